This design comes from an exercise in tuning for small area on the open sky130 flow, not from production work.
The RTL was checked by simulation tests, not by an equivalence proof against the original design.
Order is by start time. A run may have started before the one above it ended, and the first run may already hold edits.
Not every run is shown, and edits may drop behaviour that the tests do not exercise.
Power figures rest on the tool's default switching activity, not on a simulated workload.

### flow/run.sh
#!/bin/bash
# synth_recipe.tcl (not shown) runs the flow's synth.tcl, then flattens the netlist and writes it again
# the make line also repeats each setting of config.mk as NAME=value (left out here)
make -C /OpenROAD-flow-scripts/flow DESIGN_CONFIG=/design/flow/config.mk WORK_HOME=/design/flow/orfs CLKGATE_MAP_FILE= SYNTH_SCRIPT=/design/flow/synth_recipe.tcl finish
### flow/config.mk
export PLATFORM = sky130hd
export DESIGN_NAME = mips_core
export DESIGN_NICKNAME = mips_core
export VERILOG_FILES = /design/flow/design.v
export SDC_FILE = /design/flow/constraint.sdc
export NUM_CORES = 4
export LEC_CHECK = 0
export CAP_MARGIN = 20
export CORE_MARGIN = 2
export CORE_UTILIZATION = 40
export SLEW_MARGIN = 20
### flow/constraint.sdc
create_clock -name core_clock -period 15.0 [get_ports {clk}]
set_input_delay 3.0000 -clock core_clock [delete_from_list [all_inputs] [get_ports {clk}]]
set_output_delay 3.0000 -clock core_clock [all_outputs]
set_load 0.01 [all_outputs]
### flow/design.v
module pc(
    input [31:0] newpc,
    input clk,
    input reset,
    output [31:0] oldpc
    );
	reg [31:0] _pc;
	always@(posedge clk or posedge reset)
	begin
		if(reset) _pc <= 32'h00003000;
		else begin
			_pc  <= newpc;
		end
	end
	assign oldpc = _pc;
endmodule
module npc(
   	input [31:0] oldPC,
	input [15:0] beq_imm,
	input [25:0] addr,
	input [31:0] reg_in,
	input [31:0] PC_ID,
	input beq_zero,    
    input [1:0] PC_sel,   
    output reg [31:0] newPC,
	output reg Flush,
	input Stall1,
	input Stall2
    );
   wire [31:0] PC4;
   wire [31:0] PC4_ID;
   assign PC4 = oldPC + 4;
   assign PC4_ID = PC_ID + 4;
	always @(*) begin
		if(Stall1 || Stall2) begin
			newPC = oldPC;
			Flush = 0;
		end
		else
			case(PC_sel)
				2'b00:	begin
					newPC = PC4;
					Flush = 0;
				end
				2'b01:	begin			
					if(beq_zero == 1) begin
						newPC = PC4_ID + {{14{beq_imm[15]}},beq_imm[15:0],2'b00}; 
						Flush = 1;
					end
					else begin
						newPC = PC4;	
						Flush = 0;
					end
				end
				2'b10:  
					begin
						newPC = {{PC4[31:28]},addr[25:0],2'b00};
						Flush = 1;
					end
				2'b11:  
				begin
					newPC = reg_in; 
					Flush = 1;
				end
			endcase
	 end	 
endmodule
module IF_ID (clk, rst, IRWr, Flush,
PC_in, im_dout, 
PC, instr);
   input clk;
   input rst;
   input IRWr; 
   input Flush;
   input  [31:0] PC_in;
   input  [31:0] im_dout;
   output reg [31:0] PC;
   output reg [31:0] instr;
   always @(posedge clk or posedge rst) begin
      if ( rst ) begin
         PC <= 0;
         instr <= 0;
      end
      else if (IRWr) begin
         if(Flush) begin
            PC <= PC_in;
            instr <= 32'b0;
         end
         else begin
            PC <= PC_in;
            instr <= im_dout;
         end
      end
   end  
endmodule
module ctrl(
    input [5:0] opcode,
    input [5:0] func,
    output reg [1:0] RegDst,
    output reg ALUSrc,
    output reg MemRead,
    output reg RegWrite,
    output reg MemWrite,
    output reg [1:0] DatatoReg,
    output reg [1:0] PC_sel,
    output reg ExtOp,
    output reg [4:0] ALUCtrl,
    output reg ShamtSrc,
	output reg Branch
    );
	always @(opcode or func ) begin
		case(opcode)
		6'b000000:    
				case(func)
				  6'b100001:
				  begin
					  RegDst = 2'b01;
					  ALUSrc = 0;
					  MemRead = 0;
					  RegWrite = 1;
					  MemWrite = 0;
					  DatatoReg = 2'b00;
					  PC_sel = 2'b00;
					  ExtOp = 0;
					  ALUCtrl = 5'b00001;		
					  ShamtSrc = 0;
					  Branch = 0;
				  end
				  6'b100011:
				  begin
					  RegDst = 2'b01;
				    ALUSrc = 0;
					  MemRead = 0;
					  RegWrite = 1;
					  MemWrite = 0;
					  DatatoReg = 2'b00;
					  PC_sel = 2'b00;
					  ExtOp = 0;
					  ALUCtrl = 5'b00011;		
					  ShamtSrc = 0;
					  Branch = 0;
				  end								
					6'b100000:
					begin
					  RegDst = 2'b01;
						ALUSrc = 0;
						MemRead = 0;
						RegWrite = 1;
						MemWrite = 0;
						DatatoReg = 2'b00;
						PC_sel = 2'b00;
						ExtOp = 0;
						ALUCtrl = 5'b00010;		
						ShamtSrc = 0;
						Branch = 0;
					end								
					6'b100010:
					begin
					  RegDst = 2'b01;
						ALUSrc = 0;
						MemRead = 0;
						RegWrite = 1;
						MemWrite = 0;
						DatatoReg = 2'b00;
						PC_sel = 2'b00;
						ExtOp = 0;
						ALUCtrl = 5'b00100;		
						ShamtSrc = 0;
						Branch = 0;
					end
					6'b100101:
					begin
					  RegDst = 2'b01;
						ALUSrc = 0;
						MemRead = 0;
						RegWrite = 1;
						MemWrite = 0;
						DatatoReg = 2'b00;
						PC_sel = 2'b00;
						ExtOp = 0;
						ALUCtrl = 5'b00110;		
						ShamtSrc = 0;
						Branch = 0;
					end
					6'b100100:
					begin
					  RegDst = 2'b01;
						ALUSrc = 0;
						MemRead = 0;
						RegWrite = 1;
						MemWrite = 0;
						DatatoReg = 2'b00;
						PC_sel = 2'b00;
						ExtOp = 0;
						ALUCtrl = 5'b00101;		
						ShamtSrc = 0;
						Branch = 0;
					end
					6'b000000:
					begin
					  RegDst = 2'b01;
						ALUSrc = 0;
						MemRead = 0;
						RegWrite = 1;
						MemWrite = 0;
						DatatoReg = 2'b00;
						PC_sel = 2'b00;
						ExtOp = 0;
						ALUCtrl = 5'b10001;
						ShamtSrc = 1;
						Branch = 0;
					end
					6'b000010:
					begin
					  RegDst = 2'b01;
						ALUSrc = 0;
						MemRead = 0;
						RegWrite = 1;
						MemWrite = 0;
						DatatoReg = 2'b00;
						PC_sel = 2'b00;
						ExtOp = 0;
						ALUCtrl = 5'b10010;
						ShamtSrc = 1;
						Branch = 0;
					end
					6'b000011:
					begin
					  RegDst = 2'b01;
						ALUSrc = 0;
						MemRead = 0;
						RegWrite = 1;
						MemWrite = 0;
						DatatoReg = 2'b00;
						PC_sel = 2'b00;
						ExtOp = 0;
						ALUCtrl = 5'b10011;
						ShamtSrc = 1;
						Branch = 0;
					end
			    6'b001000:
			    begin
			      RegDst = 2'b00;
				    ALUSrc = 0;
				    MemRead = 0;
				    RegWrite = 0;
				    MemWrite = 0;
				    DatatoReg = 2'b00;
				    PC_sel = 2'b11;
				    ExtOp = 0;
				    ALUCtrl = 3'b000;			
				    ShamtSrc = 0;
					Branch = 1;
			    end
			    6'b101010:
			    begin
					  RegDst = 2'b01;
						ALUSrc = 0;
						MemRead = 0;
						RegWrite = 1;
						MemWrite = 0;
						DatatoReg = 2'b00;
						PC_sel = 2'b00;
						ExtOp = 0;
						ALUCtrl = 5'b01001;		
						ShamtSrc = 0;
						Branch = 0;
					end
					default:
					begin
						RegDst = 2'b00;
						ALUSrc = 0;
						MemRead = 0;
						RegWrite = 0;
						MemWrite = 0;
						DatatoReg = 2'b00;
						PC_sel = 2'b00;
						ExtOp = 0;
						ALUCtrl = 3'b000;
						ShamtSrc = 0;
						Branch = 0;
					end
				endcase  
			6'b001000:
			begin
			  RegDst = 2'b00;
				ALUSrc = 1;
				MemRead = 0;
				RegWrite = 1;
				MemWrite = 0;
				DatatoReg = 2'b00;
				PC_sel = 2'b00;
				ExtOp = 1;
				ALUCtrl = 5'b00010;		
				ShamtSrc = 0;
				Branch = 0;
			end
			6'b001010:
			begin
			  RegDst = 2'b00;
				ALUSrc = 1;
				MemRead = 0;
				RegWrite = 1;
				MemWrite = 0;
				DatatoReg = 2'b00;
				PC_sel = 2'b00;
				ExtOp = 1;
				ALUCtrl = 5'b01001;		
				ShamtSrc = 0;
				Branch = 0;
			end
			6'b001101:   
			 begin
				 RegDst = 2'b00;
				 ALUSrc = 1;
				 MemRead = 0;
				 RegWrite = 1;
				 MemWrite = 0;
				 DatatoReg = 2'b00;
				 PC_sel = 2'b00;
				 ExtOp = 0;
				 ALUCtrl = 5'b00110;				
				 ShamtSrc = 0;
				 Branch = 0;
			 end
			 6'b001111:
			 begin
			   RegDst = 2'b00;
				 ALUSrc = 1;
				 MemRead = 0;
				 RegWrite = 1;
				 MemWrite = 0;
				 DatatoReg = 2'b00;
				 PC_sel = 2'b00;
				 ExtOp = 0;
				 ALUCtrl = 5'b10100;		
				 ShamtSrc = 0;
				 Branch = 0;
			 end
			6'b000100:  
			begin
				RegDst = 2'b00;
				ALUSrc = 0;
				MemRead = 0;
				RegWrite = 0;
				MemWrite = 0;
				DatatoReg = 2'b00;
				PC_sel = 2'b01;
				ExtOp = 0;
				ALUCtrl = 5'b01011;			
				ShamtSrc = 0;
				Branch = 1;
			end
			6'b000101:  
			begin
				RegDst = 2'b00;
				ALUSrc = 0;
				MemRead = 0;
				RegWrite = 0;
				MemWrite = 0;
				DatatoReg = 2'b00;
				PC_sel = 2'b01;
				ExtOp = 0;
				ALUCtrl = 5'b01100;			
				ShamtSrc = 0;
				Branch = 1;
			end
			6'b000010:
			begin
			  RegDst = 2'b00;
				ALUSrc = 0;
				MemRead = 0;
				RegWrite = 0;
				MemWrite = 0;
				DatatoReg = 2'b00;
				PC_sel = 2'b10;
				ExtOp = 0;
				ALUCtrl = 3'b000;			
				ShamtSrc = 0;
				Branch = 1;
			end
			6'b000011:
			begin
			  RegDst = 2'b10;
				ALUSrc = 0;
				MemRead = 0;
				RegWrite = 1;
				MemWrite = 0;
				DatatoReg = 2'b10;
				PC_sel = 2'b10;
				ExtOp = 0;
				ALUCtrl = 3'b000;			
				ShamtSrc = 0;
				Branch = 1;
			end
			6'b100011:
			begin
			  RegDst = 2'b00;
				ALUSrc = 1;
				MemRead = 1;
				RegWrite = 1;
				MemWrite = 0;
				DatatoReg = 2'b01;
				PC_sel = 2'b00;
				ExtOp = 0;
				ALUCtrl = 5'b11111;			
				ShamtSrc = 0;
				Branch = 0;
			end
			6'b101011:
			begin
			  RegDst = 2'b00;
				ALUSrc = 1;
				MemRead = 0;
				RegWrite = 0;
				MemWrite = 1;
				DatatoReg = 2'b00;
				PC_sel = 2'b00;
				ExtOp = 0;
				ALUCtrl = 5'b11110;			
				ShamtSrc = 0;
				Branch = 0;
			end
			default:
					begin
						RegDst = 2'b00;
						ALUSrc = 0;
						MemRead = 0;
						RegWrite = 0;
						MemWrite = 0;
						DatatoReg = 2'b00;
						PC_sel = 2'b00;
						ExtOp = 0;
						ALUCtrl = 3'b000;
					  ShamtSrc = 0;
					  Branch = 0;
					end
		endcase
	 end
endmodule
module RegDst_mux(
		input [1:0] RegDst,
		input [20:16] Instrl_rs,
		input [15:11] Instrl_rt,
		output reg [4:0] Reg_rd
    );
	always@(RegDst or Instrl_rs or Instrl_rt)begin
		case(RegDst)
			2'b00: Reg_rd = Instrl_rs[20:16];
			2'b01: Reg_rd = Instrl_rt[15:11];		
			2'b10: Reg_rd = 5'b11111;
			default: Reg_rd = 5'b00000;
		endcase
	end
endmodule
module ALUSrc_mux(
	input [31:0] grf_out,
	input [31:0] extend_out,
	input ALUSrc,
	output reg [31:0] ALUSrc_mux_out
	);	
	always@(grf_out or extend_out or ALUSrc)begin
		if(ALUSrc == 1) ALUSrc_mux_out = extend_out;
		else ALUSrc_mux_out = grf_out;
	end
endmodule
module ShamtSrc_mux(
  input [4:0] in,
  input ShamtSrc,
  output reg [4:0] out);
  always@(in or ShamtSrc) begin
    if(ShamtSrc == 1) out = in;
    else out = 5'b00000;
  end
endmodule
module DatatoReg_mux(
	input [31:0] ALU_data,
	input [31:0] Mem_data,
	input [31:0] PC_data,
	input [1:0]  DatatoReg,
	output reg [31:0] DatatoReg_out
	);
	always@(ALU_data or Mem_data or DatatoReg or PC_data) begin
		case(DatatoReg)
			2'b00: DatatoReg_out = ALU_data;
			2'b01: DatatoReg_out = Mem_data;	
			2'b10: DatatoReg_out = PC_data - 4;		
			default: DatatoReg_out = 32'h0000_0000;
		endcase
	end
endmodule
module ForwardA_mux(
	input [1:0] ForwardA,
	input [31:0] grf_out_A,  
	input [31:0] dm,  
	input [31:0] ALURes,  
	output reg [31:0] out
);
	always@(*) begin
		if(ForwardA == 2'b00)
			out <= grf_out_A;
		else if(ForwardA == 2'b01)
			out <= dm;
		else if(ForwardA == 2'b10)
			out <= ALURes;
		else
			out <= grf_out_A;
	end
endmodule
module ForwardB_mux(
	input [1:0] ForwardB,
	input [31:0] grf_out_B,
	input [31:0] dm, 
	input [31:0] ALURes,
	output reg [31:0] out
);
	always@(*) begin
		if(ForwardB == 2'b00)
			out <= grf_out_B;
		else if(ForwardB == 2'b01)
			out <= dm;
		else if(ForwardB == 2'b10)
			out <= ALURes;
		else
			out <= grf_out_B;
	end
endmodule
module Mux_Gpr(
	input Gpr_sel,
	input [31:0] WrData,
	input [31:0] GprData,
	output reg [31:0] out
);
	always @(*) begin
		if(Gpr_sel)
			out <= WrData;
		else
			out <= GprData;
	end
endmodule
module gpr(
    input clk,
	input rst,
	input [4:0] rs,
    input [4:0] rt,
    input [4:0] rd,
    input [31:0] wd,
    input we,
    output [31:0] outa,
    output [31:0] outb
    );
	reg [31:0] Gpr[31:0];
	wire [31:0] out1;
	wire [31:0] out2;
	genvar g;
	generate
		for(g = 0; g < 32; g = g+1) begin : regs
			always @(posedge clk or posedge rst) begin
				if(rst)
					Gpr[g] <= 0;
				else if(we && rd == g)
					Gpr[g] <= (rd == 0)?0:wd;
			end
		end
	endgenerate
	assign Gpr_sel1 = wd && (rd == rs);
	assign Gpr_sel2 = wd && (rd == rt);
	Mux_Gpr mux1(Gpr_sel1,wd,Gpr[rs],out1);
	Mux_Gpr mux2(Gpr_sel2,wd,Gpr[rt],out2);
	assign outa = (rs == 0) ? 0: out1;
	assign outb = (rt == 0) ? 0: out2;
endmodule
module extend(
    input [15:0] in,
    input ExtOp,
    output reg[31:0] out
    );
	always@(in or ExtOp)begin
		if(ExtOp == 1) out = {{16{in[15]}},in[15:0]};
		else out = {{16{1'b0}},in[15:0]};
	end
endmodule
module Forward_EX(EX_MEM_RegRd, MEM_WB_RegRd, EX_MEM_RegWr, MEM_WB_RegWr, ID_EX_RegRs, ID_EX_RegRt,
ForwardA_EX, ForwardB_EX);
    input [4:0] EX_MEM_RegRd;
    input [4:0] MEM_WB_RegRd;
    input EX_MEM_RegWr;
    input MEM_WB_RegWr;
    input [4:0] ID_EX_RegRs;
    input [4:0] ID_EX_RegRt;
    output reg [1:0] ForwardA_EX;
    output reg [1:0] ForwardB_EX;
    always @(*) begin
        if(EX_MEM_RegWr && EX_MEM_RegRd != 5'b00000 && EX_MEM_RegRd == ID_EX_RegRs ) begin
            ForwardA_EX <= 2'b10;
            ForwardB_EX <= 2'b00;
        end
        else if (EX_MEM_RegWr && EX_MEM_RegRd != 5'b00000 && EX_MEM_RegRd == ID_EX_RegRt) begin
            ForwardA_EX <= 2'b00;
            ForwardB_EX <= 2'b10;
        end
        else if (MEM_WB_RegWr && MEM_WB_RegRd != 5'b00000 && MEM_WB_RegRd == ID_EX_RegRs) begin
            ForwardA_EX <= 2'b01;
            ForwardB_EX <= 2'b00;
        end
        else if (MEM_WB_RegWr && MEM_WB_RegRd != 5'b00000 && MEM_WB_RegRd == ID_EX_RegRt) begin
            ForwardA_EX <= 2'b00;
            ForwardB_EX <= 2'b01;
        end
        else begin
            ForwardA_EX <= 2'b00;
            ForwardB_EX <= 2'b00;
        end
    end
endmodule
module Forward_ID(EX_MEM_RegRd, MEM_WB_RegRd, EX_MEM_RegWr, MEM_WB_RegWr, IF_ID_RegRs, IF_ID_RegRt,
ForwardA_ID, ForwardB_ID);
    input [4:0] EX_MEM_RegRd;
    input [4:0] MEM_WB_RegRd;
    input EX_MEM_RegWr;
    input MEM_WB_RegWr;
    input [4:0] IF_ID_RegRs;
    input [4:0] IF_ID_RegRt;
    output reg [1:0] ForwardA_ID;
    output reg [1:0] ForwardB_ID;
    always @(*) begin
        if(EX_MEM_RegWr && EX_MEM_RegRd != 5'b00000 && EX_MEM_RegRd == IF_ID_RegRs ) begin
            ForwardA_ID <= 2'b10;
            ForwardB_ID <= 2'b00;
        end
        else if (EX_MEM_RegWr && EX_MEM_RegRd != 5'b00000 && EX_MEM_RegRd == IF_ID_RegRt) begin
            ForwardA_ID <= 2'b00;
            ForwardB_ID <= 2'b10;
        end
        else if (MEM_WB_RegWr && MEM_WB_RegRd != 5'b00000 && MEM_WB_RegRd == IF_ID_RegRs) begin
            ForwardA_ID <= 2'b01;
            ForwardB_ID <= 2'b00;
        end
        else if (MEM_WB_RegWr && MEM_WB_RegRd != 5'b00000 && MEM_WB_RegRd == IF_ID_RegRt) begin
            ForwardA_ID <= 2'b00;
            ForwardB_ID <= 2'b01;
        end
        else begin
            ForwardA_ID <= 2'b00;
            ForwardB_ID <= 2'b00;
        end
    end
endmodule
module ID_comp(Instr_Type,in_A,in_B,isValid);
    input [5:0] Instr_Type;
    input [31:0] in_A;
    input [31:0] in_B;
    output reg isValid;
    always @(*) begin
        if(Instr_Type == 6'b000100)
            isValid <= ~|(in_A ^ in_B)?1'b1:1'b0;
        else if(Instr_Type == 6'b000101)
            isValid <= ~|(in_A ^ in_B)?1'b0:1'b1;
        else
            isValid <= 1'b0;
    end
endmodule
module Hazard_Data(IF_ID_RegRs, IF_ID_RegRt, ID_EX_RegRt, ID_EX_MemRead, Stall);
    input [4:0] IF_ID_RegRs;
    input [4:0] IF_ID_RegRt;
    input [4:0] ID_EX_RegRt;
    input ID_EX_MemRead;
    output reg Stall;
    always @(*) begin
        if(ID_EX_MemRead && 
        ((ID_EX_RegRt == IF_ID_RegRs) || (ID_EX_RegRt == IF_ID_RegRt)))
            Stall <= 1;
        else
            Stall <= 0;
    end
endmodule
module Hazard_Ctrl_1(IF_ID_RegRs1, IF_ID_RegRt1, ID_EX_RegRd1, ID_EX_RegWrite, Branch, Stall1);
    input [4:0] IF_ID_RegRs1;
    input [4:0] IF_ID_RegRt1;
    input [4:0] ID_EX_RegRd1;
    input ID_EX_RegWrite;
    input Branch;
    output reg Stall1;
    always @(*) begin
        if(ID_EX_RegWrite && Branch &&
        ((ID_EX_RegRd1 == IF_ID_RegRs1) || (ID_EX_RegRd1 == IF_ID_RegRt1)))
            Stall1 <= 1;
        else
            Stall1 <= 0;
    end
endmodule
module Hazard_Ctrl_2(IF_ID_RegRs2, IF_ID_RegRt2, ID_EX_RegRt2, ID_EX_MemRead2, IRWr_IF,IRWr_ID,IRWr_EX,IRWr_MEM,Branch2);
    input [4:0] IF_ID_RegRs2;
    input [4:0] IF_ID_RegRt2;
    input [4:0] ID_EX_RegRt2;
    input ID_EX_MemRead2;
    input Branch2;
    output reg IRWr_IF;
    output reg IRWr_ID;
    output reg IRWr_EX;
    output reg IRWr_MEM;
    always @(*) begin
        if(ID_EX_MemRead2 && Branch2 &&
        ((ID_EX_RegRt2 == IF_ID_RegRs2) || (ID_EX_RegRt2 == IF_ID_RegRt2))) begin
            IRWr_IF <= 1'b0;
            IRWr_ID <= 1'b0;
            IRWr_EX <= 1'b1;
            IRWr_MEM <= 1'b1;
        end
        else begin
            IRWr_IF <= 1'b1;
            IRWr_ID <= 1'b1;
            IRWr_EX <= 1'b1;
            IRWr_MEM <= 1'b1;
        end
    end
endmodule
module ID_EX (clk, rst, IRWr, Stall1, Stall2,
PC_in, im_dout, grf_out_A_in, grf_out_B_in, reg_write_no_in, RegDst_in, ALUOp_in, ALUSrc_in, Branch_in, MemRead_in, MemWrite_in, RegWrite_in, DatatoReg_in,ext_in,ShamtSrc_in,
PC, instr, grf_out_A, grf_out_B, reg_write_no , RegDst, ALUOp, ALUSrc, Branch, MemRead, MemWrite, RegWrite, DatatoReg, ext, ShamtSrc);               
   input clk;
   input rst;
   input IRWr; 
   input Stall1;
   input Stall2;
   input [31:0] PC_in;
   input [31:0] im_dout;
   input [31:0] grf_out_A_in;
   input [31:0] grf_out_B_in;
   input [31:0] ext_in;
   input [4:0] reg_write_no_in;
   input [1:0] RegDst_in;
   input [4:0] ALUOp_in;
   input ALUSrc_in;
   input Branch_in;
   input MemRead_in;
   input MemWrite_in;
   input RegWrite_in;
   input [1:0] DatatoReg_in;
   input ShamtSrc_in;
   output reg [31:0] PC;
   output reg [31:0] instr;
   output reg [31:0] grf_out_A;
   output reg [31:0] grf_out_B;
   output reg [31:0] ext;
   output reg [4:0] reg_write_no;
   output reg [1:0] RegDst;
   output reg [4:0] ALUOp;
   output reg ALUSrc;
   output reg Branch;
   output reg MemRead;
   output reg MemWrite;
   output reg RegWrite;
   output reg [1:0] DatatoReg;
   output reg ShamtSrc;
   always @(posedge clk or posedge rst) begin
      if ( rst ) begin
         PC <= 0;
         instr <= 0;
         grf_out_A <= 0;
         grf_out_B <= 0;
         reg_write_no <= 0;
         RegDst <= 0;
         ALUOp <= 5'b00000;
         ALUSrc <= 0;
         Branch <= 0;
         MemRead <= 0;
         MemWrite <= 0;
         RegWrite <= 0;
         DatatoReg <= 2'b00;
         ext <= 0;
         ShamtSrc <= 0;
      end
      else if (IRWr) begin
         if(Stall1 || Stall2) begin
            PC <= PC_in;
            instr <= im_dout;
            grf_out_A <= grf_out_A_in;
            grf_out_B <= grf_out_B_in;
            reg_write_no <= reg_write_no_in;
            RegDst <= RegDst_in;
            ALUOp <= ALUOp_in;
            ALUSrc <= ALUSrc_in;
            Branch <= Branch_in;
            MemRead <= 0;
            MemWrite <= 0;
            RegWrite <= 0;
            DatatoReg <= DatatoReg_in;
            ext <= ext_in;
            ShamtSrc <= ShamtSrc_in;
         end
         else begin
            PC <= PC_in;
            instr <= im_dout;
            grf_out_A <= grf_out_A_in;
            grf_out_B <= grf_out_B_in;
            reg_write_no <= reg_write_no_in;
            RegDst <= RegDst_in;
            ALUOp <= ALUOp_in;
            ALUSrc <= ALUSrc_in;
            Branch <= Branch_in;
            MemRead <= MemRead_in;
            MemWrite <= MemWrite_in;
            RegWrite <= RegWrite_in;
            DatatoReg <= DatatoReg_in;
            ext <= ext_in;
            ShamtSrc <= ShamtSrc_in;
         end
      end
   end  
endmodule
module alu(
    input [31:0] A,
    input [31:0] B,  
    input [4:0] ALUOp,
    input [4:0] shamt,
    input [15:0] offset,
    output reg [31:0] C
    );
	 always @(*) begin
		case(ALUOp)
			5'b00001: C = A + B;  
			5'b00011: C = A - B;  
			5'b00010: C = $signed(A) + $signed(B);  
			5'b00100: C = $signed(A) - $signed(B);  
			5'b00110: C = A | B;  
			5'b00101: C = A & B;  
			5'b10100: C = {B[15:0],16'h0000};  
			5'b10001: C = B << shamt;  
			5'b10010: C = B >> shamt;  
			5'b10011: C = $signed(B) >>> shamt;  
			5'b01001: begin  
			     if($signed(A)<$signed(B)) C = 32'h0001;
			     else C = 32'h0000;
			   end
			5'b11110: C = $signed(A) + {{16{offset[15]}},offset[15:0]};
			5'b11111: C = $signed(A) + {{16{offset[15]}},offset[15:0]};
			default: C = 32'h0000_0000;
		endcase
	 end
endmodule
module EX_MEM (clk, rst, IRWr, 
ext_in, ALURes_in,   grf_out_B_in, reg_write_no_in, Branch_in, MemRead_in, MemWrite_in, RegWrite_in, DatatoReg_in,
ext, ALURes,   grf_out_B, reg_write_no, Branch, MemRead, MemWrite, RegWrite, DatatoReg);
   input clk;
   input rst;
   input IRWr;
   input [31:0] ext_in;
   input [31:0] ALURes_in;
   input [31:0] grf_out_B_in;
   input [4:0] reg_write_no_in;
   input Branch_in;
   input MemRead_in;
   input MemWrite_in;
   input RegWrite_in;
   input [1:0] DatatoReg_in;
   output reg [31:0] ext;
   output reg [31:0] ALURes;
   output reg [31:0] grf_out_B;
   output reg [4:0] reg_write_no;
   output reg Branch;
   output reg MemRead;
   output reg MemWrite;
   output reg RegWrite;
   output reg [1:0] DatatoReg;
   always @(posedge clk or posedge rst) begin
      if ( rst ) begin
         ext <= 0;
         ALURes <= 0;
         grf_out_B <= 0;
         reg_write_no <= 0;
         Branch <= 0;
         MemRead <= 0;
         MemWrite <= 0;
         RegWrite <= 0;
         DatatoReg <= 0;
      end
      else if (IRWr) begin
         ext <= ext_in;
         ALURes <= ALURes_in;
         grf_out_B <= grf_out_B_in;
         reg_write_no <= reg_write_no_in;
         Branch <= Branch_in;
         MemRead <= MemRead_in;
         MemWrite <= MemWrite_in;
         RegWrite <= RegWrite_in;
         DatatoReg <= DatatoReg_in;
      end
   end  
endmodule
module MEM_WB (clk, rst, IRWr, 
MemAddr_in, Mem_out_in, reg_write_no_in, RegWrite_in, DatatoReg_in,
MemAddr, Mem_out, reg_write_no, RegWrite, DatatoReg);
   input clk;
   input rst;
   input IRWr; 
   input [31:0] MemAddr_in;
   input [31:0] Mem_out_in;
   input [4:0] reg_write_no_in;
   input RegWrite_in;
   input [1:0] DatatoReg_in;
   output reg [31:0] MemAddr;
   output reg [31:0] Mem_out;
   output reg [4:0] reg_write_no;
   output reg RegWrite;
   output reg [1:0] DatatoReg;
   always @(posedge clk or posedge rst) begin
      if ( rst ) begin
         MemAddr <= 0;
         Mem_out <= 0;
         reg_write_no <= 0;
         RegWrite <= 0;
         DatatoReg <= 0;
      end
      else if (IRWr) begin
         MemAddr <= MemAddr_in;
         Mem_out <= Mem_out_in;
         reg_write_no <= reg_write_no_in;
         RegWrite <= RegWrite_in;
         DatatoReg <= DatatoReg_in;
      end
   end  
endmodule
module mips_core(
	input         clk,
	input         reset,
	output [31:0] imem_addr,
	input  [31:0] imem_rdata,
	output [31:0] dmem_addr,
	output [31:0] dmem_wdata,
	output        dmem_we,
	output        dmem_re,
	input  [31:0] dmem_rdata
	);
	wire [31:0] old_PC;
	wire [31:0] new_PC;
	wire beq_zero;
	wire [1:0]  PC_sel;
	wire [31:0] Instrl;
	wire ExtOp;
	wire [31:0] ext_out;
	wire [1:0]  Data_to_Reg_sel;
	wire [31:0] Data_to_Reg;
	wire [1:0]  RegDst;
	wire [4:0]  Reg_rd;
	wire RegWrite;
	wire [31:0] grf_out_A;
	wire [31:0] grf_out_B;
	wire ShamtSrc;
	wire ALUSrc;
	wire [31:0] ALUSrc_out;
	wire [4:0]  ALUCtr;
	wire [4:0]  Shamt;
	wire [31:0] ALU_out;	 
	wire [31:0] dm_data_out;
	wire MemWrite;
	wire MemRead;
	wire [31:0] PC_ID;
	wire [31:0] Instrl_ID;
	wire IRWr_IF;
	wire Flush;
	wire [31:0] grf_out_A_comp;
	wire [31:0] grf_out_B_comp;
	wire [1:0] ForwardA_ID;
	wire [1:0] ForwardB_ID;
	wire IRWr_ID;
	wire Stall1;
	wire Stall2;
	wire Branch;
	wire [31:0] PC_EX;
	wire [31:0] Instrl_EX;
	wire [31:0] grf_out_A_EX;
	wire [31:0] grf_out_B_EX;
	wire [4:0] reg_write_no_EX;
	wire [1:0] RegDst_EX;
	wire [4:0] ALUOp_EX;
	wire ALUSrc_EX;
	wire Branch_EX;
	wire MemRead_EX;
	wire MemWrite_EX;
	wire RegWrite_EX;
	wire [1:0] DatatoReg_EX;
	wire [31:0] ext_EX;
	wire ShmatSrc_EX;
	wire [31:0] grf_out_A_alu;
	wire [31:0] grf_out_B_alu;
	wire [1:0] ForwardA_EX;
	wire [1:0] ForwardB_EX;
	wire IRWr_EX;
	wire IRWr_MEM;
	wire [31:0] ext_MEM;
	wire [31:0] ALURes_MEM;
	wire [31:0] grf_out_B_MEM;
	wire [4:0] reg_write_no_MEM;
	wire Branch_MEM;
	wire MemRead_MEM;
	wire MemWrite_MEM;
	wire RegWrite_MEM;
	wire [1:0] DatatoReg_MEM;
	wire [31:0] ALURes_WB;
	wire [31:0] Mem_out_WB;
	wire [4:0] reg_write_no_WB;
	wire RegWrite_WB;
	wire [1:0] DatatoReg_WB;
	assign imem_addr = old_PC;
	assign Instrl = imem_rdata;
	npc NPC(old_PC,Instrl_ID[15:0],Instrl_ID[25:0],grf_out_A,PC_ID,beq_zero,PC_sel,new_PC,Flush,Stall1,Stall2);
	pc  PC(new_PC,clk,reset,old_PC);
	IF_ID if_id(clk,reset,IRWr_IF,Flush,old_PC,Instrl,PC_ID,Instrl_ID);
	ctrl CTRL(Instrl_ID[31:26],Instrl_ID[5:0],RegDst,ALUSrc,MemRead,RegWrite,MemWrite,Data_to_Reg_sel,PC_sel,ExtOp,ALUCtr,ShamtSrc,Branch);
	RegDst_mux REGDST(RegDst,Instrl_ID[20:16],Instrl_ID[15:11],Reg_rd);
	gpr GRF(clk,reset,Instrl_ID[25:21],Instrl_ID[20:16],reg_write_no_WB,Data_to_Reg,RegWrite_WB,grf_out_A,grf_out_B);
	extend EXTEND(Instrl_ID[15:0],ExtOp,ext_out);
	Forward_ID FrID(reg_write_no_EX,reg_write_no_MEM,RegWrite_MEM,RegWrite_WB,Instrl_ID[25:21],Instrl_ID[20:16],ForwardA_ID, ForwardB_ID);
	ForwardA_mux FrA_ID(ForwardA_ID,grf_out_A,Data_to_Reg,ALU_out,grf_out_A_comp);
	ForwardB_mux FrB_ID(ForwardB_ID,grf_out_B,Data_to_Reg,ALU_out,grf_out_B_comp);
	ID_comp comp(Instrl_ID[31:26],grf_out_A_comp,grf_out_B_comp,beq_zero);
	Hazard_Data HzDt(Instrl_ID[25:21],Instrl_ID[20:16],Instrl_EX[20:16],MemRead_EX,Stall1);
	Hazard_Ctrl_1 HzCt1(Instrl_ID[25:21],Instrl_ID[20:16],reg_write_no_EX,RegWrite_EX,Branch_EX,Stall2);
	Hazard_Ctrl_2 HzCt2(Instrl_ID[25:21],Instrl_ID[20:16],Instrl_EX[20:16],MemRead_EX,IRWr_IF,IRWr_ID,IRWr_EX,IRWr_MEM,Branch_EX);
	ID_EX id_ex(clk,reset,IRWr_ID,Stall1,Stall2,PC_ID,Instrl_ID,grf_out_A,grf_out_B,Reg_rd,RegDst,ALUCtr,ALUSrc,Branch,MemRead,MemWrite,RegWrite,Data_to_Reg_sel,ext_out, ShamtSrc,
				PC_EX,Instrl_EX,grf_out_A_EX,grf_out_B_EX,reg_write_no_EX,RegDst_EX,ALUOp_EX,ALUSrc_EX,Branch_EX,MemRead_EX,MemWrite_EX,RegWrite_EX,DatatoReg_EX,ext_EX, ShmatSrc_EX);  
	Forward_EX FrEX(reg_write_no_MEM,reg_write_no_WB,RegWrite_MEM,RegWrite_WB,Instrl_EX[25:21],Instrl_EX[20:16],ForwardA_EX,ForwardB_EX);
	ForwardA_mux FrA_EX(ForwardA_EX,grf_out_A_EX,Data_to_Reg,ALURes_MEM,grf_out_A_alu);
	ForwardB_mux FrB_EX(ForwardB_EX,grf_out_B_EX,Data_to_Reg,ALURes_MEM,grf_out_B_alu);
	ALUSrc_mux ALUSRC(grf_out_B_alu,ext_EX,ALUSrc_EX,ALUSrc_out);
	ShamtSrc_mux SHAMTSRC(Instrl_EX[10:6],ShmatSrc_EX,Shamt);
	alu ALU(grf_out_A_alu,ALUSrc_out,ALUOp_EX,Shamt,Instrl_EX[15:0],ALU_out);
	EX_MEM ex_mem(clk,reset,IRWr_EX,ext_EX,ALU_out,grf_out_B_alu,reg_write_no_EX,Branch_EX,MemRead_EX,MemWrite_EX,RegWrite_EX,DatatoReg_EX,
					ext_MEM,ALURes_MEM,grf_out_B_MEM,reg_write_no_MEM,Branch_MEM,MemRead_MEM,MemWrite_MEM,RegWrite_MEM,DatatoReg_MEM);
	assign dmem_addr  = ALURes_MEM;
	assign dmem_wdata = grf_out_B_MEM;
	assign dmem_we    = MemWrite_MEM;
	assign dmem_re    = MemRead_MEM;
	assign dm_data_out = dmem_rdata;
	MEM_WB mem_wb(clk,reset,IRWr_MEM,ALURes_MEM,dm_data_out,reg_write_no_MEM,RegWrite_MEM,DatatoReg_MEM,
					ALURes_WB,Mem_out_WB,reg_write_no_WB,RegWrite_WB,DatatoReg_WB);
	DatatoReg_mux DATATOREG(ALURes_WB,Mem_out_WB,PC_EX,DatatoReg_WB,Data_to_Reg);
endmodule
==> metrics.md, run 1 <==
| Metric | Value |
|---|---|
| Clock buffer depth | `3` |
| Worst R2R Start | `mem_wb.reg_write_no[3]` |
| Worst path slowest cell | `nor4_1` |
| CTS Buf Count | `159` |
| Crit path launch type | `register` |
| CP Launch Point | `mem_wb.reg_write_no[3]` |
| Drt total wl | `493600 um` |
| Slew @ Worst Pin | `1.335 ns` |
| Fin area | `95090 sq um` |
| Layout cell share with drive strength beyond 1 | `0.08783` |
| Synth async-reset ratio | `1.000` |
| Final setup vio count | `0` |
| Routed len/inst | `38.34 um` |
| Hold_buf cts | `0` |
| RSZ-0062 raised after global routing | `false` |
| Starting Density | `0.4030` |
| Filler Cell Count | `20251` |
| I/O Buffers | `163` |
| Most flops, register | `GRF.Gpr` |
| Vias | `91357` |
| Die Y | `461.2 um` |
| Power Dens Cells | `112.6 nW/um^2` |
| Most frequent cells after synthesis | `2013 x nand2_1, 1373 x dfrtp_1, 1323 x o21ai_0` |
| IO Pins | `164` |
| Maxcap violations | `0` |
| Final Max Tran Viols | `0` |
| Post-synth EDFFs | `0` |
| Highest clock rate | `0.07682 GHz` |
| Status | `timing/DRC/antenna clean` |
| Setup WS post-layout | `1.983 ns` |
| Top cells by area, synth | `dfrtp_1 41%, nand2_1 9.0%, o21ai_0 7.9%` |
| Syn avg cell area | `8.293 sq um` |
| CTS tree | `built` |
| Critical Path Sink Type | `register` |
| Routability congestion estimate | `1.110` |
| Min Tclk post-route | `13.02 ns` |
| Main synth FF type | `dfrtp_1` |
| Post-route ant nets | `0` |
| Initial antenna violation count | `43` |
| Max incr delay on CP | `1.09 ns` |
| Layout net count | `10211` |
| Die Width | `461.2 um` |
| Top Family by Delay on Critical Path | `simple AND/OR/NAND/NOR gates` |
| Count of cell types in the netlist | `107` |
| CP Data Arrival Time | `13.78 ns` |
| Clock Sinks | `1375` |
| Global-route wire length before repair | `675000 um` |
| Relative slew margins | `0.1008` |
| Max reg flops | `992` |
| Most common cell in the netlist | `nand2_1` |
| Post-synthesis cell count | `10083` |
| Mapped Area | `83620 sq um` |
| Largest net degree at the start of global routing | `174` |
| DRT Pass-1 Iters | `9` |
| Post-CTS resize count | `0` |
| Worst min path class | `reg2reg` |
| GR Util All Layers | `0.4506` |
| Layout Skew | `0.07400 ns` |
| Worst hold path startpoint | `ex_mem.DatatoReg[0]` |
| CP max FO | `34` |
| Post-CTS setup buffers | `0` |
| Final hold slack | `0.3667 ns` |
| Required time of the worst setup path | `15.76 ns` |
| Place WS | `2.496 ns` |
| Maximum vdd ir drop | `0.0001260 V` |
| Yosys top cell area share | `0.4109` |
| Crit share post-route | `0.8678` |
| Synth-to-Final Area Change | `13.72%` |
| Grt total ovfl | `0` |
| Yosys warns | `29` |
| Synthesized flop and latch total | `1375` |
| Lkg Pwr | `40.36 nW` |
| Register area share after synthesis | `0.4115` |
| H-tree depth | `4` |
| CTS root buf | `clkbuf_16` |
| Die ar. | `212700 sq um` |
| Final HPWL DP | `321700 um` |
| Row cnt | `167` |
| Final Hold Violating Endpoints | `0` |
| Worst-path clk slew | `0.06 ns` |
| CP Class | `reg2reg` |
| Vias in the first global route | `84038` |
| Final core occ | `0.4583` |
| Initial drt markers | `15743` |
| Worst-Skew Late Latency | `0.87 ns` |
| Residual DRC count | `0` |
| CP Buf/Inv Count | `2` |
| Synth area leader | `dfrtp_1` |
| Area post-placement | `89110 sq um` |
| Core region area | `207500 sq um` |
| DR vias/cell | `7.095` |
-- cell families (layout without fill, tap and decap cells) --
logic type                 Yosys count  count (layout)  share of synthesized area
and+or+nand+nor                   3567            3567                     0.1883
AOI/OAI and AO/OA                 3565            3565                     0.2795
DFF                               1375            1375                     0.4115
buffers and inverters              984             954                    0.04522
adders and majority gates          222             222                    0.03358
xor gates and xnor gates           221             221                    0.02315
muxes                              149             149                    0.01873
other                                0              35                          0
-- cell usage in the layout (no fill, tap or decap), types with 125 or more instances in the layout --
master / netlist / routed
a21oi_1: 391 / 389
nand3_1: 230 / 222
ha_1: 218 / 218
mux2i_1: 125 / 125
clkdlybuf4s50_1: 0 / 163
o21ai_0: 1323 / 1302
a22oi_1: 793 / 793
nand2_1: 2013 / 1976
nor2_1: 537 / 476
xnor2_1: 154 / 154
buf_4: 1 / 337
nand4_1: 161 / 161
nor3_1: 170 / 164
dfrtp_1: 1373 / 1368
inv_1: 139 / 138
clkbuf_16: 0 / 162
-- metrics by stage --
stage	setup TNS, ns	power, mW	cells
floorplan	-9644.16	5.434	10083
detailed placement	0	6.342	12544
finish	0	10.71	12876
global route	0	10.97	12842
global placement	0	6.315	12541
CTS	0	10.59	12835
-- per-layer routing --
metal,global-route usage,share of wire,vias to the layer above
li1,-,-,36680
met1,0.5528,0.36,43895
met2,0.6192,0.39,8208
met3,0.1971,0.15,2536
met4,0.3376,0.096,38
met5,0,0.00066,-
-- layout make-up --
cell class                 instances  area [sq um]  share of cell area
multi-input combinational       7724         46350              0.4874
clock buffer                     214          4559             0.04795
sequential                      1375         34420              0.3620
inverter                         148         559.3            0.005882
timing repair buffer             515          4451             0.04680
clock inverter                    77          1179             0.01239
antenna                           35         87.58           0.0009211
tap                             2788          3488             0.03668
-- worst paths after layout --
kind	end	cells past startpoint	slack (ns)
max	PC._pc[0]	33	1.98
max in group asynchronous	GRF.Gpr[7][26]	5	9.17
min	mem_wb.DatatoReg[0]	0	0.37
max reg2reg	PC._pc[0]	33	1.98
min in group asynchronous	GRF.Gpr[15][14]	2	2.62
min reg2reg	mem_wb.DatatoReg[0]	0	0.37
-- where the power goes --
group | switching (mW) | internal [mW] | leakage, nW
combinational | 1.45 | 0.754 | 18.8
clock | 1.78 | 2.53 | 2.80
sequential | 0.300 | 3.89 | 18.8
-- worst register-to-register path: cells and delay by family, from the launching register on --
| family | cells | cell delay, ns |
|---|---|---|
| AND/OR/NAND/NOR | 11 | 5.54 |
| XOR/XNOR | 1 | 0.17 |
| flip-flops | 1 | 0.33 |
| buffers and inverters | 2 | 0.43 |
| adder cells (fa/ha/maj) | 1 | 0.37 |
| multiplexers | 1 | 0.94 |
| AO/OA/AOI/OAI | 17 | 5.21 |
==> inputs of run 2 (changes only) <==
==> flow/design.v (replaced) <==
module mips_core(
	input         clk,
	input         reset,
	output [31:0] imem_addr,
	input  [31:0] imem_rdata,
	output [31:0] dmem_addr,
	output [31:0] dmem_wdata,
	output        dmem_we,
	output        dmem_re,
	input  [31:0] dmem_rdata
	);
	localparam [3:0] A_ZERO = 4'd0, A_ADD = 4'd1, A_SUB = 4'd2, A_AND = 4'd3,
	                 A_OR   = 4'd4, A_SLT = 4'd5, A_SLL = 4'd6, A_SRL = 4'd7,
	                 A_SRA  = 4'd8, A_LUI = 4'd9;
	reg  [31:0] pc;                  
	reg  [31:0] pc_id;               
	reg  [31:0] ir;
	reg  [31:0] a_ex, b_ex;          
	reg  [15:0] imm_ex;
	reg         immhi_ex;            
	reg  [4:0]  rn_ex;
	reg  [3:0]  aop_ex;
	reg         alusrc_ex, mr_ex, mw_ex, rw_ex, lw_ex, jal_ex;
	reg         fam_ex, fbm_ex, faw_ex, fbw_ex;    
	reg  [31:0] res_mem, b_mem;      
	reg  [4:0]  rn_mem;
	reg         mr_mem, mw_mem, rw_mem, lw_mem, jal_mem;
	reg  [31:0] wd;                  
	reg  [4:0]  rn_wb;
	reg         rw_wb;
	reg  [31:0] gpr [1:31];
	reg  [31:1] gv;
	wire wdnz = |wd;
	wire [5:0] op = ir[31:26];
	wire [5:0] fn = ir[5:0];
	wire [4:0] rs = ir[25:21];
	wire [4:0] rt = ir[20:16];
	wire [4:0] rd = ir[15:11];
	wire isR    = (op == 6'h00);
	wire r_addu = isR & (fn == 6'h21);
	wire r_add  = isR & (fn == 6'h20);
	wire r_subu = isR & (fn == 6'h23);
	wire r_sub  = isR & (fn == 6'h22);
	wire r_and  = isR & (fn == 6'h24);
	wire r_or   = isR & (fn == 6'h25);
	wire r_slt  = isR & (fn == 6'h2a);
	wire r_sll  = isR & (fn == 6'h00);
	wire r_srl  = isR & (fn == 6'h02);
	wire r_sra  = isR & (fn == 6'h03);
	wire r_jr   = isR & (fn == 6'h08);
	wire i_addi = (op == 6'h08);
	wire i_slti = (op == 6'h0a);
	wire i_ori  = (op == 6'h0d);
	wire i_lui  = (op == 6'h0f);
	wire i_beq  = (op == 6'h04);
	wire i_bne  = (op == 6'h05);
	wire i_j    = (op == 6'h02);
	wire i_jal  = (op == 6'h03);
	wire i_lw   = (op == 6'h23);
	wire i_sw   = (op == 6'h2b);
	wire r_alu  = r_addu | r_add | r_subu | r_sub | r_and | r_or | r_slt | r_sll | r_srl | r_sra;
	wire d_rw   = r_alu | i_addi | i_slti | i_ori | i_lui | i_jal | i_lw;
	wire d_src  = i_addi | i_slti | i_ori | i_lui | i_lw | i_sw;
	wire d_sx   = i_addi | i_slti | i_lw | i_sw;
	wire [4:0] d_rn = r_alu ? rd : (i_jal ? 5'd31 : rt);
	reg [3:0] d_aop;
	always @(*) begin
		d_aop = A_ZERO;
		if (r_addu | r_add | i_addi | i_lw | i_sw) d_aop = A_ADD;
		if (r_subu | r_sub)  d_aop = A_SUB;
		if (r_and)           d_aop = A_AND;
		if (r_or | i_ori)    d_aop = A_OR;
		if (r_slt | i_slti)  d_aop = A_SLT;
		if (r_sll)           d_aop = A_SLL;
		if (r_srl)           d_aop = A_SRL;
		if (r_sra)           d_aop = A_SRA;
		if (i_lui)           d_aop = A_LUI;
	end
	wire rsnz = |rs;
	wire rtnz = |rt;
	wire wtA = wdnz & (rn_wb == rs);
	wire wtB = wdnz & (rn_wb == rt);
	wire [31:0] sa, sb;
	assign sa[0] = rsnz & wtA;
	assign sb[0] = rtnz & wtB;
	wire [31:0] grfA, grfB;
	genvar g, b;
	generate
		for (g = 1; g < 32; g = g + 1) begin : sel
			assign sa[g] = (rs == g) & gv[g] & ~wtA;
			assign sb[g] = (rt == g) & gv[g] & ~wtB;
		end
		for (b = 0; b < 32; b = b + 1) begin : rdp
			wire [31:0] col;
			assign col[0] = wd[b];
			for (g = 1; g < 32; g = g + 1) begin : c
				assign col[g] = gpr[g][b];
			end
			rf_mux32 ma(.s(sa), .d(col), .y(grfA[b]));
			rf_mux32 mb(.s(sb), .d(col), .y(grfB[b]));
		end
	endgenerate
	wire ex_rs  = (rn_ex == rs);
	wire ex_rt  = (rn_ex == rt);
	wire mem_rs = (rn_mem == rs);
	wire mem_rt = (rn_mem == rt);
	wire stall = (mr_ex | (rw_ex & jal_ex)) & (ex_rs | ex_rt);
	wire fi_a1 = rw_mem & rsnz & ex_rs;
	wire fi_b1 = rw_mem & rtnz & ex_rt & ~fi_a1;
	wire fi_x  = fi_a1 | (rw_mem & rtnz & ex_rt);
	wire fi_a2 = ~fi_x & rw_wb & rsnz & mem_rs;
	wire fi_b2 = ~fi_x & ~(rw_wb & rsnz & mem_rs) & rw_wb & rtnz & mem_rt;
	wire [31:0] alu_out;
	wire [31:0] cmpA, cmpB;    
	sel3n u_cmpa(.s1(fi_a1), .d1(alu_out), .s2(fi_a2), .d2(wd), .s0(~(fi_a1 | fi_a2)), .d0(grfA), .y(cmpA));
	sel3n u_cmpb(.s1(fi_b1), .d1(alu_out), .s2(fi_b2), .d2(wd), .s0(~(fi_b1 | fi_b2)), .d0(grfB), .y(cmpB));
	wire eq;
	eq32 u_eq(.a(cmpA), .b(cmpB), .eq(eq));
	wire taken = (i_beq & eq) | (i_bne & ~eq);
	wire fe_a1 = rw_ex & rsnz & ex_rs;
	wire fe_b1 = rw_ex & rtnz & ex_rt & ~fe_a1;
	wire fe_x  = fe_a1 | (rw_ex & rtnz & ex_rt);
	wire fe_a2 = ~fe_x & rw_mem & rsnz & mem_rs;
	wire fe_b2 = ~fe_x & ~(rw_mem & rsnz & mem_rs) & rw_mem & rtnz & mem_rt;
	wire [29:0] pc4h, brh, pcm4h;
	inc30 u_pc4(.a(pc[31:2]), .y(pc4h));
	add30c1 u_br(.a(pc_id[31:2]), .b({{14{ir[15]}}, ir[15:0]}), .y(brh));
	dec30 u_pcm4(.a(pc_id[31:2]), .y(pcm4h));
	wire flush = ~stall & (taken | i_j | i_jal | r_jr);
	wire n_br = ~stall & taken;
	wire n_j  = ~stall & (i_j | i_jal);
	wire n_jr = ~stall & r_jr;
	wire n_4  = ~stall & ~taken & ~(i_j | i_jal) & ~r_jr;
	wire [31:0] npc;
	sel5 u_npc(.s0(stall), .d0(pc),
	           .s1(n_br),  .d1({brh, pc_id[1:0]}),
	           .s2(n_j),   .d2({pc4h[29:26], ir[25:0], 2'b00}),
	           .s3(n_jr),  .d3(grfA),
	           .s4(n_4),   .d4({pc4h, pc[1:0]}),
	           .y(npc));
	wire [31:0] fA, fB;
	sel3 u_fa(.s1(fam_ex), .d1(res_mem), .s2(faw_ex), .d2(wd), .s0(~(fam_ex | faw_ex)), .d0(a_ex), .y(fA));
	sel3 u_fb(.s1(fbm_ex), .d1(res_mem), .s2(fbw_ex), .d2(wd), .s0(~(fbm_ex | fbw_ex)), .d0(b_ex), .y(fB));
	wire [31:0] opB = alusrc_ex ? {{16{immhi_ex}}, imm_ex} : fB;
	wire c_sub  = (aop_ex == A_SUB) | (aop_ex == A_SLT);
	wire c_sum  = (aop_ex == A_ADD) | (aop_ex == A_SUB);
	wire c_log  = (aop_ex == A_AND) | (aop_ex == A_OR);
	wire c_or   = (aop_ex == A_OR);
	wire c_slt  = (aop_ex == A_SLT);
	wire c_left = (aop_ex == A_SLL) | (aop_ex == A_LUI);
	wire c_sl   = c_left;
	wire c_sr   = (aop_ex == A_SRL) | (aop_ex == A_SRA);
	wire c_fill = (aop_ex == A_SRA) & opB[31];
	wire [4:0] c_sh = (aop_ex == A_LUI) ? 5'd16 : imm_ex[10:6];
	alu32 u_alu(.a(fA), .b(opB), .sub(c_sub), .e_sum(c_sum), .e_log(c_log), .log_or(c_or),
	            .e_slt(c_slt), .left(c_left), .e_sl(c_sl), .e_sr(c_sr), .fill(c_fill), .sh(c_sh),
	            .y(alu_out));
	assign imem_addr  = pc;
	assign dmem_addr  = res_mem;
	assign dmem_wdata = b_mem;
	assign dmem_we    = mw_mem;
	assign dmem_re    = mr_mem;
	always @(posedge clk or posedge reset) begin
		if (reset) begin
			pc <= 32'h00003000;
			ir <= 32'b0;
			rn_ex <= 5'b0; aop_ex <= A_ZERO; immhi_ex <= 1'b0;
			alusrc_ex <= 1'b0; mr_ex <= 1'b0; mw_ex <= 1'b0; rw_ex <= 1'b0;
			lw_ex <= 1'b0; jal_ex <= 1'b0;
			fam_ex <= 1'b0; fbm_ex <= 1'b0; faw_ex <= 1'b0; fbw_ex <= 1'b0;
			res_mem <= 32'b0; rn_mem <= 5'b0;
			mr_mem <= 1'b0; mw_mem <= 1'b0; rw_mem <= 1'b0; lw_mem <= 1'b0; jal_mem <= 1'b0;
			rn_wb <= 5'b0; rw_wb <= 1'b0;
		end else begin
			pc <= npc;
			ir <= flush ? 32'b0 : imem_rdata;
			rn_ex <= d_rn; aop_ex <= d_aop; immhi_ex <= d_sx & ir[15];
			alusrc_ex <= d_src;
			mr_ex <= i_lw & ~stall; mw_ex <= i_sw & ~stall; rw_ex <= d_rw & ~stall;
			lw_ex <= i_lw; jal_ex <= i_jal;
			fam_ex <= fe_a1; fbm_ex <= fe_b1; faw_ex <= fe_a2; fbw_ex <= fe_b2;
			res_mem <= alu_out; rn_mem <= rn_ex;
			mr_mem <= mr_ex; mw_mem <= mw_ex; rw_mem <= rw_ex; lw_mem <= lw_ex; jal_mem <= jal_ex;
			rn_wb <= rn_mem; rw_wb <= rw_mem;
		end
	end
	always @(posedge clk) begin
		pc_id  <= pc;
		a_ex   <= grfA;
		b_ex   <= grfB;
		imm_ex <= ir[15:0];
		b_mem  <= fB;
		wd     <= (lw_mem ? dmem_rdata : res_mem) | ({32{jal_mem}} & {pcm4h, pc_id[1:0]});
	end
	always @(posedge clk or posedge reset) begin
		if (reset) gv <= 31'b0;
		else if (rw_wb && rn_wb != 5'd0) gv[rn_wb] <= 1'b1;
	end
	generate
		for (g = 1; g < 32; g = g + 1) begin : regs
			always @(posedge clk)
				if (rw_wb && rn_wb == g) gpr[g] <= wd;
		end
	endgenerate
endmodule
module alu32(
	input  [31:0] a,
	input  [31:0] b,
	input         sub,       
	input         e_sum,     
	input         e_log,     
	input         log_or,
	input         e_slt,
	input         left,      
	input         e_sl,
	input         e_sr,
	input         fill,      
	input  [4:0]  sh,
	output [31:0] y
	);
	wire [31:0] bx;
	wire [31:0] sum;
	genvar i;
	generate for (i = 0; i < 32; i = i + 1) begin : inv
		cell_xor2 u(.a(b[i]), .b(sub), .y(bx[i]));
	end endgenerate
	csa32 u_add(.a(a), .b(bx), .ci(sub), .s(sum));
	wire lt = (a[31] ^ b[31]) ? a[31] : sum[31];
	wire fn = ~fill;
	wire [31:0] s0n, s1, s2n, s3, s4n, s5;
	generate for (i = 0; i < 32; i = i + 1) begin : sft
		cell_mux2i m0(.a0(b[i]), .a1(b[31-i]), .s(left), .y(s0n[i]));
		cell_mux2i m1(.a0(s0n[i]), .a1(i + 16 < 32 ? s0n[(i + 16) % 32] : fn), .s(sh[4]), .y(s1[i]));
		cell_mux2i m2(.a0(s1[i]),  .a1(i + 8  < 32 ? s1[(i + 8) % 32]   : fill), .s(sh[3]), .y(s2n[i]));
		cell_mux2i m3(.a0(s2n[i]), .a1(i + 4  < 32 ? s2n[(i + 4) % 32]  : fn), .s(sh[2]), .y(s3[i]));
		cell_mux2i m4(.a0(s3[i]),  .a1(i + 2  < 32 ? s3[(i + 2) % 32]   : fill), .s(sh[1]), .y(s4n[i]));
		cell_mux2i m5(.a0(s4n[i]), .a1(i + 1  < 32 ? s4n[(i + 1) % 32]  : fn), .s(sh[0]), .y(s5[i]));
	end endgenerate
	generate for (i = 0; i < 32; i = i + 1) begin : res
		wire lg, t1, t2;
		cell_maj3 ml(.a(a[i]), .b(b[i]), .c(log_or), .y(lg));
		cell_a222oi ao(.a1(e_sum), .a2(sum[i]), .b1(e_log), .b2(lg), .c1(e_sr), .c2(s5[i]), .y(t1));
		cell_nand2 nl(.a(e_sl), .b(s5[31-i]), .y(t2));
		if (i == 0) begin : b0
			wire t3;
			cell_nand2 ns(.a(e_slt), .b(lt), .y(t3));
			cell_nand3 o(.a(t1), .b(t2), .c(t3), .y(y[i]));
		end else begin : bn
			cell_nand2 o(.a(t1), .b(t2), .y(y[i]));
		end
	end endgenerate
endmodule
module csa32(input [31:0] a, input [31:0] b, input ci, output [31:0] s);
	wire cl;
	wire [15:0] h0, h1;
	wire c0, c1;
	rca16 lo(.a(a[15:0]), .b(b[15:0]), .ci(ci), .s(s[15:0]), .co(cl));
	rca16 hi0(.a(a[31:16]), .b(b[31:16]), .ci(1'b0), .s(h0), .co(c0));
	rca16 hi1(.a(a[31:16]), .b(b[31:16]), .ci(1'b1), .s(h1), .co(c1));
	assign s[31:16] = cl ? h1 : h0;
endmodule
module rca16(input [15:0] a, input [15:0] b, input ci, output [15:0] s, output co);
	wire [16:0] c;
	assign c[0] = ci;
	genvar i;
	generate for (i = 0; i < 16; i = i + 1) begin : r
		assign s[i] = a[i] ^ b[i] ^ c[i];
		assign c[i+1] = (a[i] & b[i]) | (c[i] & (a[i] ^ b[i]));
	end endgenerate
	assign co = c[16];
endmodule
module sel3(input s0, input [31:0] d0, input s1, input [31:0] d1, input s2, input [31:0] d2, output [31:0] y);
	wire [31:0] yn;
	sel3n u(.s0(s0), .d0(d0), .s1(s1), .d1(d1), .s2(s2), .d2(d2), .y(yn));
	genvar i;
	generate for (i = 0; i < 32; i = i + 1) begin : b
		cell_inv v(.a(yn[i]), .y(y[i]));
	end endgenerate
endmodule
module sel3n(input s0, input [31:0] d0, input s1, input [31:0] d1, input s2, input [31:0] d2, output [31:0] y);
	genvar i;
	generate for (i = 0; i < 32; i = i + 1) begin : b
		cell_a222oi u(.a1(s0), .a2(d0[i]), .b1(s1), .b2(d1[i]), .c1(s2), .c2(d2[i]), .y(y[i]));
	end endgenerate
endmodule
module sel5(input s0, input [31:0] d0, input s1, input [31:0] d1, input s2, input [31:0] d2,
            input s3, input [31:0] d3, input s4, input [31:0] d4, output [31:0] y);
	assign y = ({32{s0}} & d0) | ({32{s1}} & d1) | ({32{s2}} & d2) | ({32{s3}} & d3) | ({32{s4}} & d4);
endmodule
module eq32(input [31:0] a, input [31:0] b, output eq);
	assign eq = ~|(a ^ b);
endmodule
module rf_mux32(input [31:0] s, input [31:0] d, output y);
	wire [9:0] t;
	genvar i;
	generate for (i = 0; i < 10; i = i + 1) begin : g3
		cell_a222oi u(.a1(s[3*i]), .a2(d[3*i]), .b1(s[3*i+1]), .b2(d[3*i+1]), .c1(s[3*i+2]), .c2(d[3*i+2]), .y(t[i]));
	end endgenerate
	wire u30, u31;
	cell_nand2 u10(.a(s[30]), .b(d[30]), .y(u30));
	cell_nand2 u11(.a(s[31]), .b(d[31]), .y(u31));
	wire n0, n1, n2;
	cell_nand4 v0(.a(t[0]), .b(t[1]), .c(t[2]), .d(t[3]), .y(n0));
	cell_nand4 v1(.a(t[4]), .b(t[5]), .c(t[6]), .d(t[7]), .y(n1));
	cell_nand4 v2(.a(t[8]), .b(t[9]), .c(u30), .d(u31), .y(n2));
	cell_or3 w(.a(n0), .b(n1), .c(n2), .y(y));
endmodule
module cell_a222oi(input a1, a2, b1, b2, c1, c2, output y); assign y = ~((a1 & a2) | (b1 & b2) | (c1 & c2)); endmodule
module cell_a22oi(input a1, a2, b1, b2, output y); assign y = ~((a1 & a2) | (b1 & b2)); endmodule
module cell_nand2(input a, b, output y); assign y = ~(a & b); endmodule
module cell_inv(input a, output y); assign y = ~a; endmodule
module cell_xor2(input a, b, output y); assign y = a ^ b; endmodule
module cell_maj3(input a, b, c, output y); assign y = (a & b) | (c & (a | b)); endmodule
module cell_mux2i(input a0, a1, s, output y); assign y = ~(s ? a1 : a0); endmodule
module cell_nand4(input a, b, c, d, output y); assign y = ~(a & b & c & d); endmodule
module cell_nand3(input a, b, c, output y); assign y = ~(a & b & c); endmodule
module cell_or3(input a, b, c, output y); assign y = a | b | c; endmodule
module inc30(input [29:0] a, output [29:0] y);
	wire [30:0] c;
	assign c[0] = 1'b1;
	genvar i;
	generate for (i = 0; i < 30; i = i + 1) begin : r
		assign y[i] = a[i] ^ c[i];
		assign c[i+1] = a[i] & c[i];
	end endgenerate
endmodule
module dec30(input [29:0] a, output [29:0] y);
	wire [30:0] c;
	assign c[0] = 1'b1;
	genvar i;
	generate for (i = 0; i < 30; i = i + 1) begin : r
		assign y[i] = a[i] ^ c[i];
		assign c[i+1] = ~a[i] & c[i];
	end endgenerate
endmodule
module add30c1(input [29:0] a, input [29:0] b, output [29:0] y);
	wire [30:0] c;
	assign c[0] = 1'b1;
	genvar i;
	generate for (i = 0; i < 30; i = i + 1) begin : r
		assign y[i] = a[i] ^ b[i] ^ c[i];
		assign c[i+1] = (a[i] & b[i]) | (c[i] & (a[i] ^ b[i]));
	end endgenerate
endmodule
--- a/flow/config.mk
+++ b/flow/config.mk
@@ -8,4 +8,6 @@
 export CAP_MARGIN = 20
 export CORE_MARGIN = 2
-export CORE_UTILIZATION = 40
+export CORE_UTILIZATION = 55
 export SLEW_MARGIN = 20
+export SYNTH_HIERARCHICAL = 1
+export SYNTH_MINIMUM_KEEP_SIZE = 0
==> metrics.md, run 2 <==
| Metric | Value |
|---|---|
| Min Tclk post-route | `12.61 ns (-0.4093 ns)` |
| Drt total wl | `245600 um (-50%)` |
| P_int | `6.693 mW (-6.7%)` |
| Psw | `2.436 mW (-31%)` |
| Starting Density | `0.5562 (+0.1532)` |
| IO Pins | `164 (unchanged)` |
| CTS tree | `built` |
| Crit share post-route | `0.8405 (-0.02729)` |
| Die ar. | `109500 sq um (-49%)` |
| Worst min path class | `reg2reg` |
| H-tree depth | `4 (unchanged)` |
| Die Y | `331.0 um (-28%)` |
| Cells on worst reg2reg path | `34 (+3.0%)` |
| Post-CTS resize count | `0 (unchanged)` |
| CP Data Arrival Time | `13.25 ns (-0.53 ns)` |
| Hold_buf cts | `0 (unchanged)` |
| Final core occ | `0.6484 (+0.1901)` |
| CP Class | `reg2reg` |
| GR Util All Layers | `0.4409 (-0.009692)` |
| Max reg flops | `992 (unchanged)` |
| Setup TNS | `0 ns (unchanged)` |
| Final setup vio count | `0 (unchanged)` |
| Layout Skew | `0.04791 ns (-0.02609 ns)` |
| Most flops, register | `gpr` |
| Maximum vdd ir drop | `0.0001169 V (-7.2%)` |
| Final Hold Violating Endpoints | `0 (unchanged)` |
| WL met2 | `104300 um (-46%)` |
| WL met1 | `80850 um (-54%)` |
| Final Max Tran Viols | `0 (unchanged)` |
| CP max FO | `10 (-71%)` |
| Die Width | `331.0 um (-28%)` |
| WL met3 | `39880 um (-48%)` |
| Slew @ Worst Pin | `1.229 ns (-0.1057 ns)` |
| Critical Path Sink Type | `register` |
| Synth-to-Final Area Change | `16.57%` |
| Critical Path Most Common Cell | `fa_1` |
| Global-route wire length before repair | `335200 um (-50%)` |
| Flop pwr share | `0.472 (+0.081)` |
| Worst path slowest cell | `dfrtp_1` |
| WHS Endpoint | `lw_mem` |
| Post-CTS setup buffers | `0 (unchanged)` |
| Power Dens Cells | `133.2 nW/um^2 (+18%)` |
| Lkg Pwr | `25.54 nW (-37%)` |
| Syn avg cell area | `14.74 sq um (+78%)` |
| Final HPWL DP | `150300 um (-53%)` |
| Clock share of power | `0.392 (-0.011)` |
| Required time of the worst setup path | `15.64 ns (-0.12 ns)` |
| DR vias/cell | `7.954 (+12%)` |
| Status | `timing/DRC/antenna clean` |
| Grt total ovfl | `0 (unchanged)` |
| Worst-Skew Late Latency | `0.79 ns (-0.08 ns)` |
| Fin cells | `5943 (-54%)` |
| Routed len/inst | `41.32 um (+7.8%)` |
| Combinational Power Share | `0.137 (-0.069)` |
| Clock Sinks | `1331 (-3.2%)` |
| CTS Buf Count | `140 (-12%)` |
| Initial antenna violation count | `15 (-65%)` |
| Worst R2R Start | `ir[0]` |
| Hold Path Depth | `0 (unchanged)` |
| Post-route ant nets | `0 (unchanged)` |
| Vias in the first global route | `44355 (-47%)` |
| Core region area | `105700 sq um (-49%)` |
| Layout net count | `4635 (-55%)` |
| Crit path launch type | `register` |
| Relative slew margins | `0.1720 (+0.07124)` |
| R2r setup slk | `2.39 ns (+0.41 ns)` |
| Placed Cells | `5670 (-55%)` |
| Clock buffer depth | `3 (unchanged)` |
| Maxcap violations | `0 (unchanged)` |
| Sw Share | `0.2669 (-0.06291)` |
| Initial drt markers | `12106 (-23%)` |
| Routability congestion estimate | `1.000 (-9.9%)` |
| Mapped Area | `58800 sq um (-30%)` |
| RSZ-0062 raised after global routing | `false` |
| Yosys warns | `8 (-72%)` |
| Highest clock rate | `0.07932 GHz (+3.2%)` |
| Commonest non-fill, non-tap cell in the layout | `edfxtp_1` |
| Residual DRC count | `0 (unchanged)` |
| Row cnt | `119 (-29%)` |
| I/O Buffers | `163 (unchanged)` |
| Top sig layer | `met5` |
| Post-synthesis cell count | `3989 (-60%)` |
| Most frequent cells in the layout | `992 x edfxtp_1, 832 x a222oi_1, 256 x nand2_1` |
| Worst hold path startpoint | `lw_ex` |
| Vias | `47271 (-48%)` |
| CTS root buf | `clkbuf_16` |
| DRT Pass-1 Iters | `12 (+3)` |
| Worst-path clk slew | `0.06 ns (about the same)` |
| Layout cell share with drive strength beyond 1 | `0.1256 (+0.03780)` |
| Max incr delay on CP | `0.48 ns (-0.61 ns)` |
| Reg2Reg Capture Point | `pc[31]` |
| Largest net degree at the start of global routing | `90 (-48%)` |
[run 2: cell count changes in the layout (fill, tap and decap cells not counted), moves of 379 or more]
cell	previous run	this run
nand2_1	1976	256
nor2_1	476	28
edfxtp_1	0	992
o21ai_0	1302	51
a21oi_1	389	10
dfrtp_1	1368	160
a222oi_1	44	832
a22oi_1	793	64
[run 2: worst max-delay path by stage]
stage | start | to | slack [ns] | cells after the start
6_report | ir[0] | pc[31] | 2.39 | 34
5_1_grt | ir[0] | pc[31] | 2.00 | 34
4_1_cts | ir[0] | pc[31] | 2.42 | 34
3_5_place_dp | ir[0] | pc[31] | 2.41 | 34
3_3_place_gp | ir[0] | pc[31] | 2.52 | 34
2_1_floorplan | aop_ex[0] | pc[2] | 2.73 | 41
[run 2: layout make-up]
type | count | area [sq um]
flip-flops and latches | 1331 | 37400
clock buffers | 194 | 3956
multi-input cells | 2375 | 20690
inverters | 219 | 827.0
fillers | 7805 | 37170
clock inverters | 61 | 744.5
diodes | 15 | 37.54
repair buffers | 357 | 3152
well taps | 1391 | 1740
[run 2: stage by stage]
| stage | total power, mW | hold WS (ns) | worst slack (ns) | area, sq um |
|---|---|---|---|---|
| floorplan | 5.000 | 0.3312 | 2.726 | 58800 |
| global placement | 5.561 | 0.3340 | 2.522 | 63720 |
| detailed placement | 5.566 | 0.3377 | 2.410 | 63720 |
| CTS | 9.076 | 0.3513 | 2.419 | 68420 |
| global route | 9.352 | 0.3534 | 1.997 | 68520 |
| finish | 9.129 | 0.3490 | 2.393 | 68540 |
[run 2: routing by layer]
layer	GRT usage	vias up
met1	0.5514	23237
met5	0.0004348	-
met3	0.1571	947
met2	0.6407	4660
li1	-	18423
met4	0.3086	4
[run 2: power by group through the flow]
stage / combinational [mW] / clock, mW / sequential [mW]
2_1_floorplan: 0.633 / 0 / 4.37
3_3_place_gp: 1.19 / 0 / 4.38
3_5_place_dp: 1.19 / 0 / 4.38
4_1_cts: 1.20 / 3.57 / 4.30
5_1_grt: 1.32 / 3.71 / 4.33
6_report: 1.25 / 3.57 / 4.31
[run 2: critical path: cells and delay by family (launching register included)]
kind                       cells  cell delay [ns]
AOI/OAI and AO/OA              1             0.19
xor gates and xnor gates       1             0.37
adders and majority gates     29            11.21
buffers and inverters          2             0.14
DFF                            1             0.48
and+or+nand+nor                1             0.08
==> inputs of run 3 (changes only) <==
==> flow/flow/run.sh (new file) <==
#!/bin/bash
# Own flow: the standard layout (standard.sh, unchanged synthesis, floorplan, power grid,
# placement, routing), with two arguments changed:
#  - the port buffers are buf_1 cells (buffer_ports -buffer_cell) instead of the default choice;
#  - clock tree synthesis uses clkbuf_4 cells, clusters of at most 8 flip-flops within 50 um,
#    and inserts no dummy loads.
# make's full output goes to standard.log; ORFS keeps each step's log under orfs/logs.
set -euo pipefail
bash standard.sh \
  "BUFFER_PORTS_ARGS=-buffer_cell sky130_fd_sc_hd__buf_1" \
  "CTS_ARGS=-sink_clustering_enable -repair_clock_nets -dont_use_dummy_load -buf_list sky130_fd_sc_hd__clkbuf_4 -sink_clustering_size 8 -sink_clustering_max_diameter 50" \
  finish > standard.log 2>&1
==> flow/standard.sh (new file) <==
#!/bin/bash
# synth_recipe.tcl (not shown) runs the flow's synth.tcl, then flattens the netlist and writes it again
# the make line also repeats each setting of config.mk as NAME=value (left out here)
make -C /OpenROAD-flow-scripts/flow DESIGN_CONFIG=/design/flow/config.mk WORK_HOME=/design/flow/orfs CLKGATE_MAP_FILE= SYNTH_SCRIPT=/design/flow/synth_recipe.tcl "${@:-finish}"
removed: flow/run.sh
==> metrics.md, run 3 <==
| Metric | Value |
|---|---|
| IO Pins | `164 (unchanged)` |
| Final setup vio count | `0 (unchanged)` |
| CP Data Arrival Time | `13.61 ns (+0.36 ns)` |
| Core region area | `105700 sq um (unchanged)` |
| Hold Path Depth | `0 (unchanged)` |
| Post-CTS resize count | `0 (unchanged)` |
| Setup TNS | `0 ns (unchanged)` |
| Crit share post-route | `0.8358 (-0.004656)` |
| DR vias/cell | `8.042 (+1.1%)` |
| Lkg Pwr | `23.66 nW (-7.3%)` |
| Initial antenna violation count | `19 (+4)` |
| Clock Sinks | `1331 (unchanged)` |
| Worst R2R Start | `ir[0]` |
| Layout cell share with drive strength beyond 1 | `0.1250 (-0.0006337)` |
| Routability congestion estimate | `1.006 (+0.56%)` |
| CP max FO | `10 (unchanged)` |
| CP Class | `reg2reg` |
| Global-route wire length before repair | `336800 um (+0.48%)` |
| Layout net count | `4677 (+0.91%)` |
| Final Hold Violating Endpoints | `0 (unchanged)` |
| Hold_buf cts | `0 (unchanged)` |
| Routed len/inst | `41.83 um (+1.3%)` |
| Worst-Skew Late Latency | `1.24 ns (+0.45 ns)` |
| Synth-to-Final Area Change | `9.112%` |
| Setup WS post-layout | `2.462 ns (+0.06984 ns)` |
| CTS Buf Count | `190 (+36%)` |
| Commonest non-fill, non-tap cell in the layout | `edfxtp_1` |
| CTS tree | `built` |
| Post-synthesis cell count | `3989 (unchanged)` |
| Final Power | `7.253 mW (-21%)` |
| Max incr delay on CP | `0.49 ns (about the same)` |
| Most frequent cells in the layout | `992 x edfxtp_1, 832 x a222oi_1, 256 x nand2_1` |
| Grt total ovfl | `0 (unchanged)` |
| Die Y | `331.0 um (unchanged)` |
| Min Tclk post-route | `12.54 ns (-0.06984 ns)` |
| Cells on worst reg2reg path | `34 (unchanged)` |
| Slew @ Worst Pin | `1.224 ns (-0.004826 ns)` |
| Vias | `47273 (+0.0042%)` |
| R2r setup slk | `2.46 ns (+0.07 ns)` |
| Most flops, register | `gpr` |
| Drt total wl | `245900 um (+0.14%)` |
| Post-CTS setup buffers | `0 (unchanged)` |
| Final HPWL DP | `147200 um (-2.1%)` |
| RSZ-0062 raised after global routing | `false` |
| Largest net degree at the start of global routing | `86 (-4.4%)` |
| Crit path launch type | `register` |
| GR Util All Layers | `0.4427 (+0.001764)` |
| Worst min path class | `reg2reg` |
| Max reg flops | `992 (unchanged)` |
| Row cnt | `119 (unchanged)` |
| Die ar. | `109500 sq um (unchanged)` |
| Clock buffer depth | `3 (unchanged)` |
| Place WS | `2.379 ns (-0.03093 ns)` |
| Starting Density | `0.5562 (unchanged)` |
| Final core occ | `0.6069 (-0.04151)` |
| Maximum vdd ir drop | `0.00007932 V (-32%)` |
| Worst hold path startpoint | `mw_ex` |
| Yosys warns | `8 (unchanged)` |
| Worst-path clk slew | `0.10 ns (+0.04 ns)` |
| Relative slew margins | `0.1724 (+0.0003780)` |
| H-tree depth | `4 (unchanged)` |
| Syn avg cell area | `14.74 sq um (unchanged)` |
| Reg2Reg Capture Point | `pc[31]` |
| Layout Skew | `0.1183 ns (+0.07040 ns)` |
| Vias in the first global route | `45043 (+1.6%)` |
| Status | `timing/DRC/antenna clean` |
| Residual DRC count | `0 (unchanged)` |
| Fin area | `64160 sq um (-6.4%)` |
| Area post-placement | `62620 sq um (-1.7%)` |
| I/O Buffers | `163 (unchanged)` |
| Worst path slowest cell | `dfrtp_1` |
| Highest clock rate | `0.07976 GHz (+0.56%)` |
| DRT Pass-1 Iters | `14 (+2)` |
| Critical Path Sink Type | `register` |
| Final Max Tran Viols | `0 (unchanged)` |
| Power Dens Cells | `113.1 nW/um^2 (-15%)` |
| Critical Path Most Common Cell | `fa_1` |
| Post-route ant nets | `0 (unchanged)` |
| Maxcap violations | `0 (unchanged)` |
| Required time of the worst setup path | `16.07 ns (+0.43 ns)` |
| WHS Endpoint | `mw_mem` |
| Die Width | `331.0 um (unchanged)` |
| Mapped Area | `58800 sq um (unchanged)` |
| Initial drt markers | `11504 (-5.0%)` |
| CTS root buf | `clkbuf_4` |
-- run 3: changes by cell type in the layout (fill, tap and decap cells not counted), sizes merged --
cell / previous run / this run
clkdlybuf4s50: 163 / 0
buf: 194 / 349
clkinv: 44 / 0
bufinv: 13 / 0
diode: 15 / 23
clkbuf: 194 / 190
clkinvlp: 2 / 0
inv: 221 / 219
-- run 3: layout make-up --
type,instances,area (sq um)
fill,8348,41560
antenna,23,57.56
tap,1391,1740
inverter,219,827.0
multi-input combinational,2375,20670
timing repair buffer,349,2041
clock buffer,190,1426
sequential,1331,37390
-- run 3: power by group --
part | total [mW] | switching [mW] | internal, mW
registers | 4.30 | 0.171 | 4.13
clock network | 1.78 | 1.20 | 0.578
logic | 1.17 | 0.772 | 0.400
-- run 3: stage by stage --
| stage | cells | hold WS, ns |
|---|---|---|
| 5_1_grt | 5862 | 0.3565 |
| 2_1_floorplan | 3990 | 0.3312 |
| 3_3_place_gp | 5663 | 0.3356 |
| 3_5_place_dp | 5663 | 0.3347 |
| 4_1_cts | 5853 | 0.3538 |
| 6_report | 5878 | 0.3521 |
-- run 3: worst max-delay path by stage --
| stage | startpoint | endpoint | slack, ns |
|---|---|---|---|
| final | ir[0] | pc[31] | 2.46 |
| after global routing | ir[0] | pc[31] | 2.00 |
| after CTS | ir[0] | pc[31] | 2.51 |
| after detailed placement | ir[0] | pc[31] | 2.38 |
| after global placement | ir[0] | pc[31] | 2.52 |
| after floorplan | aop_ex[0] | pc[2] | 2.73 |
-- run 3: critical path: cells and delay by family, from the launching register on --
kind / cells / cell delay [ns]
AOI/OAI and AO/OA: 1 / 0.20
xor gates and xnor gates: 1 / 0.36
adders and majority gates: 29 / 11.20
buffers and inverters: 2 / 0.14
DFF: 1 / 0.49
and+or+nand+nor: 1 / 0.07
-- run 3: metal layers --
metal / vias up / GRT usage / wire length (um)
li1: 18438 / - / -
met1: 23441 / 0.5483 / 81830
met2: 4451 / 0.6417 / 103600
met3: 933 / 0.1651 / 39190
met4: 10 / 0.3137 / 21240
met5: - / 0 / 69
==> inputs of run 4 (changes only) <==
--- a/flow/design.v
+++ b/flow/design.v
@@ -156,4 +156,6 @@
 	            .e_slt(c_slt), .left(c_left), .e_sl(c_sl), .e_sr(c_sr), .fill(c_fill), .sh(c_sh),
 	            .y(alu_out));
+	wire [31:0] wd_d;
+	sel3 u_wd(.s0(lw_mem), .d0(dmem_rdata), .s1(~lw_mem), .d1(res_mem), .s2(jal_mem), .d2({pcm4h, pc_id[1:0]}), .y(wd_d));
 	assign imem_addr  = pc;
 	assign dmem_addr  = res_mem;
@@ -191,5 +193,5 @@
 		imm_ex <= ir[15:0];
 		b_mem  <= fB;
-		wd     <= (lw_mem ? dmem_rdata : res_mem) | ({32{jal_mem}} & {pcm4h, pc_id[1:0]});
+		wd     <= wd_d;
 	end
 	always @(posedge clk or posedge reset) begin
@@ -286,5 +288,12 @@
 module sel5(input s0, input [31:0] d0, input s1, input [31:0] d1, input s2, input [31:0] d2,
             input s3, input [31:0] d3, input s4, input [31:0] d4, output [31:0] y);
-	assign y = ({32{s0}} & d0) | ({32{s1}} & d1) | ({32{s2}} & d2) | ({32{s3}} & d3) | ({32{s4}} & d4);
+	genvar i;
+	generate for (i = 0; i < 32; i = i + 1) begin : b
+		wire t0, t1, t2;
+		cell_a222oi u(.a1(s0), .a2(d0[i]), .b1(s1), .b2(d1[i]), .c1(s2), .c2(d2[i]), .y(t0));
+		cell_nand2 v(.a(s3), .b(d3[i]), .y(t1));
+		cell_nand2 w(.a(s4), .b(d4[i]), .y(t2));
+		cell_nand3 o(.a(t0), .b(t1), .c(t2), .y(y[i]));
+	end endgenerate
 endmodule
 module eq32(input [31:0] a, input [31:0] b, output eq);
==> metrics.md, run 4 <==
| Metric | Value |
|---|---|
| Status | `timing/DRC/antenna clean` |
| Initial drt markers | `11438 (-0.57%)` |
| Commonest non-fill, non-tap cell in the layout | `edfxtp_1` |
| H-tree depth | `4 (unchanged)` |
| I/O Buffers | `163 (unchanged)` |
| Highest clock rate | `0.07893 GHz (-1.0%)` |
| Routed len/inst | `42.11 um (+0.66%)` |
| CTS tree | `built` |
| Relative slew margins | `0.1846 (+0.01214)` |
| Final core occ | `0.6060 (-0.0008510)` |
| Layout Skew | `0.1630 ns (+0.04468 ns)` |
| Layout cell share with drive strength beyond 1 | `0.1233 (-0.001749)` |
| Worst R2R Start | `ir[0]` |
| Worst-path clk slew | `0.10 ns (about the same)` |
| CP max FO | `11 (+1)` |
| Top sig layer | `met5` |
| Max incr delay on CP | `0.49 ns (about the same)` |
| Worst hold path startpoint | `mw_ex` |
| Layout net count | `4643 (-0.73%)` |
| Max reg flops | `992 (unchanged)` |
| Worst-Skew Late Latency | `1.24 ns (about the same)` |
| Final HPWL DP | `150600 um (+2.3%)` |
| Final Hold Violating Endpoints | `0 (unchanged)` |
| Global-route wire length before repair | `337100 um (about the same)` |
| Die ar. | `109200 sq um (-0.27%)` |
| Reg2Reg Capture Point | `pc[31]` |
| Min Tclk post-route | `12.67 ns (+0.1315 ns)` |
| Starting Density | `0.5554 (-0.0007800)` |
| Drt total wl | `246200 um (+0.13%)` |
| Critical Path Sink Type | `register` |
| Row cnt | `119 (unchanged)` |
| Core region area | `105600 sq um (-0.14%)` |
| Most frequent cells in the layout | `992 x edfxtp_1, 864 x a222oi_1, 287 x nand2_1` |
| Vias | `47250 (-0.049%)` |
| Hold_buf cts | `0 (unchanged)` |
| Post-synthesis cell count | `3946 (-1.1%)` |
| Die Y | `330.5 um (-0.14%)` |
| Final setup vio count | `0 (unchanged)` |
| CP Class | `reg2reg` |
| Vias in the first global route | `44313 (-1.6%)` |
| Syn avg cell area | `14.86 sq um (+0.81%)` |
| Initial antenna violation count | `27 (+8)` |
| Hold Path Depth | `0 (unchanged)` |
| Post-CTS setup buffers | `0 (unchanged)` |
| RSZ-0062 raised after global routing | `false` |
| DRT Pass-1 Iters | `14 (unchanged)` |
| Post-route ant nets | `0 (unchanged)` |
| WL met2 | `104000 um (+0.45%)` |
| Worst min path class | `reg2reg` |
| Grt total ovfl | `0 (unchanged)` |
| Final Max Tran Viols | `0 (unchanged)` |
| Die Width | `330.5 um (-0.14%)` |
| Power Dens Cells | `115.4 nW/um^2 (+2.1%)` |
| WL met1 | `82420 um (+0.72%)` |
| Clock buffer depth | `3 (unchanged)` |
| WHS Endpoint | `mw_mem` |
| Synth-to-Final Area Change | `9.112% (about the same)` |
| Routability congestion estimate | `0.9684 (-3.7%)` |
| Worst path slowest cell | `dfrtp_1` |
| Residual DRC count | `0 (unchanged)` |
| IO Pins | `164 (unchanged)` |
| Mapped Area | `58630 sq um (-0.28%)` |
| Post-CTS resize count | `0 (unchanged)` |
| CTS Buf Count | `190 (unchanged)` |
| Most flops, register | `gpr` |
| Cells on worst reg2reg path | `34 (unchanged)` |
| Yosys warns | `8 (unchanged)` |
| Setup TNS | `0 ns (unchanged)` |
| Maxcap violations | `0 (unchanged)` |
| Crit share post-route | `0.8446 (+0.008769)` |
| Top Family by Delay on Critical Path | `adder cells` |
| Clock Sinks | `1331 (unchanged)` |
| CP Buf/Inv Count | `2 (unchanged)` |
| CTS root buf | `clkbuf_4` |
| GR Util All Layers | `0.4457 (+0.003063)` |
| Lkg Pwr | `23.82 nW (+0.64%)` |
| Filler Cell Count | `8366 (+0.22%)` |
| Crit path launch type | `register` |
| Critical Path Most Common Cell | `fa_1` |
| Required time of the worst setup path | `16.06 ns (about the same)` |
| CP Data Arrival Time | `13.73 ns (+0.12 ns)` |
| Largest net degree at the start of global routing | `63 (-27%)` |
| Maximum vdd ir drop | `0.00006908 V (-13%)` |
| DR vias/cell | `8.081 (+0.48%)` |
| Slew @ Worst Pin | `1.223 ns (-0.0009599 ns)` |
| WL met3 | `40210 um (+2.6%)` |
| R2r setup slk | `2.33 ns (-0.13 ns)` |
[run 4: changes by cell type in the layout (fill, tap and decap cells not counted), sizes merged, moves of 29 or more]
| cell | change |
|---|---|
| a22oi | -63 |
| a21boi | +33 |
| a222oi | +32 |
| o21ai | -32 |
| nand2 | +31 |
| and2 | -29 |
[run 4: worst max path at each step]
| stage | startpoint | to | slack [ns] | cells after the start |
|---|---|---|---|---|
| 2_1_floorplan | aop_ex[0] | pc[0] | 2.04 | 41 |
| 3_3_place_gp | ir[0] | pc[31] | 2.48 | 34 |
| 3_5_place_dp | ir[0] | pc[31] | 2.33 | 34 |
| 4_1_cts | ir[0] | pc[31] | 2.35 | 34 |
| 5_1_grt | aop_ex[0] | pc[10] | 1.75 | 40 |
| 6_report | ir[0] | pc[31] | 2.33 | 34 |
[run 4: report_power, final]
part           total, mW  leakage [nW]  internal [mW]  switching [mW]
Combinational       1.26          10.1          0.422           0.843
Clock               1.78         0.874          0.577            1.20
Sequential          4.34          12.9           4.14           0.201
[run 4: area by class of cell]
cell class | instances | area, sq um | area share
Antenna cell | 26 | 65.06 | 0.001017
Clock buffer | 190 | 1426 | 0.02230
Inverter | 218 | 823.3 | 0.01287
Multi-Input combinational cell | 2353 | 20580 | 0.3217
Sequential cell | 1331 | 37400 | 0.5846
Tap cell | 1391 | 1740 | 0.02720
Timing Repair Buffer | 338 | 1938 | 0.03029
[run 4: metrics by stage]
| stage | power (mW) | cell area, sq um | hold WS [ns] | worst slack, ns | std cells |
|---|---|---|---|---|---|
| 2_1_floorplan | 5.060 | 58640 | 0.3312 | 2.036 | 3947 |
| 3_3_place_gp | 5.606 | 62460 | 0.3350 | 2.483 | 5630 |
| 3_5_place_dp | 5.620 | 62460 | 0.3365 | 2.331 | 5630 |
| 4_1_cts | 7.325 | 63890 | 0.3507 | 2.354 | 5820 |
| 5_1_grt | 7.615 | 63940 | 0.3721 | 1.750 | 5831 |
| 6_report | 7.383 | 63980 | 0.3491 | 2.331 | 5847 |
[run 4: routing by layer]
layer	track usage	vias up
met3	0.1580	908
li1	-	18393
met5	0	-
met2	0.6451	4597
met4	0.2900	14
met1	0.5699	23338
==> inputs of run 5 (changes only) <==
--- a/flow/config.mk
+++ b/flow/config.mk
@@ -6,8 +6,8 @@
 export NUM_CORES = 4
 export LEC_CHECK = 0
-export CAP_MARGIN = 20
+export CAP_MARGIN = 10
 export CORE_MARGIN = 2
 export CORE_UTILIZATION = 55
-export SLEW_MARGIN = 20
+export SLEW_MARGIN = 10
 export SYNTH_HIERARCHICAL = 1
 export SYNTH_MINIMUM_KEEP_SIZE = 0
==> metrics.md, run 5 <==
| Metric | Value |
|---|---|
| Crit share post-route | `0.8488 (+0.004207)` |
| Critical Path Most Common Cell | `fa_1` |
| Crit path launch type | `register` |
| Power Dens Cells | `115.4 nW/um^2 (about the same)` |
| DRT Pass-1 Iters | `15 (+1)` |
| Max reg flops | `992 (unchanged)` |
| Vias | `47363 (+0.24%)` |
| Placed Cells | `5630 (unchanged)` |
| Lkg Pwr | `23.81 nW (about the same)` |
| Vias in the first global route | `44313 (unchanged)` |
| Worst-Skew Late Latency | `1.24 ns (about the same)` |
| Layout Skew | `0.1526 ns (-0.01043 ns)` |
| H-tree depth | `4 (unchanged)` |
| Cells on worst reg2reg path | `40 (+18%)` |
| Row cnt | `119 (unchanged)` |
| Syn avg cell area | `14.86 sq um (unchanged)` |
| CP Class | `reg2reg` |
| R2r setup slk | `2.27 ns (-0.06 ns)` |
| Post-route ant nets | `0 (unchanged)` |
| Flop pwr share | `0.588 (about the same)` |
| I/O Buffers | `163 (unchanged)` |
| Worst R2R Start | `aop_ex[0]` |
| CP max FO | `33 (+22)` |
| Post-synthesis cell count | `3946 (unchanged)` |
| Largest net degree at the start of global routing | `63 (unchanged)` |
| Die ar. | `109200 sq um (unchanged)` |
| Top Family by Delay on Critical Path | `adder cells` |
| Synth-to-Final Area Change | `9.091% (about the same)` |
| Post-CTS resize count | `0 (unchanged)` |
| Hold Path Depth | `0 (unchanged)` |
| Final setup vio count | `0 (unchanged)` |
| Critical Path Sink Type | `register` |
| Maxcap violations | `0 (unchanged)` |
| Min Tclk post-route | `12.73 ns (+0.06311 ns)` |
| Worst path slowest cell | `dfrtp_1` |
| Status | `timing/DRC/antenna clean` |
| Clock Sinks | `1331 (unchanged)` |
| Layout net count | `4642 (-0.022%)` |
| Place WS | `2.331 ns (unchanged)` |
| Clock share of power | `0.241 (about the same)` |
| CP Buf/Inv Count | `6 (+4)` |
| Clock buffer depth | `3 (unchanged)` |
| Final Power | `7.382 mW (about the same)` |
| Worst-path clk slew | `0.10 ns (about the same)` |
| Layout cell share with drive strength beyond 1 | `0.1228 (-0.0004237)` |
| Final hold slack | `0.3491 ns (-0.00004400 ns)` |
| Fin cells | `5849 (+0.034%)` |
| Relative slew margins | `0.1538 (-0.03076)` |
| CTS root buf | `clkbuf_4` |
| Routed len/inst | `42.13 um (about the same)` |
| Combinational Power Share | `0.171 (about the same)` |
| Hold_buf cts | `0 (unchanged)` |
| P_int | `5.135 mW (about the same)` |
| Residual DRC count | `0 (unchanged)` |
| Max incr delay on CP | `0.56 ns (+0.07 ns)` |
| Most flops, register | `gpr` |
| Reg2Reg Capture Point | `pc[8]` |
| Most frequent cells in the layout | `992 x edfxtp_1, 864 x a222oi_1, 287 x nand2_1` |
| Required time of the worst setup path | `16.08 ns (+0.02 ns)` |
| Die Width | `330.5 um (unchanged)` |
| Mapped Area | `58630 sq um (unchanged)` |
| Core region area | `105600 sq um (unchanged)` |
| WHS Endpoint | `mw_mem` |
| DR vias/cell | `8.098 (+0.20%)` |
| Worst min path class | `reg2reg` |
| Highest clock rate | `0.07854 GHz (-0.50%)` |
| Routability congestion estimate | `0.9684 (unchanged)` |
| CTS Buf Count | `190 (unchanged)` |
| Grt total ovfl | `0 (unchanged)` |
| Slew @ Worst Pin | `1.268 ns (+0.04474 ns)` |
| IO Pins | `164 (unchanged)` |
| Global-route wire length before repair | `337100 um (unchanged)` |
| Initial drt markers | `11887 (+3.9%)` |
| Starting Density | `0.5554 (unchanged)` |
| Sw Share | `0.3045 (about the same)` |
| Psw | `2.248 mW (about the same)` |
| Final Max Tran Viols | `0 (unchanged)` |
| Drt total wl | `246400 um (about the same)` |
| Final HPWL DP | `150600 um (unchanged)` |
| Die Y | `330.5 um (unchanged)` |
| Yosys warns | `8 (unchanged)` |
| Setup WS post-layout | `2.268 ns (-0.06311 ns)` |
| Maximum vdd ir drop | `0.00006946 V (+0.54%)` |
| Final Hold Violating Endpoints | `0 (unchanged)` |
| Commonest non-fill, non-tap cell in the layout | `edfxtp_1` |
| Filler Cell Count | `8370 (+0.048%)` |
| Setup TNS | `0 ns (unchanged)` |
| RSZ-0062 raised after global routing | `false` |
| Initial antenna violation count | `27 (unchanged)` |
| Worst hold path startpoint | `mw_ex` |
| CTS tree | `built` |
| Post-CTS setup buffers | `0 (unchanged)` |
| CP Data Arrival Time | `13.81 ns (+0.08 ns)` |
| GR Util All Layers | `0.4457 (unchanged)` |
[run 5: layout make-up]
cell class,count,area (sq um),area share
Antenna cell,29,72.57,0.001135
Clock buffer,190,1426,0.02230
Inverter,218,823.3,0.01287
Multi-Input combinational cell,2353,20580,0.3218
Sequential cell,1331,37400,0.5847
Tap cell,1391,1740,0.02721
Timing Repair Buffer,337,1918,0.02999
[run 5: per-layer routing]
metal | wire [um] | track usage | up-vias
met5 | 103 | 0 | -
met4 | 18970 | 0.2900 | 14
met3 | 40740 | 0.1580 | 876
met2 | 104600 | 0.6451 | 4656
met1 | 81980 | 0.5699 | 23410
li1 | - | - | 18407
[run 5: through the flow]
step                instance area [sq um]    util
floorplan                           58640       -
global placement                    62460  0.5917
detailed placement                  62460  0.5917
CTS                                 63890  0.6052
global route                        63920  0.6055
finish                              63960  0.6059
[run 5: worst max path at each step]
| stage | from | slack (ns) | cells past startpoint | endpoint |
|---|---|---|---|---|
| floorplan | aop_ex[0] | 2.04 | 41 | pc[0] |
| global placement | ir[0] | 2.48 | 34 | pc[31] |
| detailed placement | ir[0] | 2.33 | 34 | pc[31] |
| CTS | ir[0] | 2.35 | 34 | pc[31] |
| global route | aop_ex[0] | 1.75 | 40 | pc[10] |
| finish | aop_ex[0] | 2.27 | 40 | pc[8] |
[run 5: power by group through the flow]
stage / clock (mW) / combinational [mW] / sequential [mW]
2_1_floorplan: 0 / 0.684 / 4.38
3_5_place_dp: 0 / 1.21 / 4.41
6_report: 1.78 / 1.26 / 4.34
3_3_place_gp: 0 / 1.20 / 4.41
5_1_grt: 1.92 / 1.34 / 4.35
4_1_cts: 1.78 / 1.22 / 4.33
[run 5: worst register-to-register path, delay by kind of cell, from the launching register on]
family / cells / cell delay, ns
fa+ha+maj: 16 / 5.94
simple gates: 9 / 2.64
buf+inv: 6 / 1.48
compound gates: 4 / 0.87
mux: 2 / 0.61
xor+xnor: 3 / 0.57
flops: 1 / 0.56

-- re-timing with driven ports --
In the flow no input, the clock included, has a driving cell. The finished layouts below were timed again as built, in two steps.
Step 1 sets driving cells, clkbuf_16 on the clock port and buf_2 on the other inputs (assumed; they add their load-dependent delay and slew).
Step 2 also shifts input and output timing later by t, the mid clock arrival at the registers, as if the neighbouring blocks saw the same clock.
Slacks: ideal ports / drivers / drivers and shift; pairs: ideal ports / drivers.
run	t, ns	slack for setup (ns)	worst setup path after step 2	clock arrival spread, ns	pins driven straight from the clock port
run 1	0.924	1.983 / 1.983 / 1.983	register to register	0.074 / 0.074	1
run 2	0.843	2.393 / 2.393 / 2.393	register to register	0.048 / 0.048	1
run 3	1.242	2.462 / 2.462 / 2.462	register to register	0.149 / 0.149	1
run 4	1.230	2.331 / 2.331 / 2.331	register to register	0.169 / 0.169	1
run 5	1.236	2.268 / 2.268 / 2.268	register to register	0.157 / 0.157	1
After both steps setup and hold are still met in every run listed.
